What follows belongs to an exercise in optimizing a design on an open flow for a short achievable clock period and few clock cycles; a production flow would make more cautious choices. In this exercise RTL edits were held to simulation tests only and were not proved equivalent to the original. The runs stand in the order in which they began. Some may have run side by side, so a run need not build on the results above it, and the first need not be the original design. Not every run is shown, and edits may drop behaviour that the tests do not exercise.

==> flow/design.v <==
module controller(
input [31:0]din,
output wire [1:0]regdst,
output wire memwr,
output wire [2:0]write_sel,
output wire [1:0]pc_sel,
output wire [1:0]aluctr,
output wire alusrc,
output wire [1:0]extop,
output wire addi1,
output wire en,
input clk,
input rst,
input zero,
output wire pcwr,
output wire irwr,
output wire lb1,
output wire sb1,
input intreq,
output wire cp0_en,
output wire bridge_en,
output wire exlset,
output wire exlclr,
output wire intpc
);
wire [5:0]opcode=din[31:26]; 
wire [5:0]func=din[5:0];
parameter S0 = 0, S1=1 ,S2 = 2,S3=3,S4=4,S5=5,S6=6,S7=7,S8=8,S9=9,S10 = 10;
reg [3:0]current_state,next_state;
wire lw = opcode[5] & ~opcode[4] & ~opcode[3] & ~opcode[2] & opcode[1] & opcode[0];
wire sw = opcode[5] & ~opcode[4] & opcode[3] & ~opcode[2] & opcode[1] & opcode[0];
wire typer = ~opcode[5] & ~opcode[4] & ~opcode[3] & ~opcode[2] & ~opcode[1] & ~opcode[0];
wire addu = typer & func[5] & ~func[4] & ~func[3] & ~func[2] & ~func[1] & func[0];
wire subu = typer & func[5] & ~func[4] & ~func[3] & ~func[2] & func[1] & func[0];
wire slt = typer & func[5] & ~func[4] & func[3] & ~func[2] & func[1] & ~func[0];
wire jr = typer & ~func[5] & ~func[4] & func[3] & ~func[2] & ~func[1] & ~func[0];
wire ori = ~opcode[5] & ~opcode[4] & opcode[3] & opcode[2] & ~opcode[1] & opcode[0];
wire beq = ~opcode[5] & ~opcode[4] & ~opcode[3] & opcode[2] & ~opcode[1] & ~opcode[0];
wire lui = ~opcode[5] & ~opcode[4] & opcode[3] & opcode[2] & opcode[1] & opcode[0];
wire j = ~opcode[5] & ~opcode[4] & ~opcode[3] & ~opcode[2] & opcode[1] & ~opcode[0];
wire addi = ~opcode[5] & ~opcode[4] & opcode[3] & ~opcode[2] & ~opcode[1] & ~opcode[0];
wire addiu = ~opcode[5] & ~opcode[4] & opcode[3] & ~opcode[2] & ~opcode[1] & opcode[0];
wire jal = ~opcode[5] & ~opcode[4] & ~opcode[3] & ~opcode[2] & opcode[1] & opcode[0];
wire lb = opcode[5] & ~opcode[4] & ~opcode[3] & ~opcode[2] & ~opcode[1] & ~opcode[0];
wire sb = opcode[5] & ~opcode[4] & opcode[3] & ~opcode[2] & ~opcode[1] & ~opcode[0];
wire eret = (opcode==6'b010000&func==6'b011000);
wire mfc0 = (opcode==6'b010000&din[25:21]==00000);
wire mtc0 = (opcode==6'b010000&din[25:21]==5'b00100);
always@(posedge clk or posedge rst)
begin
if(rst)
begin
current_state <= S0;
end
else
begin
current_state <= next_state;
end
end
always@(*)
begin
case(current_state)
S0:
begin
next_state = S1;
end
S1:
begin
if(lw||sw||lb||sb||mtc0||mfc0)
begin
next_state = S2;
end
else if(addu||subu||ori||lui||addi||addiu||slt)
begin
next_state=S6;
end
else if(beq||jr)
begin
next_state=S8;
end
else if(j||jal||eret)
begin
next_state=S9;
end
else next_state=S0;
end
S2:
begin
if(lw||lb||mfc0)
begin
next_state=S3;
end
else if(sw||sb||mtc0)
begin
next_state=S5;
end
else next_state=S0;
end
S3:
begin
next_state=S4;
end
S4:
begin
if(intreq) next_state=S10;
else next_state=S0;
end
S5:
begin
if(intreq) next_state=S10;
else next_state=S0;
end
S6:
begin
if(addu||subu||ori||lui||addi||addiu||slt)
begin
next_state=S7;
end
else next_state=S0;
end
S7:
begin
if(intreq) next_state=S10;
else next_state=S0;
end
S8:
begin
if(intreq) next_state=S10;
else next_state=S0;
end
S9:
begin
if(intreq) next_state=S10;
else next_state=S0;
end
S10:
begin
next_state=S0;
end
default:
begin
next_state=S0;
end
endcase
end
wire s0,s1,s2,s3,s4,s5,s6,s7,s8,s9,s10;
assign s0=(~current_state[3])&(~current_state[2])&(~current_state[1])&(~current_state[0]);
assign s1=(~current_state[3])&(~current_state[2])&(~current_state[1])&( current_state[0]);
assign s2=(~current_state[3])&(~current_state[2])&( current_state[1])&(~current_state[0]);
assign s3=(~current_state[3])&(~current_state[2])&( current_state[1])&( current_state[0]);
assign s4=(~current_state[3])&( current_state[2])&(~current_state[1])&(~current_state[0]);
assign s5=(~current_state[3])&( current_state[2])&(~current_state[1])&( current_state[0]);
assign s6=(~current_state[3])&( current_state[2])&( current_state[1])&(~current_state[0]);
assign s7=(~current_state[3])&( current_state[2])&( current_state[1])&( current_state[0]);
assign s8=( current_state[3])&(~current_state[2])&(~current_state[1])&(~current_state[0]);
assign s9=( current_state[3])&(~current_state[2])&(~current_state[1])&( current_state[0]);
assign s10=( current_state[3])&(~current_state[2])&( current_state[1])&(~current_state[0]);
assign regdst[0]=ori||lw||sw||beq||lui||addi||addiu||lb||sb;
assign regdst[1]=jal;
assign memwr=(sw||sb)&s5;
assign pc_sel[0]=(jr||beq)&(~s0);
assign pc_sel[1]=(j||jal||jr)&(~s0);
assign aluctr[0]=(subu||slt||beq);
assign aluctr[1]=ori;
assign alusrc=ori||lw||sw||lb||sb||lui||addi||addiu;
assign extop[0]=addiu||addi||beq||sw||sb||lw||lb;
assign extop[1]=lui;
assign write_sel[0]=lw||lb||slt||sw||sb;
assign write_sel[1]=jal||slt;
assign write_sel[2]=mfc0;
assign addi1=(addi==1)?1:0;
assign en=((addu||subu||ori||lui||addi||addiu||slt)&(current_state==S7))||((lw||lb||mfc0)&s4)||(jal&s9);
assign pcwr=s0||((jal||j)&s9)||((beq&zero)&s8)||(jr&s8)||(eret&s9)||s10;
assign irwr=s0;
assign lb1=(lb==1)?1:0;
assign sb1=(sb==1)?1:0;
assign exlset=s10;
assign exlclr=eret;
assign cp0_en=mtc0&s5||s10;
assign intpc=intreq&s10;
assign bridge_en=(sw||sb)&s5;
endmodule
module splitter(
input [31:0]data,
output wire [4:0]rs,
output wire [4:0]rt,
output wire [4:0]rd,
output wire [15:0]imm,
output wire [25:0]imm1
);
assign rs={data[25:21]};
assign rt={data[20:16]};
assign rd={data[15:11]};
assign imm={data[15:0]};
assign imm1={data[25:0]};
endmodule 
module gpr(
input [31:0]aluout,
input [31:0]dm_out,
input [31:0]pc_4,
input [2:0]write_sel,
input en,
input clk,
input rst,
output wire [31:0]busa,
output wire [31:0]busb,
input [4:0]ra,
input [4:0]rb,
input [4:0]wr1,
input [4:0]wr2,
input [1:0]regdst,
input less,
input carry,
input addi,
input lb,
input [31:0]cp0_out
);
reg [31:0]data[31:0];
integer i;
reg [4:0]wr;
reg [31:0]din;
always @(*)begin
case(regdst)
2'b00:begin
wr = wr1;
end
2'b01:begin
wr = wr2;
end
default:begin
wr = 5'b11111;
end
endcase
case(write_sel)
3'b001:begin
	if(lb) din = {{24{dm_out[7]}},dm_out[7:0]};
	else din = dm_out;
end
3'b010:begin
din = pc_4;
end
3'b011:begin
if(less) din=32'h00000001;
else din =32'h00000000;
end
3'b100:begin
din = cp0_out;
end
default:begin
din = aluout;
end
endcase
end
always @(posedge clk)begin
if(rst)begin
for(i=0;i<32;i=i+1) data[i]<=0;
end
else if(en)begin
	if(wr!=0)begin
		if(addi&&carry)begin
			if(wr!=5'b11110) data[wr]<=din;
			data[5'b11110]<=1;
		end
		else data[wr]<=din;
	end
end
end
assign busa=data[ra];
assign busb=data[rb]; 
endmodule
module npc(
input [25:0]imm1,
input [31:0]pc,
input [31:0]gpr,
output reg [31:0]npc,
output reg [31:0]pc_4_1,
input [1:0]pc_sel,
input zero,
input intreq,
input [31:0]epc,
input eret
);
reg [15:0]imm;
reg [31:0]pc_4;
always @(*)begin
imm = {imm1[15:0]};
pc_4 = pc+4;
pc_4_1 = pc;
if(intreq)begin
npc = 32'h00004180;
end
else if(eret==1) npc = epc;
case(pc_sel)
2'b00:begin
npc=pc_4;
end
2'b01:begin
if(zero) npc={{14{imm[15]}},imm[15:0],{2'b00}}+pc;
else npc=pc_4;
end
2'b10:begin
npc={pc_4[31:28],imm1[25:0],{2'b00}};
end
2'b11:begin
npc=gpr;
end
default:npc=pc_4;
endcase
end
endmodule
module pc(
input [31:0]pcin,
output reg [12:0]pcout,
output reg [31:0]pcout_31,
input clk,
input rst,
input pcen
);
always@(posedge clk,posedge rst)begin
if(rst) begin
	pcout_31 <= 32'h00003000;
	pcout <= 13'h1000;
end
else if(pcen)begin
	pcout_31 <= pcin;
	pcout <= {pcin[12:0]};
end
end
endmodule
module ext(
input [15:0]din,
input [1:0]extop,
output reg [31:0]dout
);
always@(*)
begin
case(extop)
2'b00:dout={{16{1'b0}},din};
2'b01:dout={{16{din[15]}},din};
2'b10:dout={din,{16{1'b0}}};
default:dout={din,{16{1'b0}}};
endcase
end
endmodule
module alu(
input [31:0]ina,
input [31:0]inb1,
input [31:0]imm,
input alusrc,
input addi,
input [1:0]aluctr,
output wire [31:0]out_32,
output wire [9:0]out_10,
output reg zero,
output reg carry,
output reg less
);
reg [31:0]temp;
reg [31:0]inb;
always@(*)
begin
zero=0;
less=0;
carry=0;
case(alusrc)
1'b0:inb=inb1;
default:inb=imm;
endcase
case(aluctr)
2'b00:begin 
temp=ina+inb;
carry=0;
if(addi)begin
	if (ina[31]==0&&inb[31]==0&&temp[31]==1) begin carry =1; temp=0; end
	else if (ina[31]==1&&inb[31]==1&&temp[31]==0) begin carry =1; temp=0; end 
end
end
2'b01:begin 
temp=ina-inb;
if(temp[31]==1) less = 1;
if(temp == 0) zero = 1;
end
2'b10:temp=ina|inb;
default:temp=ina|inb;
endcase
end
assign out_32 = temp;
assign out_10 = {temp[9:0]};
endmodule
module rega(
input [31:0]busa,
output reg [31:0]ra_out,
input clk
);
always@(posedge clk)begin
ra_out <= busa;
end
endmodule
module regb(
input [31:0]busb,
output reg [31:0]rb_out,
input clk
);
always@(posedge clk)begin
rb_out <= busb;
end
endmodule
module sb(
input [31:0]dm_out,
input [31:0]busb,
input [9:0]addr,
input sb,
output reg [31:0]dm_in,
output reg [9:0]addr_out
);
always@(*)begin
case(sb)
1'b0:begin
dm_in = busb;
addr_out = addr;
end
1'b1:begin
	addr_out = {addr[9:2],{2'b00}};
	case(addr[1:0])
	2'b00:begin
	dm_in = {dm_out[31:8],busb[7:0]};	
	end
	2'b01:begin
	dm_in = {dm_out[31:16],busb[7:0],dm_out[7:0]};
	end
	2'b10:begin
	dm_in = {dm_out[31:24],busb[7:0],dm_out[15:0]};	
	end
	2'b11:begin
	dm_in = {busb[7:0],dm_out[23:0]};
	end
	endcase
end
endcase
end
endmodule
module aluout(
input [31:0]in_32,
input [9:0]in_10,
output reg [31:0]out_32,
output reg [9:0]out_10,
input clk
);
always@(posedge clk)begin
out_32 <= in_32;
out_10 <= in_10;
end
endmodule
module datareg(
input [31:0] in,
input [31:0]addr,
input clk,
output reg [31:0] dout
);
always@(posedge clk)begin
dout <= in;
end
endmodule
module ir(
input [31:0]in,
output reg [31:0]out,
input clk,
input en
);
always@(posedge clk)begin
if(en) out<=in;
end
endmodule
module cp0(
input [31:0]pc,
input [31:0]busb,
input [7:2]hwint,
input [4:0]sel,
input wen,
input exlset,
input exlclr,
input clk,
input rst,
output wire intreq,
output reg [31:0]epc,
output wire [31:0]dout
);
reg [15:10]cause;
reg [31:0]prid;
reg [15:10]im;
reg exl,ie;
assign intreq=|(hwint[7:2]&im[15:10])&ie&(~exl);
assign dout = (sel==12)?{16'b0,im,8'b0,exl,ie}:
				(sel==13)?{16'b0,cause,10'b0}:
				(sel==14)?epc:
				(sel==15)?prid:32'h11111111;
always@(posedge clk or posedge rst)begin
if(rst)begin
im<=6'b000000;
exl<=0;
ie<=0;
cause<=6'b000000;
epc<=32'h00000000;
prid<=32'h00000000;
end
else begin
cause<=hwint;
if(wen&&sel==12) begin im<=busb[15:10]; ie<=busb[0]; end
else if(wen&&sel==14) epc<=pc;
else if(wen&&sel==15) prid<=busb;
if(exlclr) exl<=0;
else if(exlset) exl<=1;
else if(wen&&sel==12) exl<=busb[1];
end
end
endmodule
module mips(
input clk,
input rst,
output wire [12:0]imem_addr,
input [31:0]imem_rdata,
output wire [9:0]dmem_addr,
output wire [31:0]dmem_wdata,
output wire dmem_we,
input [31:0]dmem_rdata
);
wire [12:0]addr_10;
wire [31:0]addr_32;
wire [31:0]command;
wire en;
wire [3:0]next_state;
wire intreq;
wire cp0_en;
wire bridge_en;
wire exlset;
wire exlclr; 
wire intpc;
wire [31:0]epc;
wire [31:0]cp0_out;
wire [5:0]hwint;
wire [4:0]rs;
wire [4:0]rt;
wire [4:0]rd;
wire [15:0]imm;
wire [25:0]imm1;
wire [31:0]nextpc;
wire [31:0]pc_4;
wire zero;
wire [31:0]dm_out;
wire [31:0]busa;
wire [31:0]busb;
wire less;
wire carry;
wire addi;
wire [31:0]ext_out;
wire [9:0]alu_out_10;
wire [31:0]alu_out_32;
wire [1:0]regdst;
wire memwr;
wire [2:0]write_sel;
wire [1:0]pc_sel;
wire [1:0]aluctr;
wire alusrc;
wire [1:0]extop;
wire lb1;
wire sb1;
wire irwr;
wire pcwr;
wire [31:0]sbout;
wire [9:0]sb_addr;
wire [31:0]ra_out;
wire [31:0]rb_out;
wire [9:0]alureg_out_10;
wire [31:0]alureg_out_32;
wire [31:0]dmreg_out;
wire [3:0]current_state;
wire [31:0]ir_out;
assign imem_addr = addr_10;
assign command = imem_rdata;
assign dmem_addr = sb_addr;
assign dmem_wdata = sbout;
assign dmem_we = memwr;
assign dm_out = dmem_rdata;
assign hwint = 6'b000000;
controller ctr(ir_out,regdst,memwr,write_sel,pc_sel,aluctr,alusrc,extop,addi,en,clk,rst,zero,pcwr,irwr,lb1,sb1,intreq,cp0_en,bridge_en,exlset,exlclr,intpc);
splitter spl(ir_out,rs,rt,rd,imm,imm1);
gpr g(alureg_out_32,dmreg_out,pc_4,write_sel,en,clk,rst,busa,busb,rs,rt,rd,rt,regdst,less,carry,addi,lb1,cp0_out);
npc npc_1(imm1,addr_32,ra_out,nextpc,pc_4,pc_sel,zero,intpc,epc,exlclr);
pc pc_1(nextpc,addr_10,addr_32,clk,rst,pcwr);
ext ext_1(imm,extop,ext_out);
alu alu_1(ra_out,rb_out,ext_out,alusrc,addi,aluctr,alu_out_32,alu_out_10,zero,carry,less);
rega a(busa,ra_out,clk);
regb b(busb,rb_out,clk);
sb dmsb(dm_out,rb_out,alureg_out_10,sb1,sbout,sb_addr);
aluout alureg(alu_out_32,alu_out_10,alureg_out_32,alureg_out_10,clk);
datareg dreg(dm_out,alureg_out_32,clk,dmreg_out);
ir ir1(command,ir_out,clk,irwr);
cp0 cp0_1(pc_4,busb,hwint,rd,cp0_en,exlset,exlclr,clk,rst,intreq,epc,cp0_out);
endmodule
==> flow/run.sh <==
#!/bin/bash
# synth_recipe.tcl (not shown) runs the flow's synth.tcl, then flattens the netlist and writes it again
# the make line also repeats each setting of config.mk as NAME=value (left out here)
make -C /OpenROAD-flow-scripts/flow DESIGN_CONFIG=/design/flow/config.mk WORK_HOME=/design/flow/orfs CLKGATE_MAP_FILE= SYNTH_SCRIPT=/design/flow/synth_recipe.tcl finish
==> flow/config.mk <==
export PLATFORM = sky130hd
export DESIGN_NAME = mips
export DESIGN_NICKNAME = mips
export VERILOG_FILES = /design/flow/design.v
export SDC_FILE = /design/flow/constraint.sdc
export NUM_CORES = 4
export LEC_CHECK = 0
export CAP_MARGIN = 20
export CORE_MARGIN = 2
export CORE_UTILIZATION = 40
export SLEW_MARGIN = 20
==> flow/constraint.sdc <==
create_clock -name core_clock -period 8.5 [get_ports {clk}]
set_input_delay 1.7000 -clock core_clock [delete_from_list [all_inputs] [get_ports {clk}]]
set_output_delay 1.7000 -clock core_clock [all_outputs]
set_load 0.01 [all_outputs]
==> results of run 1 <==
==> worst min-delay path by stage <==
stage | startpoint | endpoint | cells past startpoint
final | cp0_1.epc[20] | cp0_1.epc[20] | 1
after detailed placement | cp0_1.epc[20] | cp0_1.epc[20] | 1
after global placement | cp0_1.epc[4] | cp0_1.epc[4] | 1
after global routing | cp0_1.epc[28] | cp0_1.epc[28] | 1
after CTS | cp0_1.epc[20] | cp0_1.epc[20] | 1
after floorplan | ir1.out[16] | flip-flop | 2
==> cell type report <==
cell class              instances  share of cell area
flip-flops and latches       1297               0.465
multi-input cells            3646               0.400
clock buffers                 200              0.0508
well taps                    2340              0.0367
repair buffers                295              0.0334
clock inverters                59             0.00765
inverters                     118             0.00562
diodes                          4            0.000126
==> critical path, cell delays in order (launching register included) <==
cell and delay [ns]:
edfxtp_1 0.54, xnor2_1 0.21, inv_1 0.10, or3_1 0.38, and2_1 0.33, o21ai_0 0.48
inv_1 0.18, ha_1 0.34, a21oi_1 0.15, o21bai_1 0.13, a2111oi_0 0.64, o211ai_1 0.40
a41oi_1 0.57, nand2_1 0.20, a311oi_2 0.43, mux2i_1 0.18, a21boi_2 0.53, nand2_2 0.07
buf_4 0.30, nand2_2 0.35, buf_4 0.43
==> per-stage QoR <==
stage,instance area [sq um],hold WS (ns),utilization
after global routing,79700,0.515,0.452
after global placement,75000,0.481,0.425
after floorplan,71100,0.459,-
final,79700,0.503,0.452
after CTS,79700,0.505,0.452
after detailed placement,75000,0.492,0.425
==> cells in the mapped netlist (all sizes together) (40+ instances only) <==
| master | count |
|---|---|
| nor3 | 40 |
| a21oi | 172 |
| dfrtp | 106 |
| nand2 | 301 |
| edfxtp | 1056 |
| o21ai | 226 |
| mux4 | 640 |
| nand3 | 53 |
| mux2i | 59 |
| o211ai | 48 |
| nor2 | 1208 |
| clkbuf | 401 |
| nor2b | 41 |
| dfxtp | 133 |
| ha | 135 |
| inv | 118 |
| buf | 103 |
| mux2 | 147 |
| xnor2 | 49 |
==> layout by cell type, fill, tap and decap left out, drive strengths merged, types with 14 or more instances in the layout <==
master         synthesis  final
a211oi                31     31
a21o                  35     35
a21oi                172    172
a221oi                18     18
a31oi                 29     29
and3                  26     26
buf                  103    175
clkbuf               401    200
clkdlybuf4s50          0    120
clkinv                 0     48
conb                   1     32
dfrtp                106    106
dfxtp                133    133
edfxtp              1056   1056
ha                   135    135
inv                  118    121
mux2                 147    147
mux2i                 59     59
mux4                 640    640
nand2                301    301
nand2b                17     17
nand3                 53     53
nand4                 20     20
nor2                1208   1208
nor2b                 41     41
nor3                  40     40
nor3b                 14     14
nor4                  22     22
o211ai                48     48
o21ai                226    226
o21bai                23     23
o22ai                 16     16
xnor2                 49     49
xor2                  26     26
==> sequential cells by signal (all words and copies together), names as in the netlist, 4 cells and up, named ones only <==
register and cells:
a.ra_out 32, alureg.out_32 32, b.rb_out 32, cp0_1.epc 32, cp0_1.im 6, cp0_1.prid 32
ctr.current_state 4, dreg.dout 32, g.data 1024, ir1.out 32, pc_1.pcout 10, pc_1.pcout_31 20
==> routing by layer <==
metal  part of all wire  wire length (microns)  track usage  up-vias
met2               0.46                 120000        0.449     3264
met4              0.069                  18200        0.171        6
met5            0.00013                     35            0        -
li1                   -                      -            -    20800
met3               0.11                  29100       0.0662      635
met1               0.36                  95700        0.373    25900
==> cells by family (layout without fill, tap and decap cells) <==
kind of cell	count (synthesis)	count (layout)
other	1	36
adder cells (fa/ha/maj)	138	138
XOR/XNOR	75	75
flip-flops	1297	1297
multiplexers	846	846
buffers and inverters	622	672
AO/OA/AOI/OAI	741	741
AND/OR/NAND/NOR	1814	1814
==> summary.txt, run 1 <==
Outcome
  • Status: finished clean

Layout
  • Finished Layout Cells: 7959
  • Fillcell total: 15700
  • Fin nets: 5707
  • Ratio of cells with drive above 1 in the final layout: 0.233
  • Multi-input gate area: 31900 sq um
  • Area growth syn-to-layout: 12.3%
  • Register Area: 37100 sq um

Synth
  • Avg Inst Size Synth: 12.8 sq um
  • Largest family of logic cells by synthesized area: multiplexers
  • Adder-Cell Fraction of Synth Area: 0.0246
  • Post-Synth Simple-Gate Area: 0.107
  • Sequential fraction of the synthesis area: 0.522
  • Gate count after technology mapping: 5534
  • Yosys top cell by area: edfxtp_1
  • Post-Syn Area: 71000 sq um
  • Synth async-reset ratio: 0.0833
  • Register bit count reported by yosys: 1297
  • Ys flop type: edfxtp_1
  • XOR/XNOR share of the synthesized area: 0.00926
  • Synth Warn #: 13
  • Post-synth EDFFs: 1056
  • Synth cell types: 96
  • Synth top area cells: edfxtp_1 45%, mux4_2 20%, nor2_1 6.4%
  • Synth Area in Compound Gates: 0.0674
  • Area fraction of the dominant cell type after synthesis: 0.447
  • Multiplexer share of the synthesized area: 0.235

Drt
  • 1st-pass router iterations: 8
  • Routed via count: 50600
  • WL final: 263000 microns
  • Vias per cell: 6.36
  • Drt wl/cell: 33.1 microns
  • DR DRC count: 0
  • Iter 0 DRT Violations: 6911
  • Final ANT Viol Nets: 0

Setup path
  • CP startpoint kind: flip-flop
  • Depth of the most critical reg-to-reg path: 20
  • Critical path class: flip-flop to flip-flop
  • Worst R2R Setup Slack: 1.15 ns
  • Crit-path max FO: 33
  • Launching point of the worst reg2reg path: ir1.out[27]
  • Required time of the critical path: 8.96 ns
  • CP endpoint: g.data[10][4]
  • Critical Path End Type: flip-flop
  • Critical Path AT: 7.81 ns
  • Critical path startpoint: ir1.out[27]
  • Worst R2R End: g.data[10][4]

Timing
  • Achievable Freq: 0.136 GHz
  • Final max-slew violation count: 0
  • Setup violations, final: 0
  • Slew headroom: 0.221
  • Skew final: 0.0433 ns
  • Final hold viol count: 0
  • Setup_tns: 0 ns
  • PnR worst setup slack: 1.15 ns
  • Minimum clock period: 7.35 ns
  • RSZ-0062 raised after global routing: no
  • Worst-Margin Slew: 1.16 ns
  • Period utilization: 0.865

Placement
  • Placed Instances: 7696
  • I/O Buffers: 121
  • Pre-CTS WS: 1.34 ns
  • GPL Wtd Cong: 0.979
  • Post-DP HPWL: 172000 microns

Min path
  • Hold/Removal Path Class: flip-flop to flip-flop

Clock tree
  • Setup repair bufs after CTS: 0
  • Root buf cell: clkbuf_16
  • TritonCTS clock tree: yes
  • # H-tree levels: 4
  • Worst-case clock buffer depth: 3
  • Cts hold-fix bufs: 0
  • CTS Sinks: 1297
  • Resize count post-CTS: 0
  • Clk slew on worst S/H paths: 0.06 ns
  • CTS buffer count: 145
  • Worst-skew pair later-pin latency: 0.82 ns

GRT
  • Initial antenna violation count: 10
  • Global-route wire length before repair: 370000 microns
  • Number of global-route vias before repair: 49700
  • Largest net degree at the start of global routing: 121
  • GRT overflow: 0
  • Total track usage: 0.290

Die
  • # rows: 154
  • Die height: 425 microns
  • Initial core utilization: 0.403
  • Die width: 425 microns
  • CORE AREA: 176000 sq um
  • Full die area: 181000 sq um
  • # IOs: 122

Flow run
  • Max-Cap Viols: 0
Testbench counts, summed over its fixed seeds: cycles 108,155.
Power of run 1 is not shown: the default activity estimate is doubtful for this run.
==> run 2, diff against run 1 <==
==> flow/design.v (replaced) <==
module controller(
input [31:0] w,
output wire c_addu,
output wire c_subu,
output wire c_slt,
output wire c_jr,
output wire c_ori,
output wire c_lui,
output wire c_addi,
output wire c_addiu,
output wire c_lw,
output wire c_lb,
output wire c_sw,
output wire c_sb,
output wire c_jal,
output wire c_mfc0,
output wire c_mtc0,
output wire c_eret,
output wire [4:0] c_dst,    
output wire c_wr,           
output wire c_bsame,        
output wire c_bq,           
output wire c_urs,          
output wire c_urt,          
output wire c_useimm,       
output wire [31:0] c_rsoh,  
output wire [31:0] c_rtoh   
);
wire [5:0] op = w[31:26];
wire [5:0] fn = w[5:0];
wire [4:0] rs = w[25:21];
wire [4:0] rt = w[20:16];
wire [4:0] rd = w[15:11];
wire rtype = (op == 6'b000000);
assign c_addu = rtype & (fn == 6'b100001);
assign c_subu = rtype & (fn == 6'b100011);
assign c_slt  = rtype & (fn == 6'b101010);
assign c_jr   = rtype & (fn == 6'b001000);
assign c_ori  = (op == 6'b001101);
assign c_lui  = (op == 6'b001111);
assign c_addi = (op == 6'b001000);
assign c_addiu= (op == 6'b001001);
assign c_lw   = (op == 6'b100011);
assign c_lb   = (op == 6'b100000);
assign c_sw   = (op == 6'b101011);
assign c_sb   = (op == 6'b101000);
assign c_jal  = (op == 6'b000011);
wire beq      = (op == 6'b000100);
wire cop      = (op == 6'b010000);
assign c_mfc0 = cop & (rs == 5'd0);
assign c_mtc0 = cop & (rs == 5'd4);
assign c_eret = cop & (fn == 6'b011000);
wire rdst = c_addu | c_subu | c_slt | c_mfc0;
assign c_dst = rdst ? rd : c_jal ? 5'd31 : rt;
assign c_wr = (rdst | c_jal | c_ori | c_lui | c_addi | c_addiu | c_lw | c_lb) & (c_dst != 5'd0);
wire same = (rs == rt);
wire off = (w[15:0] != 16'd0);
assign c_bsame = beq & same & off;
assign c_bq = beq & ~same & off;
assign c_urs = c_addu | c_subu | c_slt | c_jr | c_ori | c_lui | c_addi | c_addiu |
               c_lw | c_lb | c_sw | c_sb | c_bq;
assign c_urt = c_addu | c_subu | c_slt | c_sw | c_sb | c_bq | c_mtc0;
assign c_useimm = c_ori | c_lui | c_addi | c_addiu | c_lw | c_lb | c_sw | c_sb;
assign c_rsoh = 32'd1 << rs;
assign c_rtoh = 32'd1 << rt;
endmodule
module gpr(
input clk,
input rst,
input [31:0] sa,
input [31:0] sb,
output reg [31:0] da,
output reg [31:0] db,
input we,
input [4:0] wa,
input [31:0] wd,
input set30
);
reg [31:0] r [1:31];
integer i;
always @(posedge clk) begin
if (rst) begin
	for (i = 1; i < 32; i = i + 1) r[i] <= 32'd0;
end
else begin
	for (i = 1; i < 32; i = i + 1) begin
		if (set30 && i == 30) r[i] <= 32'd1;
		else if (we && wa == i) r[i] <= wd;
	end
end
end
always @(*) begin
	da = 32'd0;
	db = 32'd0;
	for (i = 1; i < 32; i = i + 1) begin
		da = da | (r[i] & {32{sa[i]}});
		db = db | (r[i] & {32{sb[i]}});
	end
end
endmodule
module alu(
input [31:0] a0,
input [31:0] a1,
input [31:0] b0,
input fa,          
input fb,          
input sub,
input [3:0] e,     
input [3:0] t,     
input eo,          
input is_addi,
input [31:0] other,
output wire [31:0] res,
output wire ovf
);
wire [31:0] b1 = a1 ^ {32{sub}};
wire [31:0] s00, s10, s01;
add #(32, 5) ad00(.a(a0), .b(b0), .cin(sub), .s(s00));
add #(32, 5) ad10(.a(a1), .b(b0), .cin(sub), .s(s10));
add #(32, 5) ad01(.a(a0), .b(b1), .cin(sub), .s(s01));
wire [31:0] s11 = sub ? 32'd0 : {a1[30:0], 1'b0};
wire lt = (s00[31] & t[0]) | (s01[31] & t[1]) | (s10[31] & t[2]) | (s11[31] & t[3]);
assign res = (s00 & {32{e[0]}}) | (s01 & {32{e[1]}}) | (s10 & {32{e[2]}}) | (s11 & {32{e[3]}}) |
             (other & {32{eo}}) | {31'd0, lt};
wire a31 = fa ? a1[31] : a0[31];
wire s31 = fa ? s10[31] : s00[31];
assign ovf = is_addi & (a31 == b0[31]) & (s31 != a31);
endmodule
module add #(parameter W = 32, parameter L = 5) (
input [W-1:0] a,
input [W-1:0] b,
input cin,
output wire [W-1:0] s
);
wire [W-1:0] g [0:L];
wire [W-1:0] p [0:L];
genvar i, k;
generate
for (i = 0; i < W; i = i + 1) begin : l0
	if (i == 0) begin
		assign g[0][i] = (a[0] & b[0]) | ((a[0] ^ b[0]) & cin);
		assign p[0][i] = 1'b0;
	end else begin
		assign g[0][i] = a[i] & b[i];
		assign p[0][i] = a[i] ^ b[i];
	end
end
for (k = 0; k < L; k = k + 1) begin : lk
	for (i = 0; i < W; i = i + 1) begin : b
		if (i < (1 << k)) begin
			assign g[k+1][i] = g[k][i];
			assign p[k+1][i] = p[k][i];
		end else begin
			assign g[k+1][i] = g[k][i] | (p[k][i] & g[k][i - (1 << k)]);
			assign p[k+1][i] = p[k][i] & p[k][i - (1 << k)];
		end
	end
end
endgenerate
assign s = (a ^ b) ^ {g[L][W-2:0], cin};
endmodule
module cp0(
input clk,
input rst,
input [4:0] sel,
input wen,         
input eret,        
input [31:0] din,  
input [31:0] pc4,  
output wire [31:0] dout
);
reg [5:0] im;
reg exl, ie;
reg [31:0] epc;
reg [31:0] prid;
wire exl_rd = exl & ~eret;
assign dout = (sel == 5'd12) ? {16'b0, im, 8'b0, exl_rd, ie} :
              (sel == 5'd13) ? 32'd0 :
              (sel == 5'd14) ? epc :
              (sel == 5'd15) ? prid : 32'h11111111;
always @(posedge clk or posedge rst) begin
if (rst) begin
	im <= 6'b0;
	exl <= 1'b0;
	ie <= 1'b0;
	epc <= 32'd0;
	prid <= 32'd0;
end
else begin
	if (wen && sel == 5'd12) begin im <= din[15:10]; ie <= din[0]; end
	if (wen && sel == 5'd14) epc <= pc4;
	if (wen && sel == 5'd15) prid <= din;
	if (eret) exl <= 1'b0;
	else if (wen && sel == 5'd12) exl <= din[1];
end
end
endmodule
module mips(
input clk,
input rst,
output wire [12:0]imem_addr,
input [31:0]imem_rdata,
output wire [9:0]dmem_addr,
output wire [31:0]dmem_wdata,
output wire dmem_we,
input [31:0]dmem_rdata
);
reg [31:0] pc;
wire [31:0] pc4 = pc + 32'd4;
wire [31:0] pc8 = pc + 32'd8;
assign imem_addr = pc[12:0];
wire [31:0] fi = imem_rdata;
wire f_j = (fi[31:27] == 5'b00001);                     
wire f_eskip = (fi[31:26] == 6'b010000) && (fi[5:0] == 6'b011000) &&
               (fi[25:21] != 5'd0) && (fi[25:21] != 5'd4);
wire [31:0] f_jt = {pc8[31:28], fi[25:0], 2'b00};
wire f_bs = (fi[31:26] == 6'b000100) && (fi[25:21] == fi[20:16]) &&
            (fi[15:6] == 10'd0) && (fi[5:0] != 6'd0);
wire [23:0] pc4_hi1 = pc4[31:8] + 24'd1;
wire [8:0] f_blo = {1'b0, pc4[7:0]} + {1'b0, fi[5:0], 2'b00};
wire [31:0] f_bt = {f_blo[8] ? pc4_hi1 : pc4[31:8], f_blo[7:0]};
wire f_jr = (fi[31:26] == 6'b000000) && (fi[5:0] == 6'b001000);
wire f_jrf;
wire c_addu, c_subu, c_slt, c_jr, c_ori, c_lui, c_addi, c_addiu, c_lw, c_lb, c_sw, c_sb;
wire c_jal, c_mfc0, c_mtc0, c_eret, c_wr, c_bsame, c_bq, c_urs, c_urt, c_useimm;
wire [4:0] c_dst;
wire [31:0] c_rsoh, c_rtoh;
controller dec(.w(fi), .c_addu(c_addu), .c_subu(c_subu), .c_slt(c_slt), .c_jr(c_jr),
    .c_ori(c_ori), .c_lui(c_lui), .c_addi(c_addi), .c_addiu(c_addiu), .c_lw(c_lw),
    .c_lb(c_lb), .c_sw(c_sw), .c_sb(c_sb), .c_jal(c_jal), .c_mfc0(c_mfc0), .c_mtc0(c_mtc0),
    .c_eret(c_eret), .c_dst(c_dst), .c_wr(c_wr), .c_bsame(c_bsame), .c_bq(c_bq),
    .c_urs(c_urs), .c_urt(c_urt), .c_useimm(c_useimm), .c_rsoh(c_rsoh), .c_rtoh(c_rtoh));
reg id_v;
reg id_done;     
reg [31:0] id_ir;
reg [31:0] id_pc4;
reg id_addu, id_subu, id_slt, id_jr, id_ori, id_lui, id_addi, id_addiu, id_lw, id_lb, id_sw, id_sb;
reg id_jal, id_mfc0, id_mtc0, id_eret, id_wr, id_bsame, id_bq, id_urs, id_urt, id_useimm;
reg [4:0] id_dst;
reg [31:0] id_rsoh, id_rtoh;
reg ex_v;
reg [31:0] ex_a, ex_b, ex_sd, ex_pc4, ex_bt;
reg [4:0] ex_dst, ex_sel;
reg ex_wr, ex_ld, ex_lb, ex_sw, ex_sb, ex_bq, ex_jr;
reg [1:0] ex_lo;
reg ex_sub, ex_or, ex_addi, ex_jal, ex_mfc0, ex_mtc0, ex_eret;
reg ex_fa, ex_fbb, ex_fs;
reg [3:0] ex_e, ex_t;
reg ex_eo;
reg mem_wr, mem_ovf, mem_ld, mem_lb;
reg [4:0] mem_rd;
reg [31:0] mem_res;
reg [9:0] m_addr;
reg [31:0] m_wdata;
reg m_we;
wire [4:0] rs = id_ir[25:21];
wire [4:0] rt = id_ir[20:16];
wire [4:0] rd = id_ir[15:11];
wire [15:0] imm = id_ir[15:0];
wire [31:0] immv = id_ori ? {16'd0, imm} : id_lui ? {imm, 16'd0} : {{16{imm[15]}}, imm};
wire [31:0] d_bt;
add #(32, 5) adbt(.a(id_pc4), .b({{14{imm[15]}}, imm, 2'b00}), .cin(1'b0), .s(d_bt));
wire [31:0] rf_a, rf_b;
wire [31:0] ldv = mem_lb ? {{24{dmem_rdata[7]}}, dmem_rdata[7:0]} : dmem_rdata;
wire [31:0] wb_d = mem_ld ? ldv : mem_ovf ? 32'd0 : mem_res;
gpr g(.clk(clk), .rst(rst), .sa(id_rsoh), .sb(id_rtoh), .da(rf_a), .db(rf_b),
      .we(mem_wr), .wa(mem_rd), .wd(wb_d), .set30(mem_ovf));
wire ba = mem_wr & (mem_rd == rs);
wire bb = mem_wr & (mem_rd == rt);
wire [31:0] id_a = (mem_ovf & (rs == 5'd30)) ? 32'd1 : ba ? wb_d : rf_a;
wire [31:0] id_b = (mem_ovf & (rt == 5'd30)) ? 32'd1 : bb ? wb_d : rf_b;
wire ex_addi_wr = ex_v & ex_addi & ex_wr;    
wire ex_wrs = ex_v & ex_wr & (ex_dst == rs) | ex_addi_wr & (rs == 5'd30);
wire ex_wrt = ex_v & ex_wr & (ex_dst == rt) | ex_addi_wr & (rt == 5'd30);
wire ex_mem = ex_v & (ex_ld | ex_sw | ex_sb);
wire [31:0] ex_or_out;
wire d_jr = id_jr & ~id_done & ex_wrs & ex_or;
wire d_bsame = id_bsame & ~id_done;
wire lu_stall = ex_v & (ex_ld | ex_addi) & ((id_urs & ex_wrs) | (id_urt & ex_wrt));
wire sb_stall = id_sb & (ex_wrs | ex_mem);
wire [9:0] id_maddr;
add #(10, 4) adma(.a(id_a[9:0]), .b(imm[9:0]), .cin(1'b0), .s(id_maddr));
wire [31:0] A  = ex_fa ? mem_res : ex_a;
wire [31:0] Br = ex_fs ? mem_res : ex_sd;                         
wire [31:0] cp0_out;
wire [31:0] ex_res;
wire ex_ovf;
assign ex_or_out = A | ex_b;
wire [31:0] other = ex_or ? ex_or_out : ex_jal ? ex_pc4 : cp0_out;
alu alu1(.a0(ex_a), .a1(mem_res), .b0(ex_b), .fa(ex_fa), .fb(ex_fbb), .sub(ex_sub),
         .e(ex_e), .t(ex_t), .eo(ex_eo), .is_addi(ex_addi), .other(other),
         .res(ex_res), .ovf(ex_ovf));
cp0 c0(.clk(clk), .rst(rst), .sel(ex_sel), .wen(ex_v & ex_mtc0), .eret(ex_v & ex_eret),
       .din(Br), .pc4(ex_pc4), .dout(cp0_out));
wire ex_redir = ex_v & (ex_bq & (A == Br) | ex_jr);
wire [31:0] ex_t_pc = ex_jr ? A : ex_bt;
wire [9:0] maddr;                           
add #(10, 4) adme(.a(A[9:0]), .b(ex_b[9:0]), .cin(1'b0), .s(maddr));
wire stall_id = id_v & (lu_stall | sb_stall);
wire id_redir = id_v & ~stall_id & (d_jr | d_bsame);
wire [31:0] id_t = d_jr ? ex_or_out : d_bt;
assign f_jrf = f_jr & id_v & id_ori & (rs == 5'd0) & id_wr & (id_dst == fi[25:21]);
wire n_fa = ex_v & ex_wr & (ex_dst == rs);
wire n_fb = ex_v & ex_wr & (ex_dst == rt) & ~id_useimm;
wire n_oth = id_ori | id_jal | id_mfc0;
wire [3:0] n_sel = {n_fa & n_fb, n_fa & ~n_fb, ~n_fa & n_fb, ~n_fa & ~n_fb};
always @(posedge clk or posedge rst) begin
if (rst) begin
	pc <= 32'h00003000;
	id_v <= 1'b0;
	id_done <= 1'b0;
	ex_v <= 1'b0;
	mem_wr <= 1'b0;
	mem_ovf <= 1'b0;
	mem_ld <= 1'b0;
	m_we <= 1'b0;
end
else begin
	if (ex_redir) pc <= ex_t_pc;
	else if (stall_id) pc <= pc;
	else if (id_redir) pc <= id_t;
	else if (f_j) pc <= f_jt;
	else if (f_eskip) pc <= pc8;
	else if (f_bs) pc <= f_bt;
	else if (f_jrf) pc <= {16'd0, imm};
	else pc <= pc4;
	if (ex_redir | id_redir) id_v <= 1'b0;
	else if (!stall_id) begin
		id_v <= 1'b1;
		id_done <= f_bs | f_jrf;
	end
	ex_v <= id_v & ~stall_id & ~ex_redir;
	mem_wr <= ex_v & ex_wr;
	mem_ovf <= ex_v & ex_ovf & ex_wr;
	mem_ld <= ex_v & ex_ld;
	m_we <= ex_v & (ex_sw | ex_sb);
end
end
always @(posedge clk) begin
	if (!stall_id) begin
		id_ir <= fi;
		id_pc4 <= pc4;
		id_addu <= c_addu;
		id_subu <= c_subu;
		id_slt <= c_slt;
		id_jr <= c_jr;
		id_ori <= c_ori;
		id_lui <= c_lui;
		id_addi <= c_addi;
		id_addiu <= c_addiu;
		id_lw <= c_lw;
		id_lb <= c_lb;
		id_sw <= c_sw;
		id_sb <= c_sb;
		id_jal <= c_jal;
		id_mfc0 <= c_mfc0;
		id_mtc0 <= c_mtc0;
		id_eret <= c_eret;
		id_wr <= c_wr;
		id_bsame <= c_bsame;
		id_bq <= c_bq;
		id_urs <= c_urs;
		id_urt <= c_urt;
		id_useimm <= c_useimm;
		id_dst <= c_dst;
		id_rsoh <= c_rsoh;
		id_rtoh <= c_rtoh;
	end
	ex_a <= id_a;
	ex_b <= id_useimm ? immv : (id_subu | id_slt) ? ~id_b : id_b;
	ex_sd <= id_b;
	ex_pc4 <= id_pc4;
	ex_bt <= d_bt;
	ex_dst <= id_dst;
	ex_sel <= rd;
	ex_wr <= id_wr;
	ex_ld <= id_lw | id_lb;
	ex_lb <= id_lb;
	ex_sw <= id_sw;
	ex_sb <= id_sb;
	ex_bq <= id_bq;
	ex_jr <= id_jr & ~id_done & ~d_jr;
	ex_sub <= id_subu | id_slt;
	ex_or <= id_ori;
	ex_addi <= id_addi;
	ex_jal <= id_jal;
	ex_mfc0 <= id_mfc0;
	ex_mtc0 <= id_mtc0;
	ex_eret <= id_eret;
	ex_fa <= n_fa;
	ex_fbb <= n_fb;
	ex_fs <= ex_v & ex_wr & (ex_dst == rt);
	ex_e <= n_sel & {4{~n_oth & ~id_slt}};
	ex_t <= n_sel & {4{id_slt}};
	ex_eo <= n_oth;
	ex_lo <= id_maddr[1:0];
	mem_rd <= ex_dst;
	mem_res <= ex_res;
	mem_lb <= ex_lb;
	if (id_v & id_sb & ~stall_id) m_addr <= {id_maddr[9:2], 2'b00};
	else m_addr <= ex_sb ? {maddr[9:2], 2'b00} : maddr;
	if (ex_sb) begin
		case (ex_lo)
		2'b00: m_wdata <= {dmem_rdata[31:8], Br[7:0]};
		2'b01: m_wdata <= {dmem_rdata[31:16], Br[7:0], dmem_rdata[7:0]};
		2'b10: m_wdata <= {dmem_rdata[31:24], Br[7:0], dmem_rdata[15:0]};
		default: m_wdata <= {Br[7:0], dmem_rdata[23:0]};
		endcase
	end
	else m_wdata <= Br;
end
assign dmem_addr = m_addr;
assign dmem_wdata = m_wdata;
assign dmem_we = m_we;
endmodule
--- a/flow/config.mk
+++ b/flow/config.mk
@@ -5,7 +5,11 @@
 export SDC_FILE = /design/flow/constraint.sdc
 export NUM_CORES = 4
 export LEC_CHECK = 0
+export ABC_CLOCK_PERIOD_IN_PS = 3000
 export CAP_MARGIN = 20
 export CORE_MARGIN = 2
-export CORE_UTILIZATION = 40
+export CORE_UTILIZATION = 30
+export PLACE_DENSITY = 0.45
+export SETUP_SLACK_MARGIN = 5
 export SLEW_MARGIN = 20
+export TNS_END_PERCENT = 100
==> run 2 against run 1 <==
  * Hold slack worse by 0.17 ns
  * Wire length up 74%
  * Utilization is 8.7 points lower
==> summary.txt, run 2 <==
Timing
  • Achievable Freq: 0.265 GHz (+95%)
  • Setup violations, final: 0 (unchanged)
  • Skew final: 0.0604 ns (+0.0171 ns)
  • Worst-Margin Slew: 1.26 ns (+0.0936 ns)
  • Period utilization: 0.444 (-0.421)
  • Setup_tns: 0 ns (unchanged)
  • Final hold viol count: 0 (unchanged)
  • Minimum clock period: 3.78 ns (-3.58 ns)
  • Final max-slew violation count: 0 (unchanged)
  • Slew headroom: 0.157 (-0.0641)
  • RSZ-0062 raised after global routing: yes

Clock tree
  • Cts hold-fix bufs: 0 (unchanged)
  • CTS Sinks: 1522 (+17%)
  • CTS buffer count: 176 (+21%)
  • Clk slew on worst S/H paths: 0.06 ns (about the same)
  • # H-tree levels: 4 (unchanged)
  • Root buf cell: clkbuf_16
  • Worst-skew pair later-pin latency: 0.88 ns (+0.06 ns)
  • Worst-case clock buffer depth: 3 (unchanged)
  • TritonCTS clock tree: yes

Die
  • # IOs: 122 (unchanged)
  • CORE AREA: 252000 sq um (+43%)
  • # rows: 184 (+19%)
  • Die height: 508 microns (+19%)
  • Full die area: 258000 sq um (+43%)
  • Initial core utilization: 0.302 (-0.100)
  • Die width: 508 microns (+19%)

Setup path
  • Critical Path AT: 4.52 ns (-3.29 ns)
  • Crit-path max FO: 33 (unchanged)
  • Critical path class: input port to flip-flop
  • CP startpoint kind: input port
  • Critical Path End Type: flip-flop
  • Worst R2R Setup Slack: 4.78 ns (+3.63 ns)
  • Required time of the critical path: 9.25 ns (+0.29 ns)

Synth
  • Sequential fraction of the synthesis area: 0.426 (-0.0961)
  • Synth Area in Compound Gates: 0.297 (+0.229)
  • Synth async-reset ratio: 0.0729 (-0.0103)
  • Register bit count reported by yosys: 1522 (+17%)
  • Synth cell types: 94 (-2.1%)
  • Multiplexer share of the synthesized area: 0.0194 (-0.215)
  • Yosys top cell by area: dfxtp_1
  • Most numerous cell in the Yosys netlist: nor2_1
  • XOR/XNOR share of the synthesized area: 0.0318 (+0.0226)
  • Synth Warn #: 6 (-7)
  • Avg Inst Size Synth: 8.87 sq um (-31%)
  • Largest family of logic cells by synthesized area: compound AO/OA/AOI/OAI gates
  • Area fraction of the dominant cell type after synthesis: 0.333 (-0.114)
  • Synth top area cells: dfxtp_1 33%, a211oi_1 11%, nor2_1 6.6%
  • Post-Syn Area: 76200 sq um (+7.3%)
  • Most frequent cells after synthesis: 1337 x nor2_1, 1266 x dfxtp_1, 1100 x a211oi_1
  • Ys flop type: dfxtp_1
  • Post-Synth Simple-Gate Area: 0.143 (+0.0355)
  • Post-synth EDFFs: 145 (-86%)
  • Gate count after technology mapping: 8589 (+55%)
  • Adder-Cell Fraction of Synth Area: 0.0332 (+0.00860)

Layout
  • Commonest non-fill, non-tap cells in the layout: 1290 x nor2_1, 1227 x dfxtp_1, 1073 x a211oi_1
  • Largest Register: g.r
  • Finished Layout Cells: 12100 (+52%)
  • Commonest non-fill, non-tap cell in the layout: nor2_1
  • Area growth syn-to-layout: 20.6%
  • Ratio of cells with drive above 1 in the final layout: 0.155 (-0.0779)
  • Fin nets: 8859 (+55%)
  • Max reg flops: 992 (-3.1%)

Drt
  • WL final: 458000 microns (+74%)
  • Routed via count: 78500 (+55%)
  • Final ANT Viol Nets: 0 (unchanged)
  • 1st-pass router iterations: 13 (+5)
  • DR DRC count: 0 (unchanged)
  • Iter 0 DRT Violations: 12000 (+74%)
  • Vias per cell: 6.47 (+1.8%)
  • Drt wl/cell: 37.8 microns (+14%)

Placement
  • Placed Instances: 11500 (+50%)
  • GPL Wtd Cong: 0.998 (+1.9%)
  • Post-DP HPWL: 286000 microns (+66%)
  • I/O Buffers: 121 (unchanged)

GRT
  • GRT overflow: 0 (unchanged)
  • Largest net degree at the start of global routing: 182 (+50%)
  • Global-route wire length before repair: 617000 microns (+67%)
  • Number of global-route vias before repair: 72400 (+46%)
  • Initial antenna violation count: 43 (+33)
  • Total track usage: 0.340 (+0.0506)

Flow run
  • Max-Cap Viols: 0 (unchanged)

Min path
  • Hold/Removal Path Class: flip-flop to flip-flop

Outcome
  • Status: finished clean
-- run 2: final timing paths --
| path | endpoint | cells after the start | start |
|---|---|---|---|
| max | m_addr[9] | 10 | dmem_rdata[9] |
| min | mem_lb | 0 | ex_lb |
| max reg2reg | m_addr[8] | 19 | id_rsoh[1] |
| min reg2reg | mem_lb | 0 | ex_lb |
| max in group asynchronous | c0.im[4] | 4 | rst |
| min in group asynchronous | c0.epc[18] | 2 | rst |
-- run 2: area by class of cell --
type,count,area (sq um)
Fill cell,25600,160000
Multi-Input combinational cell,6093,42700
Sequential cell,1522,32600
Timing Repair Buffer,626,5770
Clock buffer,262,5140
Tap cell,3348,4190
Clock inverter,63,737
Inverter,175,688
Antenna cell,29,72.6
Timing Repair inverter,2,12.5
-- run 2: repair_timing --
item                                    in CTS  in global routing
endpoints found under the setup margin     450                303
pin swaps                                  101                104
hold endpoints to repair                     0                  0
gates resized for setup                    426                214
gates cloned                                16                  3
buffers inserted                           141                 81
-- run 2: cell families after synthesis --
group                      Yosys count
AOI/OAI and AO/OA                 3064
and+or+nand+nor                   2405
DFF                               1522
buffers and inverters              984
xor gates and xnor gates           276
adders and majority gates          197
muxes                              141
-- run 2: metrics by stage --
stage / instance area, sq um / setup WS (ns) / util / hold slack (ns)
floorplan: 76800 / 4.25 / - / 0.310
global placement: 81600 / 3.04 / 0.324 / 0.320
detailed placement: 81700 / 3.23 / 0.324 / 0.318
CTS: 90300 / 4.75 / 0.358 / 0.333
global route: 91800 / 4.65 / 0.364 / 0.339
finish: 91900 / 4.72 / 0.365 / 0.330
-- run 2: critical path, cell delays in order --
cell and delay [ns]:
clkdlybuf4s50_1 0.74, inv_1 0.09, o21ai_0 0.26, a21oi_2 0.09
buf_4 0.28, nor2b_1 0.18, a211oi_1 0.50, xor2_1 0.40
xnor2_1 0.17, mux2i_1 0.08
-- run 2: per-layer routing --
layer,GRT usage,wire (microns),vias to the layer above
met5,0.00889,517,-
met4,0.225,38200,26
met3,0.101,53000,1748
met2,0.509,193000,5846
met1,0.422,174000,38200
li1,-,-,32600
Testbench counts for the RTL of run 2, summed over its fixed seeds: cycles 27,713.
Power of run 2 is not shown: the default activity estimate is doubtful for this run.
==> run 3, diff against run 2 <==
--- a/flow/design.v
+++ b/flow/design.v
@@ -71,8 +71,7 @@
 input [31:0] sb,
 output reg [31:0] da,
 output reg [31:0] db,
-input we,
-input [4:0] wa,
+input [31:0] we,   
 input [31:0] wd,
 input set30
 );
@@ -85,7 +84,7 @@
 else begin
 	for (i = 1; i < 32; i = i + 1) begin
 		if (set30 && i == 30) r[i] <= 32'd1;
-		else if (we && wa == i) r[i] <= wd;
+		else if (we[i]) r[i] <= wd;
 	end
 end
 end
@@ -103,27 +102,22 @@
 input [31:0] a1,
 input [31:0] b0,
 input fa,          
-input fb,          
 input sub,
-input [3:0] e,     
-input [3:0] t,     
+input [1:0] e,     
+input [1:0] t,     
 input eo,          
 input is_addi,
 input [31:0] other,
 output wire [31:0] res,
 output wire ovf
 );
-wire [31:0] b1 = a1 ^ {32{sub}};
-wire [31:0] s00, s10, s01;
-add #(32, 5) ad00(.a(a0), .b(b0), .cin(sub), .s(s00));
-add #(32, 5) ad10(.a(a1), .b(b0), .cin(sub), .s(s10));
-add #(32, 5) ad01(.a(a0), .b(b1), .cin(sub), .s(s01));
-wire [31:0] s11 = sub ? 32'd0 : {a1[30:0], 1'b0};
-wire lt = (s00[31] & t[0]) | (s01[31] & t[1]) | (s10[31] & t[2]) | (s11[31] & t[3]);
-assign res = (s00 & {32{e[0]}}) | (s01 & {32{e[1]}}) | (s10 & {32{e[2]}}) | (s11 & {32{e[3]}}) |
-             (other & {32{eo}}) | {31'd0, lt};
+wire [31:0] s0, s1;
+add #(32, 5) ad0(.a(a0), .b(b0), .cin(sub), .s(s0));
+add #(32, 5) ad1(.a(a1), .b(b0), .cin(sub), .s(s1));
+wire lt = (s0[31] & t[0]) | (s1[31] & t[1]);
+assign res = (s0 & {32{e[0]}}) | (s1 & {32{e[1]}}) | (other & {32{eo}}) | {31'd0, lt};
 wire a31 = fa ? a1[31] : a0[31];
-wire s31 = fa ? s10[31] : s00[31];
+wire s31 = fa ? s1[31] : s0[31];
 assign ovf = is_addi & (a31 == b0[31]) & (s31 != a31);
 endmodule
 module add #(parameter W = 32, parameter L = 5) (
@@ -159,6 +153,27 @@
 endgenerate
 assign s = (a ^ b) ^ {g[L][W-2:0], cin};
 endmodule
+module inc #(parameter W = 32, parameter L = 5) (
+input [W-1:0] a,
+output wire [W-1:0] s
+);
+wire [W-1:0] c [0:L];
+genvar i, k;
+generate
+for (k = 0; k <= L; k = k + 1) begin : lk
+	for (i = 0; i < W; i = i + 1) begin : b
+		if (k == 0) begin
+			assign c[0][i] = a[i];
+		end else if (i < (1 << (k-1))) begin
+			assign c[k][i] = c[k-1][i];
+		end else begin
+			assign c[k][i] = c[k-1][i] & c[k-1][i - (1 << (k-1))];
+		end
+	end
+end
+endgenerate
+assign s = a ^ {c[L][W-2:0], 1'b1};
+endmodule
 module cp0(
 input clk,
 input rst,
@@ -206,21 +221,32 @@
 input [31:0]dmem_rdata
 );
 reg [31:0] pc;
-wire [31:0] pc4 = pc + 32'd4;
-wire [31:0] pc8 = pc + 32'd8;
-assign imem_addr = pc[12:0];
+wire [29:0] pc_i2;                         
+wire [28:0] pc_i3;                         
+inc #(30, 5) inc2(.a(pc[31:2]), .s(pc_i2));
+inc #(29, 5) inc3(.a(pc[31:3]), .s(pc_i3));
+wire [31:0] pc4 = {pc_i2, pc[1:0]};
+wire [31:0] pc8 = {pc_i3, pc[2:0]};
+reg [12:0] ia;                             
+assign imem_addr = ia;
 wire [31:0] fi = imem_rdata;
 wire f_j = (fi[31:27] == 5'b00001);                     
 wire f_eskip = (fi[31:26] == 6'b010000) && (fi[5:0] == 6'b011000) &&
                (fi[25:21] != 5'd0) && (fi[25:21] != 5'd4);
 wire [31:0] f_jt = {pc8[31:28], fi[25:0], 2'b00};
-wire f_bs = (fi[31:26] == 6'b000100) && (fi[25:21] == fi[20:16]) &&
-            (fi[15:6] == 10'd0) && (fi[5:0] != 6'd0);
-wire [23:0] pc4_hi1 = pc4[31:8] + 24'd1;
-wire [8:0] f_blo = {1'b0, pc4[7:0]} + {1'b0, fi[5:0], 2'b00};
-wire [31:0] f_bt = {f_blo[8] ? pc4_hi1 : pc4[31:8], f_blo[7:0]};
+wire f_bs = (fi[31:26] == 6'b000100) && (fi[25:21] == fi[20:16]) && (fi[15:6] == 10'd0);
+wire [23:0] pc_i8;                         
+inc #(24, 5) inc8(.a(pc[31:8]), .s(pc_i8));
+wire [6:0] f_blo;
+add #(7, 3) adbs(.a({1'b0, pc[7:2]}), .b({1'b0, fi[5:0]}), .cin(1'b1), .s(f_blo));
+wire [31:0] f_bt = {f_blo[6] ? pc_i8 : pc[31:8], f_blo[5:0], pc[1:0]};
 wire f_jr = (fi[31:26] == 6'b000000) && (fi[5:0] == 6'b001000);
 wire f_jrf;
+wire [16:0] bt_lo;
+add #(17, 5) adbt(.a({1'b0, pc[17:2]}), .b({1'b0, fi[15:0]}), .cin(1'b1), .s(bt_lo));
+wire [13:0] ph_m1, ph_p1;
+inc #(14, 4) incm1(.a(~pc[31:18]), .s(ph_m1));       
+inc #(14, 4) incp1(.a(pc[31:18]), .s(ph_p1));
 wire c_addu, c_subu, c_slt, c_jr, c_ori, c_lui, c_addi, c_addiu, c_lw, c_lb, c_sw, c_sb;
 wire c_jal, c_mfc0, c_mtc0, c_eret, c_wr, c_bsame, c_bq, c_urs, c_urt, c_useimm;
 wire [4:0] c_dst;
@@ -234,21 +260,29 @@
 reg id_done;     
 reg [31:0] id_ir;
 reg [31:0] id_pc4;
+reg [17:0] id_btlo;            
+reg id_btc, id_bts;            
+reg [13:0] id_bh0, id_bhp, id_bhm;    
+wire [31:0] id_bt = {(id_bts == id_btc) ? id_bh0 : id_btc ? id_bhp : id_bhm, id_btlo};
 reg id_addu, id_subu, id_slt, id_jr, id_ori, id_lui, id_addi, id_addiu, id_lw, id_lb, id_sw, id_sb;
 reg id_jal, id_mfc0, id_mtc0, id_eret, id_wr, id_bsame, id_bq, id_urs, id_urt, id_useimm;
 reg [4:0] id_dst;
-reg [31:0] id_rsoh, id_rtoh;
+reg [31:0] id_ra, id_rb;       
+reg wq_wr, wq_ovf;
+reg [4:0] wq_rd;
+reg [31:0] wq_d;
 reg ex_v;
 reg [31:0] ex_a, ex_b, ex_sd, ex_pc4, ex_bt;
 reg [4:0] ex_dst, ex_sel;
 reg ex_wr, ex_ld, ex_lb, ex_sw, ex_sb, ex_bq, ex_jr;
 reg [1:0] ex_lo;
 reg ex_sub, ex_or, ex_addi, ex_jal, ex_mfc0, ex_mtc0, ex_eret;
-reg ex_fa, ex_fbb, ex_fs;
-reg [3:0] ex_e, ex_t;
+reg ex_fa, ex_fs;
+reg [1:0] ex_e, ex_t;
 reg ex_eo;
 reg mem_wr, mem_ovf, mem_ld, mem_lb;
 reg [4:0] mem_rd;
+reg [31:0] mem_weoh;           
 reg [31:0] mem_res;
 reg [9:0] m_addr;
 reg [31:0] m_wdata;
@@ -258,17 +292,19 @@
 wire [4:0] rd = id_ir[15:11];
 wire [15:0] imm = id_ir[15:0];
 wire [31:0] immv = id_ori ? {16'd0, imm} : id_lui ? {imm, 16'd0} : {{16{imm[15]}}, imm};
-wire [31:0] d_bt;
-add #(32, 5) adbt(.a(id_pc4), .b({{14{imm[15]}}, imm, 2'b00}), .cin(1'b0), .s(d_bt));
 wire [31:0] rf_a, rf_b;
 wire [31:0] ldv = mem_lb ? {{24{dmem_rdata[7]}}, dmem_rdata[7:0]} : dmem_rdata;
 wire [31:0] wb_d = mem_ld ? ldv : mem_ovf ? 32'd0 : mem_res;
-gpr g(.clk(clk), .rst(rst), .sa(id_rsoh), .sb(id_rtoh), .da(rf_a), .db(rf_b),
-      .we(mem_wr), .wa(mem_rd), .wd(wb_d), .set30(mem_ovf));
+gpr g(.clk(clk), .rst(rst), .sa(c_rsoh), .sb(c_rtoh), .da(rf_a), .db(rf_b),
+      .we(mem_weoh), .wd(wb_d), .set30(mem_ovf));
 wire ba = mem_wr & (mem_rd == rs);
 wire bb = mem_wr & (mem_rd == rt);
-wire [31:0] id_a = (mem_ovf & (rs == 5'd30)) ? 32'd1 : ba ? wb_d : rf_a;
-wire [31:0] id_b = (mem_ovf & (rt == 5'd30)) ? 32'd1 : bb ? wb_d : rf_b;
+wire ba_1 = mem_ovf & (rs == 5'd30);
+wire bb_1 = mem_ovf & (rt == 5'd30);
+wire [31:0] q_a = (wq_ovf & (rs == 5'd30)) ? 32'd1 : (wq_wr & (wq_rd == rs)) ? wq_d : id_ra;
+wire [31:0] q_b = (wq_ovf & (rt == 5'd30)) ? 32'd1 : (wq_wr & (wq_rd == rt)) ? wq_d : id_rb;
+wire [31:0] id_a = ba_1 ? 32'd1 : ba ? wb_d : q_a;
+wire [31:0] id_b = bb_1 ? 32'd1 : bb ? wb_d : q_b;
 wire ex_addi_wr = ex_v & ex_addi & ex_wr;    
 wire ex_wrs = ex_v & ex_wr & (ex_dst == rs) | ex_addi_wr & (rs == 5'd30);
 wire ex_wrt = ex_v & ex_wr & (ex_dst == rt) | ex_addi_wr & (rt == 5'd30);
@@ -277,9 +313,15 @@
 wire d_jr = id_jr & ~id_done & ex_wrs & ex_or;
 wire d_bsame = id_bsame & ~id_done;
 wire lu_stall = ex_v & (ex_ld | ex_addi) & ((id_urs & ex_wrs) | (id_urt & ex_wrt));
+wire rb_stall = (id_addu | id_subu | id_slt) & ex_wrt;
 wire sb_stall = id_sb & (ex_wrs | ex_mem);
-wire [9:0] id_maddr;
-add #(10, 4) adma(.a(id_a[9:0]), .b(imm[9:0]), .cin(1'b0), .s(id_maddr));
+wire [9:0] wb_a = ba_1 ? 10'd1 : wb_d[9:0];
+wire [9:0] ma_rf, ma_wb, ma_ra, ma_wq;
+add #(10, 4) adma(.a(id_ra[9:0]), .b(imm[9:0]), .cin(1'b0), .s(ma_ra));
+add #(10, 4) admq(.a(wq_d[9:0]), .b(imm[9:0]), .cin(1'b0), .s(ma_wq));
+assign ma_rf = (wq_ovf & (rs == 5'd30)) ? imm[9:0] + 10'd1 : (wq_wr & (wq_rd == rs)) ? ma_wq : ma_ra;
+add #(10, 4) admb(.a(wb_a), .b(imm[9:0]), .cin(1'b0), .s(ma_wb));
+wire [9:0] id_maddr = (ba | ba_1) ? ma_wb : ma_rf;
 wire [31:0] A  = ex_fa ? mem_res : ex_a;
 wire [31:0] Br = ex_fs ? mem_res : ex_sd;                         
 wire [31:0] cp0_out;
@@ -287,7 +329,7 @@
 wire ex_ovf;
 assign ex_or_out = A | ex_b;
 wire [31:0] other = ex_or ? ex_or_out : ex_jal ? ex_pc4 : cp0_out;
-alu alu1(.a0(ex_a), .a1(mem_res), .b0(ex_b), .fa(ex_fa), .fb(ex_fbb), .sub(ex_sub),
+alu alu1(.a0(ex_a), .a1(mem_res), .b0(ex_b), .fa(ex_fa), .sub(ex_sub),
          .e(ex_e), .t(ex_t), .eo(ex_eo), .is_addi(ex_addi), .other(other),
          .res(ex_res), .ovf(ex_ovf));
 cp0 c0(.clk(clk), .rst(rst), .sel(ex_sel), .wen(ex_v & ex_mtc0), .eret(ex_v & ex_eret),
@@ -296,17 +338,21 @@
 wire [31:0] ex_t_pc = ex_jr ? A : ex_bt;
 wire [9:0] maddr;                           
 add #(10, 4) adme(.a(A[9:0]), .b(ex_b[9:0]), .cin(1'b0), .s(maddr));
-wire stall_id = id_v & (lu_stall | sb_stall);
+wire stall_id = id_v & (lu_stall | sb_stall | rb_stall);
 wire id_redir = id_v & ~stall_id & (d_jr | d_bsame);
-wire [31:0] id_t = d_jr ? ex_or_out : d_bt;
+wire [31:0] id_t = d_jr ? ex_or_out : id_bt;
 assign f_jrf = f_jr & id_v & id_ori & (rs == 5'd0) & id_wr & (id_dst == fi[25:21]);
+wire f_sn = ~(f_j | f_eskip | f_bs | f_jrf);
+wire [31:0] f_next = ({32{f_j}} & f_jt) | ({32{f_eskip}} & pc8) | ({32{f_bs}} & f_bt) |
+                     ({32{f_jrf}} & {16'd0, imm}) | ({32{f_sn}} & pc4);
+wire [31:0] pc_next = ex_redir ? ex_t_pc : stall_id ? pc : id_redir ? id_t : f_next;
 wire n_fa = ex_v & ex_wr & (ex_dst == rs);
-wire n_fb = ex_v & ex_wr & (ex_dst == rt) & ~id_useimm;
 wire n_oth = id_ori | id_jal | id_mfc0;
-wire [3:0] n_sel = {n_fa & n_fb, n_fa & ~n_fb, ~n_fa & n_fb, ~n_fa & ~n_fb};
+wire [1:0] n_sel = {n_fa, ~n_fa};
 always @(posedge clk or posedge rst) begin
 if (rst) begin
-	pc <= 32'h00003000;
+	wq_wr <= 1'b0;
+	wq_ovf <= 1'b0;
 	id_v <= 1'b0;
 	id_done <= 1'b0;
 	ex_v <= 1'b0;
@@ -316,14 +362,8 @@
 	m_we <= 1'b0;
 end
 else begin
-	if (ex_redir) pc <= ex_t_pc;
-	else if (stall_id) pc <= pc;
-	else if (id_redir) pc <= id_t;
-	else if (f_j) pc <= f_jt;
-	else if (f_eskip) pc <= pc8;
-	else if (f_bs) pc <= f_bt;
-	else if (f_jrf) pc <= {16'd0, imm};
-	else pc <= pc4;
+	wq_wr <= mem_wr;
+	wq_ovf <= mem_ovf;
 	if (ex_redir | id_redir) id_v <= 1'b0;
 	else if (!stall_id) begin
 		id_v <= 1'b1;
@@ -337,9 +377,17 @@
 end
 end
 always @(posedge clk) begin
+	pc <= rst ? 32'h00003000 : pc_next;
+	ia <= rst ? 13'h1000 : pc_next[12:0];
 	if (!stall_id) begin
 		id_ir <= fi;
 		id_pc4 <= pc4;
+		id_btlo <= {bt_lo[15:0], pc[1:0]};
+		id_btc <= bt_lo[16];
+		id_bts <= fi[15];
+		id_bh0 <= pc[31:18];
+		id_bhp <= ph_p1;
+		id_bhm <= ~ph_m1;
 		id_addu <= c_addu;
 		id_subu <= c_subu;
 		id_slt <= c_slt;
@@ -363,14 +411,20 @@
 		id_urt <= c_urt;
 		id_useimm <= c_useimm;
 		id_dst <= c_dst;
-		id_rsoh <= c_rsoh;
-		id_rtoh <= c_rtoh;
+		id_ra <= rf_a;
+		id_rb <= rf_b;
+	end
+	else begin
+		id_ra <= id_a;
+		id_rb <= id_b;
 	end
+	wq_rd <= mem_rd;
+	wq_d <= wb_d;
 	ex_a <= id_a;
 	ex_b <= id_useimm ? immv : (id_subu | id_slt) ? ~id_b : id_b;
 	ex_sd <= id_b;
 	ex_pc4 <= id_pc4;
-	ex_bt <= d_bt;
+	ex_bt <= id_bt;
 	ex_dst <= id_dst;
 	ex_sel <= rd;
 	ex_wr <= id_wr;
@@ -388,13 +442,13 @@
 	ex_mtc0 <= id_mtc0;
 	ex_eret <= id_eret;
 	ex_fa <= n_fa;
-	ex_fbb <= n_fb;
 	ex_fs <= ex_v & ex_wr & (ex_dst == rt);
-	ex_e <= n_sel & {4{~n_oth & ~id_slt}};
-	ex_t <= n_sel & {4{id_slt}};
+	ex_e <= n_sel & {2{~n_oth & ~id_slt}};
+	ex_t <= n_sel & {2{id_slt}};
 	ex_eo <= n_oth;
 	ex_lo <= id_maddr[1:0];
 	mem_rd <= ex_dst;
+	mem_weoh <= (32'd1 << ex_dst) & {32{ex_v & ex_wr & ~rst}};
 	mem_res <= ex_res;
 	mem_lb <= ex_lb;
 	if (id_v & id_sb & ~stall_id) m_addr <= {id_maddr[9:2], 2'b00};
==> flow/flow/run.sh (new file) <==
#!/bin/bash
set -euo pipefail
echo 'export SETUP_SLACK_MARGIN = 5.6' >> config.mk
echo 'export BUFFER_PORTS_ARGS = -buffer_cell sky130_fd_sc_hd__buf_4' >> config.mk
bash standard.sh > standard.log 2>&1
==> flow/standard.sh (new file) <==
#!/bin/bash
# synth_recipe.tcl (not shown) runs the flow's synth.tcl, then flattens the netlist and writes it again
# the make line also repeats each setting of config.mk as NAME=value (left out here)
make -C /OpenROAD-flow-scripts/flow DESIGN_CONFIG=/design/flow/config.mk WORK_HOME=/design/flow/orfs CLKGATE_MAP_FILE= SYNTH_SCRIPT=/design/flow/synth_recipe.tcl "${@:-finish}"
==> flow/config.mk (replaced) <==
export PLATFORM = sky130hd
export DESIGN_NAME = mips
export DESIGN_NICKNAME = mips
export VERILOG_FILES = /design/flow/design.v
export SDC_FILE = /design/flow/constraint.sdc
export NUM_CORES = 4
export LEC_CHECK = 0
export CAP_MARGIN = 20
export CORE_MARGIN = 2
export CORE_UTILIZATION = 30
export PLACE_DENSITY = 0.45
export SLEW_MARGIN = 20
export TNS_END_PERCENT = 100
export SETUP_SLACK_MARGIN = 5.6
export BUFFER_PORTS_ARGS = -buffer_cell sky130_fd_sc_hd__buf_4
removed: flow/run.sh
==> run 3 against run 2 <==
  * Register-to-register slack improved by 0.43 ns
  * Synthesized cell count rose by 2.7%
  * Sequential share of layout area fell by 2.1 points
  * First-iteration DRC count rose by 16%
  * Clock skew rose by 0.0086 ns
  * Flip-flop and latch count rose by 127
  * Still clean
  * Cell count rose by 6.4%
  * Hold slack improved by 0.0087 ns
==> summary.txt, run 3 <==
Synth
  • Most frequent cells after synthesis: 1426 x dfxtp_1, 1371 x nor2_1, 1052 x a211oi_1
  • Avg Inst Size Synth: 8.93 sq um (+0.66%)
  • Ys flop type: dfxtp_1
  • Post-synth EDFFs: 142 (-2.1%)
  • Synth top area cells: dfxtp_1 36%, a211oi_1 10%, nor2_1 6.5%
  • Area fraction of the dominant cell type after synthesis: 0.363 (+0.0299)
  • Post-Syn Area: 78700 sq um (+3.4%)
  • Synth Warn #: 12 (+6)
  • Most numerous cell in the Yosys netlist: dfxtp_1
  • Sequential fraction of the synthesis area: 0.443 (+0.0161)
  • Gate count after technology mapping: 8819 (+2.7%)
  • Synth cell types: 92 (-2.1%)
  • Synth async-reset ratio: 0.0491 (-0.0238)
  • Yosys top cell by area: dfxtp_1
  • Register bit count reported by yosys: 1649 (+8.3%)

Placement
  • GPL Wtd Cong: 0.958 (-3.9%)
  • Placed Instances: 11800 (+2.5%)
  • Pre-CTS WS: 3.36 ns (+0.130 ns)
  • Post-DP HPWL: 281000 microns (-1.6%)
  • I/O Buffers: 121 (unchanged)

Timing
  • Worst-Margin Slew: 1.30 ns (+0.0377 ns)
  • PnR worst setup slack: 5.12 ns (+0.402 ns)
  • Achievable Freq: 0.296 GHz (+12%)
  • Period utilization: 0.397 (-0.0473)
  • RSZ-0062 raised after global routing: yes
  • Final max-slew violation count: 0 (unchanged)
  • Setup violations, final: 0 (unchanged)
  • Skew final: 0.0690 ns (+0.00857 ns)
  • Final hold viol count: 0 (unchanged)
  • Minimum clock period: 3.38 ns (-0.402 ns)
  • Slew headroom: 0.136 (-0.0205)
  • Setup_tns: 0 ns (unchanged)

Setup path
  • Required time of the critical path: 9.28 ns (+0.03 ns)
  • CP bufs+invs: 3 (unchanged)
  • Top delay family on crit path: compound AO/OA/AOI/OAI gates
  • Critical path startpoint: imem_rdata[0]
  • Critical Path End Type: flip-flop
  • Launching point of the worst reg2reg path: ia[3]
  • CP startpoint kind: input port
  • Crit-path max FO: 4 (-88%)
  • Critical-path top delay cell: o211ai_1
  • Critical Path AT: 4.15 ns (-0.37 ns)
  • CP Cell Sequence: buf_12, inv_12, ha_4, fa_2, nor2b_2, o31a_1, o21ai_2, nand2b_4, buf_6, and2_4, xnor2_2, o211ai_1, a21oi_1, o221ai_1
  • Crit-path max cell delay: 0.51 ns (-0.23 ns)
  • Critical path class: input port to flip-flop

Clock tree
  • Worst-case clock buffer depth: 3 (unchanged)
  • # H-tree levels: 4 (unchanged)
  • Root buf cell: clkbuf_16
  • CTS Sinks: 1649 (+8.3%)
  • Clk slew on worst S/H paths: 0.07 ns (about the same)
  • Worst-skew pair later-pin latency: 0.89 ns (about the same)
  • CTS buffer count: 186 (+5.7%)
  • TritonCTS clock tree: yes

Drt
  • Final ANT Viol Nets: 0 (unchanged)
  • Routed via count: 83500 (+6.5%)
  • Drt wl/cell: 38.8 microns (+2.6%)
  • DR DRC count: 0 (unchanged)
  • Iter 0 DRT Violations: 14000 (+16%)
  • 1st-pass router iterations: 10 (-3)
  • Vias per cell: 6.48 (about the same)
  • WL final: 500000 microns (+9.1%)

Flow run
  • Max-Cap Viols: 0 (unchanged)

GRT
  • Global-route wire length before repair: 648000 microns (+5.0%)
  • Total track usage: 0.349 (+0.00838)
  • Initial antenna violation count: 25 (-42%)
  • GRT overflow: 0 (unchanged)
  • Largest net degree at the start of global routing: 200 (+9.9%)
  • Number of global-route vias before repair: 75300 (+4.0%)

Die
  • Die height: 516 microns (+1.7%)
  • CORE AREA: 262000 sq um (+3.9%)
  • Full die area: 267000 sq um (+3.3%)
  • Die width: 516 microns (+1.7%)
  • # IOs: 122 (unchanged)
  • Initial core utilization: 0.301 (-0.00171)
  • # rows: 188 (+2.2%)

Outcome
  • Status: finished clean

Layout
  • Largest Register: g.r
  • Ratio of cells with drive above 1 in the final layout: 0.251 (+0.0956)
  • Area growth syn-to-layout: 33.8%
  • Commonest non-fill, non-tap cell in the layout: dfxtp_1
  • Commonest non-fill, non-tap cells in the layout: 1296 x dfxtp_1, 1282 x nor2_1, 1036 x a211oi_1
  • Fin nets: 9418 (+6.3%)
  • Finished Layout Cells: 12900 (+6.4%)
  • Core Util, Final: 0.402 (+0.0375)
  • Max reg flops: 992 (unchanged)

Min path
  • Hold wc startpoint: id_pc4[23]
  • Hold/Removal Path Class: flip-flop to flip-flop
## run 3: worst paths after layout
path	end	slack (ns)	cells past startpoint
max in group asynchronous	c0.epc[17]	5.92	3
worst min-delay path	ex_pc4[23]	0.34	0
worst max register to register	pc[21]	5.21	11
worst min register to register	ex_pc4[23]	0.34	0
worst max-delay path	ia[12]	5.12	14
min in group asynchronous	wq_wr	1.22	2
## run 3: routing by layer
| metal | share of wire | wire length [microns] | GRT usage | vias up |
|---|---|---|---|---|
| li1 | - | - | - | 34100 |
| met1 | 0.37 | 184000 | 0.428 | 40300 |
| met2 | 0.41 | 203000 | 0.507 | 6948 |
| met3 | 0.13 | 64300 | 0.116 | 2204 |
| met4 | 0.097 | 48600 | 0.254 | 26 |
| met5 | 0.00080 | 402 | 0.00198 | - |
## run 3: worst reg2reg max path, cell delays in order, from the launching register on
cell      delay [ns]
dfxtp_4         0.40
buf_4           0.13
ha_1            0.31
nand3_1         0.24
nor4_2          0.51
and2_1          0.44
a21oi_1         0.18
a311oi_4        0.45
a221oi_4        0.11
a211oi_2        0.25
a21oi_1         0.06
a21oi_1         0.13
## run 3: layout make-up
class                   count  area [sq um]
multi-input cells        6101         45300
well taps                3515          4400
fillers                 25500        156000
flip-flops and latches   1649         35200
clock buffers             274          5510
repair inverters            3          31.3
clock inverters            66           813
repair buffers           1080         13300
inverters                 193           782
diodes                     12          30.0
## run 3: logic make-up after synthesis
family                   after synthesis  synth area share
flip-flops                          1649             0.443
AND/OR/NAND/NOR                     2394             0.136
AO/OA/AOI/OAI                       3034             0.282
XOR/XNOR                             287            0.0319
adder cells (fa/ha/maj)              138            0.0228
buffers and inverters               1079            0.0532
multiplexers                         238            0.0314
## run 3: timing repair
item / 4_1_cts / 5_1_grt
resized for setup: 982 / 481
gates cloned: 50 / 39
endpoints found under the setup margin: 1000 / 696
setup buffers: 381 / 259
hold buffers: 0 / 0
pin swaps: 249 / 351
## run 3: stage by stage
step	area (sq um)	hold slack, ns
after floorplan	81400	0.310
after global placement	84500	0.326
after detailed placement	84600	0.328
after CTS	100000	0.341
after global routing	105000	0.341
final	105000	0.339
Testbench counts for the RTL of run 3, summed over its fixed seeds: cycles 27,767.
Power of run 3 is not shown: the default activity estimate is doubtful for this run.
==> run 4, diff against run 3 <==
==> flow/run.sh (new file) <==
#!/bin/bash
# synth_recipe.tcl (not shown) runs the flow's synth.tcl, then flattens the netlist and writes it again
# the make line also repeats each setting of config.mk as NAME=value (left out here)
make -C /OpenROAD-flow-scripts/flow DESIGN_CONFIG=/design/flow/config.mk WORK_HOME=/design/flow/orfs CLKGATE_MAP_FILE= SYNTH_SCRIPT=/design/flow/synth_recipe.tcl finish
--- a/flow/config.mk
+++ b/flow/config.mk
@@ -9,7 +9,6 @@
 export CORE_MARGIN = 2
 export CORE_UTILIZATION = 30
 export PLACE_DENSITY = 0.45
+export SETUP_SLACK_MARGIN = 5
 export SLEW_MARGIN = 20
 export TNS_END_PERCENT = 100
-export SETUP_SLACK_MARGIN = 5.6
-export BUFFER_PORTS_ARGS = -buffer_cell sky130_fd_sc_hd__buf_4
removed: flow/flow/run.sh
removed: flow/standard.sh
==> run 4 against run 3 <==
  * Maximum frequency is 5.9% lower
  * Cell area is 10% lower
  * Clock-buffer cell count is 12 higher
  * Synthesized cell count stayed put
  * Wire length is 7.1% lower
  * Critical path depth is 5 lower
  * First-iteration DRC count is 7.9% lower
  * Hold slack worse by 0.0052 ns
  * Utilization is 4.0 points lower
  * Critical path type unchanged
  * Largest cell class unchanged
==> summary.txt, run 4 <==
Clock tree
  • Cts hold-fix bufs: 0 (unchanged)
  • Clk slew on worst S/H paths: 0.06 ns (about the same)
  • CTS buffer count: 188 (+1.1%)
  • TritonCTS clock tree: yes
  • Root buf cell: clkbuf_16
  • CTS Sinks: 1649 (unchanged)
  • # H-tree levels: 4 (unchanged)
  • Worst-skew pair later-pin latency: 0.89 ns (about the same)
  • Worst-case clock buffer depth: 3 (unchanged)

Layout
  • Largest Register: g.r
  • Fin nets: 8940 (-5.1%)
  • Multi-input gate area: 42100 sq um (-7.0%)
  • Area growth syn-to-layout: 20.4%
  • Finished Layout Cells: 12400 (-3.7%)
  • Ratio of cells with drive above 1 in the final layout: 0.145 (-0.106)
  • Register Area: 35000 sq um (-0.36%)
  • Commonest non-fill, non-tap cells in the layout: 1361 x dfxtp_1, 1306 x nor2_1, 1046 x a211oi_1
  • Commonest non-fill, non-tap cell in the layout: dfxtp_1
  • Max reg flops: 992 (unchanged)
  • Fillcell total: 26400 (+3.3%)
  • Core Util, Final: 0.362 (-0.0401)

Setup path
  • Worst R2R Setup Slack: 4.92 ns (-0.29 ns)
  • Depth of the most critical reg-to-reg path: 10 (-1)
  • Critical Path Stages: 9 (-5)
  • Critical Path AT: 4.31 ns (+0.16 ns)
  • CP Cell Sequence: clkdlybuf4s15_2, nand2_2, o21ai_0, a21oi_4, buf_4, o22ai_1, nand2_1, xnor2_1, o21ai_0
  • Crit-path max FO: 34 (+30)
  • Critical-path top delay cell: nand2_1
  • Top delay family on crit path: buffers and inverters
  • Most frequent CP cell: o21ai_0
  • Launching point of the worst reg2reg path: id_ir[17]
  • Critical path class: input port to flip-flop
  • Crit-path max cell delay: 0.52 ns (about the same)
  • CP startpoint kind: input port
  • Worst R2R End: id_rb[29]
  • Critical Path End Type: flip-flop
  • Required time of the critical path: 9.22 ns (-0.06 ns)
  • CP bufs+invs: 2 (-1)

Timing
  • Final max-slew violation count: 0 (unchanged)
  • Period utilization: 0.422 (+0.0248)
  • RSZ-0062 raised after global routing: yes
  • Setup_tns: 0 ns (unchanged)
  • Slew headroom: 0.126 (-0.0103)
  • Setup violations, final: 0 (unchanged)
  • PnR worst setup slack: 4.91 ns (-0.211 ns)
  • Minimum clock period: 3.59 ns (+0.211 ns)
  • Achievable Freq: 0.279 GHz (-5.9%)
  • Skew final: 0.0658 ns (-0.00316 ns)
  • Worst-Margin Slew: 1.31 ns (+0.0154 ns)
  • Final hold viol count: 0 (unchanged)

Synth
  • Synth Warn #: 12 (unchanged)
  • Synth async-reset ratio: 0.0491 (unchanged)
  • Synth cell types: 92 (unchanged)
  • Post-synth EDFFs: 142 (unchanged)
  • Area fraction of the dominant cell type after synthesis: 0.363 (unchanged)
  • Most numerous cell in the Yosys netlist: dfxtp_1
  • Ys flop type: dfxtp_1
  • Gate count after technology mapping: 8819 (unchanged)
  • Post-Syn Area: 78700 sq um (unchanged)
  • Yosys top cell by area: dfxtp_1
  • Sequential fraction of the synthesis area: 0.443 (unchanged)
  • Synth top area cells: dfxtp_1 36%, a211oi_1 10%, nor2_1 6.5%
  • Avg Inst Size Synth: 8.93 sq um (unchanged)
  • Register bit count reported by yosys: 1649 (unchanged)
  • Most frequent cells after synthesis: 1426 x dfxtp_1, 1371 x nor2_1, 1052 x a211oi_1

Placement
  • Pre-CTS WS: 2.54 ns (-0.816 ns)
  • Placed Instances: 11800 (+0.17%)
  • GPL Wtd Cong: 0.983 (+2.6%)
  • I/O Buffers: 121 (unchanged)
  • Post-DP HPWL: 291000 microns (+3.7%)

Min path
  • Hold/Removal Path Class: flip-flop to flip-flop
  • WHS Path Cells: 0 (unchanged)
  • WHS Endpoint: ex_sw
  • Hold wc startpoint: id_sw

Die
  • # IOs: 122 (unchanged)
  • CORE AREA: 262000 sq um (unchanged)
  • Die height: 516 microns (unchanged)
  • # rows: 188 (unchanged)
  • Die width: 516 microns (unchanged)
  • Full die area: 267000 sq um (unchanged)
  • Initial core utilization: 0.301 (unchanged)

Drt
  • Routed via count: 79500 (-4.8%)
  • 1st-pass router iterations: 14 (+4)
  • Met2 Routed Length: 194000 microns (-4.3%)
  • Met3 WL post-DR: 54900 microns (-15%)
  • WL final: 465000 microns (-7.1%)
  • Vias per cell: 6.40 (-1.2%)
  • M1 wire length: 177000 microns (-3.9%)
  • Highest metal used: met5
  • Iter 0 DRT Violations: 12900 (-7.9%)
  • Final ANT Viol Nets: 0 (unchanged)
  • DR DRC count: 0 (unchanged)
  • Drt wl/cell: 37.4 microns (-3.5%)

GRT
  • Global-route wire length before repair: 625000 microns (-3.6%)
  • GRT overflow: 0 (unchanged)
  • Largest net degree at the start of global routing: 200 (unchanged)
  • Total track usage: 0.334 (-0.0149)
  • Number of global-route vias before repair: 73600 (-2.2%)
  • Initial antenna violation count: 31 (+24%)

Flow run
  • Max-Cap Viols: 0 (unchanged)

Outcome
  • Status: finished clean
## run 4: cell counts after synthesis
No cell type changed its count.
## run 4: worst max-delay path by stage
stage | endpoint | startpoint
final | ex_b[15] | dmem_rdata[7]
after global placement | id_rb[29] | imem_rdata[19]
after CTS | id_rb[29] | imem_rdata[17]
after detailed placement | id_rb[29] | imem_rdata[19]
after floorplan | pc[15] | imem_rdata[29]
after global routing | m_addr[8] | dmem_rdata[0]
## run 4: kinds of logic (layout without fill, tap and decap cells)
logic type / after synthesis / after routing / synth area share
xor+xnor: 287 / 287 / 0.0319
fa+ha+maj: 138 / 138 / 0.0228
buf+inv: 1079 / 1146 / 0.0532
mux: 238 / 238 / 0.0314
compound gates: 3034 / 3041 / 0.282
simple gates: 2394 / 2397 / 0.136
flops: 1649 / 1649 / 0.443
other cells: 0 / 10 / 0
## run 4: metrics by stage
stage | hold slack (ns) | cell area (sq um)
finish | 0.334 | 94800
global route | 0.339 | 94800
CTS | 0.337 | 93500
detailed placement | 0.327 | 84400
global placement | 0.326 | 84400
floorplan | 0.310 | 79400
## run 4: per-layer routing
layer,global-route usage,vias to the layer above
met5,0,-
met4,0.218,22
met3,0.104,1923
met2,0.498,5925
met1,0.413,38600
li1,-,33100
## run 4: final cells by class
cell class,instances,area share
inverters,193,0.00800
flip-flops and latches,1649,0.370
repair buffers,603,0.0640
clock inverters,64,0.00889
clock buffers,286,0.0588
well taps,3515,0.0464
diodes,10,0.000264
multi-input cells,6101,0.444
## run 4: what timing repair did
item / CTS / global route
pin swaps: 68 / 60
gates resized for setup: 338 / 186
cloned: 15 / 5
setup endpoints to repair: 334 / 281
setup buffers: 145 / 63
Power of run 4 is not shown: the default activity estimate is doubtful for this run.

[static timing again, ports no longer ideal]
The flow's constraints put no driver on any port. The routed layouts listed below were extracted and timed again, unchanged, in two steps. Step 1 assumes that a clkbuf_16 drives the clock port and a buf_2 every other input. Step 2 moves the port delays by t, midway between the first and last clock arrival at a register: inputs arrive t later, outputs are due t later. That takes back most of the time a late clock gives input paths. Three values: ideal, step 1, step 2; two values: the first two.
run | shift t [ns] | setup slack, ns | worst setup path after step 2 | worst data-port slew with drivers (ns)
run 1 | 0.873 | 1.145 / 1.145 / 1.145 | register to register | 0.05
run 2 | 0.945 | 4.723 / 4.675 / 3.730 | input to register | 0.19
run 3 | 0.960 | 5.125 / 5.128 / 4.168 | input to register | 0.21
run 4 | 0.952 | 4.914 / 4.919 / 4.031 | input to register | 0.07
After both steps setup and hold are still met in every run listed. The setup slack of run 2, which loses most, moves by -0.048 ns with the drivers and by -0.993 ns with both steps.
